This design comes from an exercise in tuning for small area on the open sky130 flow, not from production work. In this exercise RTL edits were held to simulation tests only and were not proved equivalent to the original. Order is by start time. A run may have started before the one above it ended, and the first run may already hold edits. Some runs may be left out. An edit can pass the tests and still lose a function that they never use.

File: flow/run.sh
#!/bin/bash
# synth_recipe.tcl (not shown) runs the flow's synth.tcl, then flattens the netlist and writes it again
# the make line also repeats each setting of config.mk as NAME=value (left out here)
make -C /OpenROAD-flow-scripts/flow DESIGN_CONFIG=/design/flow/config.mk WORK_HOME=/design/flow/orfs CLKGATE_MAP_FILE= SYNTH_SCRIPT=/design/flow/synth_recipe.tcl finish
File: flow/config.mk
export PLATFORM = sky130hd
export DESIGN_NAME = VGA
export DESIGN_NICKNAME = VGA
export VERILOG_FILES = /design/flow/design.v
export SDC_FILE = /design/flow/constraint.sdc
export NUM_CORES = 4
export LEC_CHECK = 0
export CAP_MARGIN = 20
export CORE_MARGIN = 2
export CORE_UTILIZATION = 40
export PLACE_DENSITY = 0.6
export SLEW_MARGIN = 20
File: flow/constraint.sdc
create_clock -name core_clock -period 160.0 [get_ports {clk}]
set_input_delay 32.0000 -clock core_clock [delete_from_list [all_inputs] [get_ports {clk}]]
set_output_delay 32.0000 -clock core_clock [all_outputs]
set_load 0.01 [all_outputs]
File: flow/design.v
module hvsync_generator(
    input clk,
    input rst,
    output vga_h_sync,
    output vga_v_sync,
    output reg inDisplayArea,
    output reg [9:0] CounterX,
    output reg [9:0] CounterY
  );
    reg vga_HS, vga_VS;
    wire CounterXmaxed = (CounterX == 800);
    wire CounterYmaxed = (CounterY == 525);
    always @(posedge clk)
    if (rst)
      CounterX <= 0;
    else if (CounterXmaxed)
      CounterX <= 0;
    else
      CounterX <= CounterX + 1;
    always @(posedge clk)
    begin
      if (rst)
        CounterY <= 0;
      else if (CounterXmaxed)
      begin
        if(CounterYmaxed)
          CounterY <= 0;
        else
          CounterY <= CounterY + 1;
      end
    end
    always @(posedge clk)
    if (rst)
    begin
      vga_HS <= 0;
      vga_VS <= 0;
    end
    else
    begin
      vga_HS <= (CounterX > (640 + 16) && (CounterX < (640 + 16 + 96)));    
      vga_VS <= (CounterY > (480 + 10) && (CounterY < (480 + 10 + 2)));    
    end
    always @(posedge clk)
    if (rst)
        inDisplayArea <= 0;
    else
    begin
        inDisplayArea <= (CounterX < 640) && (CounterY < 480); 
    end
    assign vga_h_sync = ~vga_HS;
    assign vga_v_sync = ~vga_VS;
endmodule
module AccelText(
    input clk,
    input rst,
    input inDisplayArea,
    input [9:0] CounterX,
    input [9:0] CounterY,
    input [7:0] ax,
    input [7:0] ay,
    input [7:0] az,
    output reg [2:0] pixel 
);
    localparam START_X = 100;   
    localparam START_Y = 100;   
    localparam CHAR_WIDTH = 16;
    localparam CHAR_HEIGHT = 16;
    localparam CHAR_SPACE = 4;     
    localparam LINE_GAP = 4;     
    localparam LINE0_Y = START_Y;
    localparam LINE1_Y = START_Y + CHAR_HEIGHT + LINE_GAP;
    localparam LINE2_Y = START_Y + 2*(CHAR_HEIGHT + LINE_GAP);
    localparam TOTAL_CHARS = 6;
    localparam CHAR_AREA = CHAR_WIDTH + CHAR_SPACE;
    reg [3:0] xCen, xDec, xUni;
    reg [3:0] yCen, yDec, yUni;
    reg [3:0] zCen, zDec, zUni;
    reg [7:0] ax_abs, ay_abs, az_abs;
	 reg sign_x, sign_y, sign_z;
    always @(*) begin
		  if (ax[7]) begin
            sign_x = 1;
            ax_abs = (~ax) + 1;
        end else begin
            sign_x = 0;
            ax_abs = ax;
        end
        if (ay[7]) begin
            sign_y = 1;
            ay_abs = (~ay) + 1;
        end else begin
            sign_y = 0;
            ay_abs = ay;
        end
        if (az[7]) begin
            sign_z = 1;
            az_abs = (~az) + 1;
        end else begin
            sign_z = 0;
            az_abs = az;
        end
        xUni = ax_abs%10;
        xDec = (ax_abs%100)/10;
        xCen = (ax_abs%1_000)/100;
        yUni = ay_abs%10;
        yDec = (ay_abs%100)/10;
        yCen = (ay_abs%1_000)/100;
        zUni = az_abs%10;
        zDec = (az_abs%100)/10;
        zCen = (az_abs%1_000)/100;
    end
    function [15:0] pattern_x;
        input [3:0] row;
        begin
            case(row)
                0: pattern_x = 16'b0000000000000000;
                1: pattern_x = 16'b0000000000000000;
                2: pattern_x = 16'b1100000000000011;
                3: pattern_x = 16'b0110000000000110;
                4: pattern_x = 16'b0011000000001100;
                5: pattern_x = 16'b0001100000011000;
                6: pattern_x = 16'b0000110000110000;
                7: pattern_x = 16'b0000011001100000;
                8: pattern_x = 16'b0000001111000000;
                9: pattern_x = 16'b0000001111000000;
                10: pattern_x = 16'b0000011001100000;
                11: pattern_x = 16'b0000110000110000;
                12: pattern_x = 16'b0001100000011000;
                13: pattern_x = 16'b0011000000001100;
                14: pattern_x = 16'b0110000000000110;
                15: pattern_x = 16'b1100000000000011;
                default: pattern_x = 16'b0;
            endcase
        end
    endfunction
    function [15:0] pattern_y;
        input [3:0] row;
        begin
            case(row)
                0: pattern_y = 16'b0000000000000000;
                1: pattern_y = 16'b0000000000000000;
                2: pattern_y = 16'b1100000000000011;
                3: pattern_y = 16'b0110000000000110;
                4: pattern_y = 16'b0011000000001100;
                5: pattern_y = 16'b0001100000011000;
                6: pattern_y = 16'b0000110000110000;
                7: pattern_y = 16'b0000011001100000;
                8: pattern_y = 16'b0000001111000000;
                9: pattern_y = 16'b0000000110000000;
                10: pattern_y = 16'b0000000110000000;
                11: pattern_y = 16'b0000000110000000;
                12: pattern_y = 16'b0000000110000000;
                13: pattern_y = 16'b0000000110000000;
                14: pattern_y = 16'b0000000110000000;
                15: pattern_y = 16'b0000000110000000;
                default: pattern_y = 16'b0;
            endcase
        end
    endfunction
    function [15:0] pattern_z;
        input [3:0] row;
        begin
            case(row)
                0: pattern_z = 16'b0000000000000000;
                1: pattern_z = 16'b0000000000000000;
                2: pattern_z = 16'b1111111111111111;
                3: pattern_z = 16'b0000000000001111;
                4: pattern_z = 16'b0000000000011110;
                5: pattern_z = 16'b0000000000111000;
                6: pattern_z = 16'b0000000001110000;
                7: pattern_z = 16'b0000000011100000;
                8: pattern_z = 16'b0000000111000000;
                9: pattern_z = 16'b0000001110000000;
                10: pattern_z = 16'b0000011100000000;
                11: pattern_z = 16'b0000111000000000;
                12: pattern_z = 16'b0001110000000000;
                13: pattern_z = 16'b0011100000000000;
                14: pattern_z = 16'b0111000000000000;
                15: pattern_z = 16'b1111111111111111;
                default: pattern_z = 16'b0;
            endcase
        end
    endfunction
    function [15:0] pattern_equal;
        input [3:0] row;
        begin
            case(row)
                0: pattern_equal = 16'b0000000000000000;
                1: pattern_equal = 16'b0000000000000000;
                2: pattern_equal = 16'b0000000000000000;
                3: pattern_equal = 16'b0000000000000000;
                4: pattern_equal = 16'b1111111111111111;
                5: pattern_equal = 16'b1111111111111111;
                6: pattern_equal = 16'b0000000000000000;
                7: pattern_equal = 16'b0000000000000000;
                8: pattern_equal = 16'b1111111111111111;
                9: pattern_equal = 16'b1111111111111111;
                10: pattern_equal = 16'b0000000000000000;
                11: pattern_equal = 16'b0000000000000000;
                12: pattern_equal = 16'b0000000000000000;
                13: pattern_equal = 16'b0000000000000000;
                14: pattern_equal = 16'b0000000000000000;
                15: pattern_equal = 16'b0000000000000000;
                default: pattern_equal = 16'b0;
            endcase
        end
    endfunction
    function [15:0] pattern_digit;
        input [3:0] digit;
        input [3:0] row;
        begin
            case(digit)
                4'd0: case(row)
                      0:  pattern_digit = 16'b0000111111110000;
							 1:  pattern_digit = 16'b0011000000001100;
							 2:  pattern_digit = 16'b0100000000000010;
							 3:  pattern_digit = 16'b1000000000000001;
							 4:  pattern_digit = 16'b1000000000000001;
							 5:  pattern_digit = 16'b1000000000000001;
							 6:  pattern_digit = 16'b1000000000000001;
							 7:  pattern_digit = 16'b1000000000000001;
							 8:  pattern_digit = 16'b1000000000000001;
							 9:  pattern_digit = 16'b1000000000000001;
							 10: pattern_digit = 16'b1000000000000001;
							 11: pattern_digit = 16'b0100000000000010;
							 12: pattern_digit = 16'b0011000000001100;
							 13: pattern_digit = 16'b0000111111110000;
							 14: pattern_digit = 16'b0000000000000000;
							 15: pattern_digit = 16'b0000000000000000;
                      endcase
                4'd1: case(row)
                      0:  pattern_digit = 16'b0000000110000000;
							 1:  pattern_digit = 16'b0000011110000000;
							 2:  pattern_digit = 16'b0001110110000000;
							 3:  pattern_digit = 16'b0111000110000000;
							 4:  pattern_digit = 16'b0000000110000000;
							 5:  pattern_digit = 16'b0000000110000000;
							 6:  pattern_digit = 16'b0000000110000000;
							 7:  pattern_digit = 16'b0000000110000000;
							 8:  pattern_digit = 16'b0000000110000000;
							 9:  pattern_digit = 16'b0000000110000000;
							 10: pattern_digit = 16'b0000000110000000;
							 11: pattern_digit = 16'b0000000110000000;
							 12: pattern_digit = 16'b0111111111111110;
							 13: pattern_digit = 16'b0000000000000000;
							 14: pattern_digit = 16'b0000000000000000;
							 15: pattern_digit = 16'b0000000000000000;
                      endcase
                4'd2: case(row)
                      0:  pattern_digit = 16'b0000111111110000;
							 1:  pattern_digit = 16'b0011000000001100;
							 2:  pattern_digit = 16'b0100000000000010;
							 3:  pattern_digit = 16'b0000000000000010;
							 4:  pattern_digit = 16'b0000000000000100;
							 5:  pattern_digit = 16'b0000000000011000;
							 6:  pattern_digit = 16'b0000000001100000;
							 7:  pattern_digit = 16'b0000000110000000;
							 8:  pattern_digit = 16'b0000011000000000;
							 9:  pattern_digit = 16'b000011000000000;
							 10: pattern_digit = 16'b0001100000000000;
							 11: pattern_digit = 16'b0011100000000000;
							 12: pattern_digit = 16'b0011111111111110;
							 13: pattern_digit = 16'b0000000000000000;
							 14: pattern_digit = 16'b0000000000000000;
							 15: pattern_digit = 16'b0000000000000000;
                      endcase
                4'd3: case(row)
                      0:  pattern_digit = 16'b0000111111110000;
							 1:  pattern_digit = 16'b0011000000001100;
							 2:  pattern_digit = 16'b0100000000000010;
							 3:  pattern_digit = 16'b0000000000000010;
							 4:  pattern_digit = 16'b0000000000000100;
							 5:  pattern_digit = 16'b0000000111111000;
							 6:  pattern_digit = 16'b0000000000000100;
							 7:  pattern_digit = 16'b0000000000000010;
							 8:  pattern_digit = 16'b0000000000000010;
							 9:  pattern_digit = 16'b0100000000000010;
							 10: pattern_digit = 16'b0011000000000100;
							 11: pattern_digit = 16'b0001000000001000;
							 12: pattern_digit = 16'b0000111111110000;
							 13: pattern_digit = 16'b0000000000000000;
							 14: pattern_digit = 16'b0000000000000000;
							 15: pattern_digit = 16'b0000000000000000;
                      endcase
					  4'd4: case(row)
							 0:  pattern_digit = 16'b0000000001100000;
							 1:  pattern_digit = 16'b0000000011100000;
							 2:  pattern_digit = 16'b0000000111100000;
							 3:  pattern_digit = 16'b0000001101100000;
							 4:  pattern_digit = 16'b0000011001100000;
							 5:  pattern_digit = 16'b0000110001100000;
							 6:  pattern_digit = 16'b0001100001100000;
							 7:  pattern_digit = 16'b0011000001100000;
							 8:  pattern_digit = 16'b0111111111111110;
							 9:  pattern_digit = 16'b0000000001100000;
							 10: pattern_digit = 16'b0000000001100000;
							 11: pattern_digit = 16'b0000000001100000;
							 12: pattern_digit = 16'b0000000001100000;
							 13: pattern_digit = 16'b0000000000000000;
							 14: pattern_digit = 16'b0000000000000000;
							 15: pattern_digit = 16'b0000000000000000;
						    endcase
					  4'd5: case(row)
							 0:  pattern_digit = 16'b0111111111111100;
							 1:  pattern_digit = 16'b0110000000000000;
							 2:  pattern_digit = 16'b0110000000000000;
							 3:  pattern_digit = 16'b0110000000000000;
							 4:  pattern_digit = 16'b0110111111100000;
							 5:  pattern_digit = 16'b0111000000110000;
							 6:  pattern_digit = 16'b0000000000011000;
							 7:  pattern_digit = 16'b0000000000001100;
							 8:  pattern_digit = 16'b0000000000001100;
							 9:  pattern_digit = 16'b0110000000001100;
							 10: pattern_digit = 16'b0011000000011000;
							 11: pattern_digit = 16'b0001110001110000;
							 12: pattern_digit = 16'b0000011111000000;
							 13: pattern_digit = 16'b0000000000000000;
							 14: pattern_digit = 16'b0000000000000000;
							 15: pattern_digit = 16'b0000000000000000;
						    endcase
					  4'd6: case(row)
							 0:  pattern_digit = 16'b0000011111110000;
							 1:  pattern_digit = 16'b0001100000001100;
							 2:  pattern_digit = 16'b0011000000000000;
							 3:  pattern_digit = 16'b0110000000000000;
							 4:  pattern_digit = 16'b0110000000000000;
							 5:  pattern_digit = 16'b1100111111100000;
							 6:  pattern_digit = 16'b1101000000110000;
							 7:  pattern_digit = 16'b1100000000011000;
							 8:  pattern_digit = 16'b1100000000001100;
							 9:  pattern_digit = 16'b1100000000001100;
							 10: pattern_digit = 16'b0110000000001100;
							 11: pattern_digit = 16'b0011110001111000;
							 12: pattern_digit = 16'b0000011111000000;
							 13: pattern_digit = 16'b0000000000000000;
							 14: pattern_digit = 16'b0000000000000000;
							 15: pattern_digit = 16'b0000000000000000;
						    endcase
					  4'd7: case(row)
							 0:  pattern_digit = 16'b0111111111111110;
							 1:  pattern_digit = 16'b0000000000000110;
							 2:  pattern_digit = 16'b0000000000001100;
							 3:  pattern_digit = 16'b0000000000011000;
							 4:  pattern_digit = 16'b0000000000110000;
							 5:  pattern_digit = 16'b0000000001100000;
							 6:  pattern_digit = 16'b0000000011000000;
							 7:  pattern_digit = 16'b0000000110000000;
							 8:  pattern_digit = 16'b0000001100000000;
							 9:  pattern_digit = 16'b0000011000000000;
							 10: pattern_digit = 16'b0000110000000000;
							 11: pattern_digit = 16'b0001100000000000;
							 12: pattern_digit = 16'b0011000000000000;
							 13: pattern_digit = 16'b0000000000000000;
							 14: pattern_digit = 16'b0000000000000000;
							 15: pattern_digit = 16'b0000000000000000;
						    endcase
					  4'd8: case(row)
							 0:  pattern_digit = 16'b0000111111110000;
							 1:  pattern_digit = 16'b0011000000001100;
							 2:  pattern_digit = 16'b0100000000000010;
							 3:  pattern_digit = 16'b0100000000000010;
							 4:  pattern_digit = 16'b0100000000000010;
							 5:  pattern_digit = 16'b0011000000001100;
							 6:  pattern_digit = 16'b0000111111110000;
							 7:  pattern_digit = 16'b0011000000001100;
							 8:  pattern_digit = 16'b0100000000000010;
							 9:  pattern_digit = 16'b0100000000000010;
							 10: pattern_digit = 16'b0100000000000010;
							 11: pattern_digit = 16'b0011000000001100;
							 12: pattern_digit = 16'b0000111111110000;
							 13: pattern_digit = 16'b0000000000000000;
							 14: pattern_digit = 16'b0000000000000000;
							 15: pattern_digit = 16'b0000000000000000;
						    endcase
					  4'd9: case(row)
							 0:  pattern_digit = 16'b0000111111110000;
							 1:  pattern_digit = 16'b0011000000001100;
							 2:  pattern_digit = 16'b0100000000000010;
							 3:  pattern_digit = 16'b0100000000000010;
							 4:  pattern_digit = 16'b0100000000000010;
							 5:  pattern_digit = 16'b0011000000001110;
							 6:  pattern_digit = 16'b0000111111111110;
							 7:  pattern_digit = 16'b0000000000000010;
							 8:  pattern_digit = 16'b0000000000000010;
							 9:  pattern_digit = 16'b0000000000000010;
							 10: pattern_digit = 16'b0010000000000110;
							 11: pattern_digit = 16'b0001100000001100;
							 12: pattern_digit = 16'b0000011111110000;
							 13: pattern_digit = 16'b0000000000000000;
							 14: pattern_digit = 16'b0000000000000000;
							 15: pattern_digit = 16'b0000000000000000;
						    endcase
                default: pattern_digit = 8'b0;
            endcase
        end
    endfunction
    function [15:0] pattern_sign;
        input sign;  
        input [3:0] row;
        begin
            if (sign) begin
                if (row == 7)
                    pattern_sign = 16'b0000001111110000;
                else
                    pattern_sign = 16'b0000000000000000;
            end else begin
                pattern_sign = 16'b0000000000000000;
            end
        end
    endfunction
    always @(posedge clk) begin
        if (rst)
            pixel <= 3'b000;
        else if (inDisplayArea) begin
            pixel <= 3'b000;
            if (CounterY >= LINE0_Y && CounterY < LINE0_Y + CHAR_HEIGHT) begin
                if (CounterX >= START_X && CounterX < START_X + TOTAL_CHARS*CHAR_AREA - CHAR_SPACE) begin
                    integer char_index, col;
                    char_index = (CounterX - START_X) / CHAR_AREA;
                    col = (CounterX - START_X) % CHAR_AREA;
                    if (col < CHAR_WIDTH) begin
                        reg [15:0] pattern;
                        case(char_index)
                            0: pattern = pattern_x(CounterY - LINE0_Y);
                            1: pattern = pattern_equal(CounterY - LINE0_Y);
                            2: pattern = pattern_sign(sign_x, CounterY - LINE0_Y);
                            3: pattern = pattern_digit(xCen, CounterY - LINE0_Y);
                            4: pattern = pattern_digit(xDec, CounterY - LINE0_Y);
                            5: pattern = pattern_digit(xUni, CounterY - LINE0_Y);
                            default: pattern = 16'b0;
                        endcase
                        if (pattern[15 - col])
                            pixel <= 3'b101; 
                        else
                            pixel <= 3'b000;
                    end else
                        pixel <= 3'b000;
                end else
                    pixel <= 3'b000;
            end
            else if (CounterY >= LINE1_Y && CounterY < LINE1_Y + CHAR_HEIGHT) begin
                if (CounterX >= START_X && CounterX < START_X + TOTAL_CHARS*CHAR_AREA - CHAR_SPACE) begin
                    integer char_index, col;
                    char_index = (CounterX - START_X) / CHAR_AREA;
                    col = (CounterX - START_X) % CHAR_AREA;
                    if (col < CHAR_WIDTH) begin
                        reg [15:0] pattern;
                        case(char_index)
                            0: pattern = pattern_y(CounterY - LINE1_Y);
                            1: pattern = pattern_equal(CounterY - LINE1_Y);
                            2: pattern = pattern_sign(sign_y, CounterY - LINE1_Y);
                            3: pattern = pattern_digit(yCen, CounterY - LINE1_Y);
                            4: pattern = pattern_digit(yDec, CounterY - LINE1_Y);
                            5: pattern = pattern_digit(yUni, CounterY - LINE1_Y);
                            default: pattern = 16'b0;
                        endcase
                        if (pattern[15 - col])
                            pixel <= 3'b101;
                        else
                            pixel <= 3'b000;
                    end else
                        pixel <= 3'b000;
                end else
                    pixel <= 3'b000;
            end
            else if (CounterY >= LINE2_Y && CounterY < LINE2_Y + CHAR_HEIGHT) begin
                if (CounterX >= START_X && CounterX < START_X + TOTAL_CHARS*CHAR_AREA - CHAR_SPACE) begin
                    integer char_index, col;
                    char_index = (CounterX - START_X) / CHAR_AREA;
                    col = (CounterX - START_X) % CHAR_AREA;
                    if (col < CHAR_WIDTH) begin
                        reg [15:0] pattern;
                        case(char_index)
                            0: pattern = pattern_z(CounterY - LINE2_Y);
                            1: pattern = pattern_equal(CounterY - LINE2_Y);
                            2: pattern = pattern_sign(sign_z, CounterY - LINE2_Y);
                            3: pattern = pattern_digit(zCen, CounterY - LINE2_Y);
                            4: pattern = pattern_digit(zDec, CounterY - LINE2_Y);
                            5: pattern = pattern_digit(zUni, CounterY - LINE2_Y);
                            default: pattern = 16'b0;
                        endcase
                        if (pattern[15 - col])
                            pixel <= 3'b101;
                        else
                            pixel <= 3'b000;
                    end else
                        pixel <= 3'b000;
                end else
                    pixel <= 3'b000;
            end else
                pixel <= 3'b000;
        end else
            pixel <= 3'b000;
    end
endmodule
module VGA(
    input clk,
    input rst,
    input [7:0] ax, 
    input [7:0] ay, 
    input [7:0] az, 
    output [2:0] pixel,
    output hsync_out,
    output vsync_out
);
    wire inDisplayArea;
    wire [9:0] CounterX, CounterY;
    hvsync_generator hvsync (
        .clk(clk),
        .rst(rst),
        .vga_h_sync(hsync_out),
        .vga_v_sync(vsync_out),
        .CounterX(CounterX),
        .CounterY(CounterY),
        .inDisplayArea(inDisplayArea)
    );
	AccelText accel_text_inst (
		.clk(clk),
        .rst(rst),
		.inDisplayArea(inDisplayArea),
		.CounterX(CounterX),
		.CounterY(CounterY),
		.ax(ax),
		.ay(ay),
		.az(az),
		.pixel(pixel)
	);
endmodule
==> impl_metrics.ini, run 1 <==
[run_status]
status = complete, no violations

[floorplanning]
die_w_um = 217
dieArea_um2 = 47000
core.rowCount = 77
initial_core_util = 0.408
die_h_um = 217
core_um2 = 44400
top_level_ports = 31

[final_layout]
fin_util = 0.428
nets = 2944
fill_cells = 4771
final_common_cell = nand2_1
seqCellArea_um2 = 485
multiInputGateArea_um2 = 16500
n_antenna_cell = 0
most-common-layout-cells = nand2_1, nor2_1, a21oi_1
areaGrowthSynthToFinish_pct = 5.05
drive_gt1_frac = 0.0837

[cts]
cts_root_buffer = clkbuf_16
clock_latency_ps = 270
cts_buffers = 3
cts_buffer_depth = 2
cts_hold_buf = 0
h-tree-depth = 1
clock_sinks = 24
ctsResizeCount = 0
postCtsSetupBuffers = 0
cts_tree = yes
clkTransAtPathRegs_ps = 70

[synthesis]
netlist_area_um2 = 18100
synthArstFlopShare = 0
synth_warnings = 2
syn_area_per_cell_um2 = 6.12
synthCells = 2956
ys_ff_latch = 24
synth-seq-area-share = 0.0265
ys.flop_type = dfxtp_1
ys_types = 135
synth_edf_count = 0

[sta]
relSlewSlack = 0.183
tightest_slew_ps = 1230
max_freq_mhz = 24.0
rsz0062_at_grt = no
skew_ps = 5.26
tns_ps = 0
finalCriticalPeriod_ps = 41650
hold_violations = 0
drv_slew = 0
period_share = 0.260
setup_viol = 0

[worst_setup_path]
cp_common_cell = ha_1
crit_type = in2reg
startpoint = ay[0]
critPathCaptureType = flip-flop
slowest_delay_ps = 810
startpoint_type = input port
rr_startpoint = hvsync.CounterX[3]$_SDFF_PP0_
worstPathArrival_ps = 41790
cp.required_ps = 160150
crit_family = compound AO/OA/AOI/OAI gates
worst-path-max-fanout = 56
cp_slowest_cell = a2111oi_0
crit_buf_inv = 7

[routing]
wire_per_inst_um = 30.6
route.detailed.drc = 0
drt-vias-per-instance = 7.61
vias = 26200
first_pass_iters = 7
wirelength_mm = 105
drtIter0Drc = 5094
ant_nets = 0

[global_route]
grt_start_max_net_pins = 57
track_usage = 0.427
antenna_found_initial = 2
grt_remaining_overflow = 0
first_global_vias = 23800
grt_pass1_wl_mm = 155

[placed_design]
io_buffer_count = 29
place_congestion = 1.12
place_hpwl_mm = 78.2

[worst_hold_path]
hp-class = reg2reg
worstHoldStart = hvsync.CounterY[9]$_SDFFE_PP0P_

[job]
drv_cap = 0
cell type report:
| class | count | share of cell area |
|---|---|---|
| Inverter | 78 | 0.0155 |
| Sequential cell | 24 | 0.0255 |
| Clock buffer | 3 | 0.00395 |
| Clock inverter | 1 | 0.00158 |
| Multi-Input combinational cell | 2644 | 0.869 |
| Timing Repair Buffer | 107 | 0.0455 |
| Tap cell | 592 | 0.0389 |
metal layers:
metal | share of wire | vias up | track usage | wire length [um]
met4 | 0.074 | 2 | 0.251 | 7780
met2 | 0.41 | 2312 | 0.627 | 42800
li1 | - | 11200 | - | -
met3 | 0.13 | 541 | 0.0977 | 13900
met1 | 0.39 | 12200 | 0.570 | 40900
met5 | 0.00012 | - | 0 | 13
through the flow:
step / worst slack, ps / instance area, um^2 / hold slack [ps] / std cells
4_1_cts: 118640 / 19000 / 550 / 3449
5_1_grt: 117850 / 19000 / 625 / 3449
3_3_place_gp: 118470 / 18900 / 527 / 3445
2_1_floorplan: 119830 / 18100 / 488 / 2963
6_report: 118350 / 19000 / 560 / 3449
3_5_place_dp: 118380 / 18900 / 538 / 3445
Yosys cell counts (13+ instances only):
master | count | area, um^2
o21ai_0 | 220 | 1100
xor2_1 | 13 | 114
ha_1 | 60 | 751
nand2b_1 | 35 | 219
or3_1 | 28 | 175
nand3_1 | 113 | 566
o221ai_1 | 27 | 236
and3_1 | 20 | 125
o22ai_1 | 52 | 325
mux2_2 | 14 | 158
o21a_1 | 28 | 210
a22oi_1 | 30 | 225
xnor2_1 | 36 | 315
and2_1 | 29 | 181
buf_2 | 44 | 220
nand4_1 | 35 | 219
dfxtp_1 | 24 | 480
nor2_1 | 350 | 1310
a32oi_1 | 19 | 166
clkbuf_1 | 143 | 537
nor4_1 | 39 | 244
o21ai_1 | 19 | 95.1
o2111ai_1 | 17 | 149
mux2i_1 | 31 | 310
a211o_1 | 17 | 149
a211oi_1 | 50 | 375
a311oi_1 | 22 | 193
nand2_1 | 348 | 1310
or2_2 | 18 | 113
a221oi_1 | 20 | 175
o211ai_1 | 58 | 435
inv_1 | 67 | 251
a21boi_0 | 13 | 97.6
a21oi_1 | 286 | 1430
a31oi_1 | 57 | 357
nor2b_1 | 30 | 188
nor3_1 | 118 | 591
buf_1 | 23 | 86.3
a21o_1 | 31 | 233
o31ai_1 | 36 | 270
a2111oi_0 | 24 | 210
worst paths after layout:
kind	end	slack, ps	cells past startpoint
worst max-delay path	accel_text_inst.pixel[0]$_SDFF_PP0_	118350	36
worst min-delay path	hvsync.CounterY[9]$_SDFFE_PP0P_	560	2
worst max register to register	accel_text_inst.pixel[0]$_SDFF_PP0_	152100	23
worst min register to register	hvsync.CounterY[9]$_SDFFE_PP0P_	560	2
worst min-delay path, cell delays in order, from the launching register on:
cell	delay, ps
dfxtp_1	360
o21ai_0	90
a21oi_1	60
flip-flops by register name, indices dropped and copies added, names as in the netlist:
signal / cells
hvsync.inDisplayArea: 1
hvsync.vga_HS: 1
hvsync.vga_VS: 1
hvsync.CounterX: 10
hvsync.CounterY: 10
accel_text_inst.pixel: 1
cell families after synthesis:
logic type / share of synthesized area
xor gates and xnor gates: 0.0267
muxes: 0.0327
AOI/OAI and AO/OA: 0.470
other: 0.000415
buffers and inverters: 0.0658
DFF: 0.0265
and+or+nand+nor: 0.336
adders and majority gates: 0.0415
Power of run 1 is not shown: the default activity estimate is doubtful for this run.
==> run 2, diff against run 1 <==
==> flow/design.v (replaced) <==
module hvsync_generator(
    input clk,
    input rst,
    output vga_h_sync,
    output vga_v_sync,
    output reg [4:0] rx,
    output reg [5:0] qx,
    output reg [4:0] ry,
    output reg [4:0] qy
  );
    reg vga_HS, vga_VS;
    wire rxmax = rx[4] & rx[1] & rx[0];                       
    wire xmax  = qx[5] & qx[3];                               
    wire rymax = ry[4] & ry[1] & ry[0];                       
    wire ymax  = qy[4] & qy[3] & qy[1] & ry[2] & ry[0] & ~ry[1] & ~ry[3];  
    always @(posedge clk)
      if (rst | xmax) begin
        rx <= 0;
        qx <= 0;
      end else if (rxmax) begin
        rx <= 0;
        qx <= qx + 1;
      end else
        rx <= rx + 1;
    always @(posedge clk)
      if (rst | (xmax & ymax)) begin
        ry <= 0;
        qy <= 0;
      end else if (xmax) begin
        if (rymax) begin
          ry <= 0;
          qy <= qy + 1;
        end else
          ry <= ry + 1;
      end
    wire q32 = qx == 6'd32, q37 = qx == 6'd37;
    wire q33_36 = qx[5] & ~qx[3] & (qx[2] ? ~(qx[1] | qx[0]) : (qx[1] | qx[0]));
    wire hs_n = (q32 & rx[4] & (rx[1] | rx[0])) | q33_36 | (q37 & ~rx[4] & ~(rx[3] & rx[2]));
    wire vs_n = qy[4] & qy[3] & ~qy[1] & ~qy[0] & ry[3] & ~ry[2] & ry[1] & ry[0];
    always @(posedge clk)
    if (rst) begin
      vga_HS <= 0;
      vga_VS <= 0;
    end else begin
      vga_HS <= hs_n;
      vga_VS <= vs_n;
    end
    assign vga_h_sync = ~vga_HS;
    assign vga_v_sync = ~vga_VS;
endmodule
module AccelText(
    input clk,
    input rst,
    input [1:0] lsel,       
    input [2:0] cidx,       
    input [3:0] row,        
    input [3:0] col,        
    input inText,           
    input [7:0] ax,
    input [7:0] ay,
    input [7:0] az,
    output pix
);
    localparam [4095:0] ROM = 4096'hfc00000000000000000000000000000000000000000000000000000ffffffff00000000ffffffff0000000000000000ffff000e001c0038007000e001c0038007000e001c007800f000ffff00000000018001800180018001800180018003c006600c301818300c6006c00300000000c0036006300c18180c30066003c003c006600c301818300c6006c003000000000000000000000fe0301860044000400040007ff0700c400240024002300c0ff00000000000000ff0300c400240024002300c0ff0300c400240024002300c0ff0000000000000000c00180030006000c00180030006000c001800300060007ffe00000000000003e01e3c30063003300318030c0b07f300060006000c30180fe000000000000003e00e38180c30063000300018000c0e07f60006000600063ffe00000000000006000600060006007ffe060c06180630066006c00780070006000000000000000ff01008200c40024000400020001f80200040004002300c0ff00000000000007ffc001c001800600060018006001800200040004002300c0ff00000000000007ffe01800180018001800180018001800180018e01b801e00180000000000ff0300c4002800180018001800180018001800180014002300c0ff0;
    reg [7:0] a;
    always @(*)
        case (lsel)
            2'd1: a = ax;
            2'd2: a = ay;
            default: a = az;
        endcase
    wire [7:0] v = a[7] ? (~a) + 8'd1 : a;
    wire [6:0] w = v[7:1];
    wire [3:0] q = w / 7'd5;
    wire [2:0] r = w % 7'd5;
    wire h = q >= 4'd10;                       
    wire [3:0] t = h ? q - 4'd10 : q;          
    reg [3:0] code;
    always @(*)
        case (cidx)
            3'd0: code = 4'd9 + lsel;
            3'd1: code = 4'd13;
            3'd2: code = {3'b111, ~a[7]};
            3'd3: code = {3'b000, h};
            3'd4: code = t;
            default: code = {r, v[0]};
        endcase
    reg p;
    always @(posedge clk)
        if (rst)
            p <= 1'b0;
        else
            p <= inText & ROM[{code, row, col}];
    assign pix = p;
endmodule
module VGA(
    input clk,
    input rst,
    input [7:0] ax,
    input [7:0] ay,
    input [7:0] az,
    output [2:0] pixel,
    output hsync_out,
    output vsync_out
);
    wire [4:0] rx, ry, qy;
    wire [5:0] qx;
    wire pix;
    hvsync_generator hvsync (
        .clk(clk), .rst(rst),
        .vga_h_sync(hsync_out), .vga_v_sync(vsync_out),
        .rx(rx), .qx(qx), .ry(ry), .qy(qy)
    );
    wire [2:0] cidx = qx[2:0] + 3'd3;                  
    wire qx_in = (qx[5:3] == 3'd0 & qx[2] & (qx[1] | qx[0])) | (qx[5:3] == 3'd1 & ~qx[2] & ~(qx[1] & qx[0]));
    wire qy_in = qy[4:3] == 2'd0 & qy[2] & (qy[1] | qy[0]);
    wire inText = qx_in & qy_in & ~rx[4] & ~ry[4];
    AccelText accel_text_inst (
        .clk(clk), .rst(rst),
        .lsel(qy[1:0]), .cidx(cidx), .row(ry[3:0]), .col(rx[3:0]), .inText(inText),
        .ax(ax), .ay(ay), .az(az), .pix(pix)
    );
    assign pixel = {pix, 1'b0, pix};
endmodule
--- a/flow/config.mk
+++ b/flow/config.mk
@@ -7,6 +7,6 @@
 export LEC_CHECK = 0
 export CAP_MARGIN = 20
 export CORE_MARGIN = 2
-export CORE_UTILIZATION = 40
-export PLACE_DENSITY = 0.6
+export CORE_UTILIZATION = 70
+export PLACE_DENSITY = 0.85
 export SLEW_MARGIN = 20
==> impl_metrics.ini, run 2 <==
[run_status]
status = complete, no violations

[synthesis]
ys_ff_latch = 24
synth_edf_count = 0
synthCells = 656
ys_types = 85
synth.most_common_cell = nand2_1
synth_warnings = 2
synth_area_leader_cell = dfxtp_1
synth-seq-area-share = 0.105
ys.flop_type = dfxtp_1
netlist_area_um2 = 4560
syn_area_per_cell_um2 = 6.95
synth_top_area_frac = 0.105
ys_top_cells_by_count = nand2_1, nor2_1, o21ai_0, a21oi_1, clkbuf_1
synthArstFlopShare = 0
synth_area_leaders = dfxtp_1, ha_1, nand2_1

[cts]
h-tree-depth = 1
cts_tree = yes
postCtsSetupBuffers = 0
clock_sinks = 24
clock_latency_ps = 270
cts_hold_buf = 0
cts_buffer_depth = 2
cts_buffers = 3
cts_root_buffer = clkbuf_8
ctsResizeCount = 0
clkTransAtPathRegs_ps = 90

[final_layout]
fill_cells = 500
most-common-layout-cells = nand2_1, nor2_1, o21ai_0
seqCellArea_um2 = 483
n_antenna_cell = 0
stdcell_area_um2 = 4810
areaGrowthSynthToFinish_pct = 5.60
largest_register_ffs = 6
final_common_cell = nand2_1
drive_gt1_frac = 0.0701
largest-register = hvsync.qx
multiInputGateArea_um2 = 3750
nets = 700

[sta]
rsz0062_at_grt = no
period_share = 0.230
drv_slew = 0
hold_violations = 0
finalCriticalPeriod_ps = 36730
tightest_slew_ps = 1050
max_freq_mhz = 27.2
relSlewSlack = 0.296
skew_ps = 11.1
setup_viol = 0
tns_ps = 0

[floorplanning]
die_h_um = 84.7
dieArea_um2 = 7170
die_w_um = 84.7
core_um2 = 6310
initial_core_util = 0.722
top_level_ports = 31
core.rowCount = 29

[global_route]
antenna_found_initial = 0
grt_pass1_wl_mm = 22.6
grt_remaining_overflow = 0
grt_start_max_net_pins = 65
track_usage = 0.376
first_global_vias = 4683

[worst_setup_path]
startpoint_type = input port
critPathCaptureType = flip-flop
startpoint = ay[1]
cp.required_ps = 160150
worst-path-max-fanout = 8
reg2reg_slack_ps = 154040
cp_slowest_cell = or4_1
cp_cell_sequence = clkdlybuf4s50_1 -> a22o_1 -> mux2i_2 -> ha_1 -> nor3b_1 -> a31oi_1 -> or4_1 -> o311a_2 -> o21ai_1 -> o21ai_0 -> a222oi_1 -> o22ai_1 -> inv_1 -> ha_1 -> a31oi_1 -> o31ai_1 -> or3_1 -> nor3_1 -> nor4b_4
slowest_delay_ps = 630
crit_type = in2reg
crit_family = compound AO/OA/AOI/OAI gates
rr_startpoint = hvsync.qy[0]$_SDFFE_PP0P_
worstPathArrival_ps = 36880
crit_buf_inv = 2

[routing]
drt-vias-per-instance = 7.39
ant_nets = 0
drtIter0Drc = 859
route.detailed.drc = 0
vias = 5311
wire_per_inst_um = 19.5
first_pass_iters = 6
wirelength_mm = 14.0

[worst_hold_path]
hp-class = reg2reg
worstHoldStart = hvsync.ry[4]$_SDFFE_PP0P_

[placed_design]
place_congestion = 1.02
place_hpwl_mm = 10.1
place_area_um2 = 4740
io_buffer_count = 29

[job]
drv_cap = 0
run 2: area by class of cell:
type / instances / share of cell area
clock buffers: 3 / 0.00858
clock inverters: 1 / 0.00624
inverters: 19 / 0.0148
multi-input cells: 560 / 0.780
flip-flops and latches: 24 / 0.100
well taps: 77 / 0.0200
repair buffers: 35 / 0.0697
run 2: kinds of logic (layout without fill, tap and decap cells):
logic type / count (synthesis) / count (layout) / share of synthesized area
AO/OA/AOI/OAI: 241 / 241 / 0.375
XOR/XNOR: 21 / 21 / 0.0404
adder cells (fa/ha/maj): 32 / 32 / 0.0873
buffers and inverters: 72 / 58 / 0.0714
flip-flops: 24 / 24 / 0.105
multiplexers: 27 / 27 / 0.0648
other: 1 / 1 / 0.000823
AND/OR/NAND/NOR: 238 / 238 / 0.255
run 2: per-stage QoR:
| stage | hold slack (ps) | util | std cells | setup WS, ps |
|---|---|---|---|---|
| after floorplan | 468 | - | 656 | 124060 |
| after global placement | 513 | 0.750 | 715 | 123360 |
| after detailed placement | 525 | 0.750 | 715 | 123140 |
| after CTS | 537 | 0.762 | 719 | 123410 |
| after global routing | 575 | 0.762 | 719 | 122980 |
| final | 540 | 0.762 | 719 | 123270 |
run 2: routing by layer:
layer  part of all wire  up-vias  GRT usage
met5                  0        -          0
met2               0.45      433      0.618
met3               0.13       62     0.0570
li1                   -     2418          -
met4              0.030        0      0.104
met1               0.40     2398      0.511
run 2: path summary, 6_finish.rpt:
path | endpoint | cells after the start
worst max register to register | accel_text_inst.p$_SDFF_PP0_ | 19
worst min-delay path | hvsync.ry[4]$_SDFFE_PP0P_ | 1
worst max-delay path | accel_text_inst.p$_SDFF_PP0_ | 19
worst min register to register | hvsync.ry[4]$_SDFFE_PP0P_ | 1
Power of run 2 is not shown: the default activity estimate is doubtful for this run.
==> run 3, diff against run 2 <==
==> flow/flow/run.sh (new file) <==
#!/bin/bash
bash standard.sh > standard.log 2>&1
==> flow/standard.sh (new file) <==
#!/bin/bash
# synth_recipe.tcl (not shown) runs the flow's synth.tcl, then flattens the netlist and writes it again
# the make line also repeats each setting of config.mk as NAME=value (left out here)
make -C /OpenROAD-flow-scripts/flow DESIGN_CONFIG=/design/flow/config.mk WORK_HOME=/design/flow/orfs CLKGATE_MAP_FILE= SYNTH_SCRIPT=/design/flow/synth_recipe.tcl "${@:-finish}"
removed: flow/run.sh
==> impl_metrics.ini, run 3 <==
[worst_setup_path]
cp.required_ps = 160150
r2r_cells = 19
slowest_delay_ps = 630
crit_type = in2reg
worst-path-max-fanout = 8
cp_cell_sequence = clkdlybuf4s50_1 -> a22o_1 -> mux2i_2 -> ha_1 -> nor3b_1 -> a31oi_1 -> or4_1 -> o311a_2 -> o21ai_1 -> o21ai_0 -> a222oi_1 -> o22ai_1 -> inv_1 -> ha_1 -> a31oi_1 -> o31ai_1 -> or3_1 -> nor3_1 -> nor4b_4
cp_slowest_cell = or4_1
rr_endpoint = accel_text_inst.p$_SDFF_PP0_
critPathCaptureType = flip-flop
crit_family = compound AO/OA/AOI/OAI gates
worstPathArrival_ps = 36880
crit_buf_inv = 2
reg2reg_slack_ps = 154040
startpoint_type = input port
rr_startpoint = hvsync.qy[0]$_SDFFE_PP0P_

[routing]
wire_per_inst_um = 19.5
first_pass_iters = 6
wirelength_mm = 14.0
ant_nets = 0
met3_length_mm = 1.78
met2_length_mm = 6.26
wl_met1_mm = 5.54
route.detailed.drc = 0
drt-vias-per-instance = 7.39
routed.top_layer = met4
vias = 5311
drtIter0Drc = 859

[sta]
skew_ps = 11.1
relSlewSlack = 0.296
max_freq_mhz = 27.2
hold_violations = 0
rsz0062_at_grt = no
drv_slew = 0
finalCriticalPeriod_ps = 36730
tightest_slew_ps = 1050
tns_ps = 0
period_share = 0.230
setup_viol = 0

[floorplanning]
core_um2 = 6310
initial_core_util = 0.722
die_h_um = 84.7
top_level_ports = 31
dieArea_um2 = 7170
die_w_um = 84.7
core.rowCount = 29

[final_layout]
most-common-layout-cells = nand2_1, nor2_1, o21ai_0
n_antenna_cell = 0
multiInputGateArea_um2 = 3750
largest_register_ffs = 6
largest-register = hvsync.qx
fill_cells = 500
final_common_cell = nand2_1
nets = 700
drive_gt1_frac = 0.0701
areaGrowthSynthToFinish_pct = 5.60
seqCellArea_um2 = 483

[synthesis]
synth_area_leaders = dfxtp_1, ha_1, nand2_1
ys_ff_latch = 24
ys.flop_type = dfxtp_1
ys_top_cells_by_count = nand2_1, nor2_1, o21ai_0, a21oi_1, clkbuf_1
synth_area_leader_cell = dfxtp_1
synth.most_common_cell = nand2_1
synthCells = 656
synthArstFlopShare = 0
syn_area_per_cell_um2 = 6.95
ys_types = 85
synth_warnings = 2
synth_top_area_frac = 0.105
netlist_area_um2 = 4560
synth-seq-area-share = 0.105
synth_edf_count = 0

[cts]
h-tree-depth = 1
clock_sinks = 24
cts_root_buffer = clkbuf_8
clock_latency_ps = 270
cts_tree = yes
postCtsSetupBuffers = 0
clkTransAtPathRegs_ps = 90
cts_hold_buf = 0
cts_buffers = 3
ctsResizeCount = 0
cts_buffer_depth = 2

[run_status]
status = complete, no violations

[placed_design]
place_hpwl_mm = 10.1
io_buffer_count = 29
place_congestion = 1.02

[worst_hold_path]
worstHoldEndpoint = hvsync.ry[4]$_SDFFE_PP0P_
worstHoldStart = hvsync.ry[4]$_SDFFE_PP0P_
hp-class = reg2reg
min_path_cells = 1

[global_route]
first_global_vias = 4683
grt_start_max_net_pins = 65
grt_pass1_wl_mm = 22.6
track_usage = 0.376
grt_remaining_overflow = 0
antenna_found_initial = 0

[job]
drv_cap = 0
[run 3: cell counts after synthesis]
No cell type changed its count.
[run 3: worst max path at each step]
stage | from | to | slack, ps | cells after the start
after floorplan | ay[1] | accel_text_inst.p$_SDFF_PP0_ | 124060 | 19
after global placement | ay[1] | accel_text_inst.p$_SDFF_PP0_ | 123360 | 19
after detailed placement | ay[1] | accel_text_inst.p$_SDFF_PP0_ | 123140 | 19
after CTS | ay[1] | accel_text_inst.p$_SDFF_PP0_ | 123410 | 19
after global routing | ay[1] | accel_text_inst.p$_SDFF_PP0_ | 122980 | 19
final | ay[1] | accel_text_inst.p$_SDFF_PP0_ | 123270 | 19
[run 3: cell type report]
cell class,instances,share of cell area
clock buffer,3,0.00858
multi-input combinational,560,0.780
clock inverter,1,0.00624
tap,77,0.0200
sequential,24,0.100
inverter,19,0.0148
timing repair buffer,35,0.0697
[run 3: cells by family (layout without fill, tap and decap cells)]
| logic type | after synthesis | after routing | synth area share |
|---|---|---|---|
| XOR/XNOR | 21 | 21 | 0.0404 |
| flip-flops | 24 | 24 | 0.105 |
| multiplexers | 27 | 27 | 0.0648 |
| adder cells (fa/ha/maj) | 32 | 32 | 0.0873 |
| buffers and inverters | 72 | 58 | 0.0714 |
| other | 1 | 1 | 0.000823 |
| AO/OA/AOI/OAI | 241 | 241 | 0.375 |
| AND/OR/NAND/NOR | 238 | 238 | 0.255 |
[run 3: through the flow]
stage	setup slack, ps	instance area (um^2)	hold slack, ps	instances	utilization
2_1_floorplan	124060	4560	468	656	-
3_3_place_gp	123360	4740	513	715	0.750
3_5_place_dp	123140	4740	525	715	0.750
4_1_cts	123410	4810	537	719	0.762
5_1_grt	122980	4810	575	719	0.762
6_report	123270	4810	540	719	0.762
[run 3: routing by layer]
layer,up-vias,global-route usage
li1,2418,-
met1,2398,0.511
met2,433,0.618
met3,62,0.0570
met4,0,0.104
met5,-,0
Power of run 3 is not shown: the default activity estimate is doubtful for this run.
==> run 4, diff against run 3 <==
==> flow/flow/run.sh (replaced) <==
#!/bin/bash
# Standard synthesis, then an area-oriented re-mapping of the combinational logic
# (registers untouched), then the standard layout steps.
set -euo pipefail
W=$PWD
R=$W/orfs/results/$FLOW_PLATFORM/VGA/base
LIB=$FLOW_HOME/platforms/$FLOW_PLATFORM/lib/sky130_fd_sc_hd__tt_025C_1v80.lib
YOSYS=$FLOW_HOME/../tools/install/yosys/bin/yosys
[ -x "$YOSYS" ] || YOSYS=yosys

bash standard.sh synth > $W/1_standard_synth.log 2>&1
cp $R/1_2_yosys.v $W/1_2_yosys_standard.v

python3 $W/flow/libmodels.py $LIB $W/1_2_yosys_standard.v $W/cells.v > $W/1_libmodels.log 2>&1
grep -v blackbox $W/cells.v > $W/cells_map.v
DU="-dont_use *probe* -dont_use *lpflow* -dont_use *clkbuf* -dont_use *clkinv* -dont_use *dly* -dont_use *_bleeder*"
$YOSYS -p "read_liberty -lib $LIB; read_verilog $W/1_2_yosys_standard.v; hierarchy -top $FLOW_TOP; \
  techmap -map $W/cells_map.v; proc; opt_expr; techmap; opt -fast; opt_clean; \
  read_liberty -lib -ignore_redef $LIB; abc -liberty $LIB $DU -script $W/flow/abc_area.script; opt_clean -purge; \
  hilomap -singleton -hicell sky130_fd_sc_hd__conb_1 HI -locell sky130_fd_sc_hd__conb_1 LO; \
  insbuf -buf sky130_fd_sc_hd__buf_1 A X; splitnets; opt_clean -purge; \
  tee -o $W/remap_stat.txt stat -liberty $LIB; check -assert; \
  write_verilog -noattr -nohex -nodec $W/1_2_yosys_remapped.v" > $W/1_remap.log 2>&1
cp $W/1_2_yosys_remapped.v $R/1_2_yosys.v
rm -f $R/1_synth.odb $R/1_synth.sdc

bash standard.sh finish "BUFFER_PORTS_ARGS=-buffer_cell sky130_fd_sc_hd__buf_1" > $W/2_standard_layout.log 2>&1
==> flow/flow/abc_area.script (new file) <==
strash
&get -n
&deepsyn -T 60
&put
dch
map -a
topo
==> flow/flow/libmodels.py (new file) <==
#!/usr/bin/env python3
# Writes Verilog models of the library cells a netlist uses: combinational cells
# as logic (from their liberty functions), every other cell as a blackbox.
# usage: libmodels.py LIB NETLIST OUT
import re, sys
lib, netlist, out = sys.argv[1:4]
used = set(re.findall(r'^\s*(sky130_fd_sc_hd__\w+)\s', open(netlist).read(), re.M))
text = open(lib).read()
starts = [(m.start(), m.group(1)) for m in re.finditer(r'^\s*cell\s*\(\s*"?(\w+)"?\s*\)\s*\{', text, re.M)]
res = []
for i, (pos, name) in enumerate(starts):
    if name not in used:
        continue
    body = text[pos: starts[i + 1][0] if i + 1 < len(starts) else len(text)]
    seq = re.search(r'^\s*(ff|latch|statetable)\s*\(', body, re.M) is not None
    pins = []
    for pm in re.finditer(r'^\s*pin\s*\(\s*"?(\w+)"?\s*\)\s*\{', body, re.M):
        seg = body[pm.end(): pm.end() + 20000]
        nxt = re.search(r'^\s*pin\s*\(', seg, re.M)
        if nxt:
            seg = seg[:nxt.start()]
        d = re.search(r'direction\s*:\s*"?(\w+)"?', seg).group(1)
        f = re.search(r'^\s*function\s*:\s*"([^"]*)"', seg, re.M)
        pins.append((pm.group(1), d, f.group(1) if f else None))
    ports = ', '.join(('input ' if d == 'input' else 'output ') + p for p, d, f in pins)
    if seq or any(d == 'output' and f is None for p, d, f in pins):
        res.append('(* blackbox *) module %s(%s); endmodule' % (name, ports))
        continue
    lines = ['module %s(%s);' % (name, ports)]
    for p, d, f in pins:
        if d == 'output':
            e = f.replace('!', '~').replace('+', '|').replace('*', '&')
            lines.append('  assign %s = %s;' % (p, e))
    lines.append('endmodule')
    res.append('\n'.join(lines))
open(out, 'w').write('\n'.join(res) + '\n')
==> impl_metrics.ini, run 4 <==
[synthesis]
synth_warnings = 2
netlist_area_um2 = 2620
syn_area_per_cell_um2 = 5.49
synthCells = 477

[worst_hold_path]
worstHoldStart = hvsync.qy[4]$_SDFFE_PP0P_
min_path_cells = 1
hp-class = reg2reg
worstHoldEndpoint = hvsync.qy[4]$_SDFFE_PP0P_

[cts]
ctsResizeCount = 0
cts_buffer_depth = 2
cts_hold_buf = 0
h-tree-depth = 1
clock_sinks = 24
clock_latency_ps = 260
postCtsSetupBuffers = 0
cts_tree = yes
cts_root_buffer = clkbuf_8
cts_buffers = 3
clkTransAtPathRegs_ps = 80

[floorplanning]
initial_core_util = 0.721
core.rowCount = 22
die_w_um = 65.2
die_h_um = 65.2
dieArea_um2 = 4250
top_level_ports = 31
core_um2 = 3630

[sta]
setup_viol = 0
drv_slew = 0
rsz0062_at_grt = no
relSlewSlack = 0.320
finalCriticalPeriod_ps = 36040
skew_ps = 5.34
tns_ps = 0
max_freq_mhz = 27.7
layout_setup_ws_ps = 123960
tightest_slew_ps = 1010
period_share = 0.225
hold_violations = 0

[final_layout]
fin_cells = 554
stdcell_area_um2 = 2820
largest_register_ffs = 6
areaGrowthSynthToFinish_pct = 7.59
largest-register = hvsync.qx
nets = 534
n_antenna_cell = 0
most-common-layout-cells = nor2_1, inv_1, nand2_1
drive_gt1_frac = 0.0198
final_common_cell = nor2_1

[routing]
drt-vias-per-instance = 6.50
drtIter0Drc = 909
route.detailed.drc = 0
routed.top_layer = met4
wirelength_mm = 8.44
first_pass_iters = 9
wire_per_inst_um = 15.2
met3_length_mm = 1.22
met2_length_mm = 3.36
wl_met1_mm = 3.53
vias = 3602
ant_nets = 0

[global_route]
grt_remaining_overflow = 0
first_global_vias = 2970
track_usage = 0.402
grt_start_max_net_pins = 17
antenna_found_initial = 0
grt_pass1_wl_mm = 13.8

[placed_design]
place_hpwl_mm = 6.54
place_congestion = 1.12
place_area_um2 = 2780
pre_cts_slack_ps = 123830
placedCellCount = 551
io_buffer_count = 29

[job]
drv_cap = 0

[worst_setup_path]
startpoint = ax[1]
cp.required_ps = 160140
worst-path-max-fanout = 10
r2r_cells = 26
critPathCaptureType = flip-flop
worstPathArrival_ps = 36180
crit_type = in2reg
reg2reg_slack_ps = 154690
startpoint_type = input port
rr_endpoint = accel_text_inst.p$_SDFF_PP0_
rr_startpoint = hvsync.qy[0]$_SDFFE_PP0P_

[run_status]
status = complete, no violations
## run 4: final cells by class
cell class                      count  area (um^2)
Clock buffer                        3         41.3
Fill cell                         307          815
Inverter                           81          304
Multi-Input combinational cell    369         1820
Sequential cell                    24          480
Tap cell                           48         60.1
Timing Repair Buffer               29          109
## run 4: worst max-delay path by stage
stage	endpoint	slack, ps	cells past startpoint
after floorplan	accel_text_inst.p$_SDFF_PP0_	124430	23
after global placement	accel_text_inst.p$_SDFF_PP0_	124060	24
after detailed placement	accel_text_inst.p$_SDFF_PP0_	123830	24
after CTS	accel_text_inst.p$_SDFF_PP0_	124080	24
after global routing	accel_text_inst.p$_SDFF_PP0_	123480	28
final	accel_text_inst.p$_SDFF_PP0_	123960	24
## run 4: metal layers
layer | track usage | vias to the layer above
li1 | - | 1674
met3 | 0.0959 | 68
met2 | 0.577 | 292
met4 | 0.115 | 0
met5 | 0 | -
met1 | 0.594 | 1568
## run 4: through the flow
step                       util  hold slack [ps]
after floorplan               -              443
after detailed placement  0.764              486
after CTS                 0.776              502
after global placement    0.764              480
final                     0.776              504
after global routing      0.776              526
## run 4: worst max-delay path, stage by stage
cell,delay (ps)
buf_1,70
o22ai_1,140
o21bai_1,180
nand3_1,140
or2_2,310
nand3_1,90
o21ai_0,210
nor2_1,150
inv_1,80
or2_2,270
nand2_1,130
nor2_1,90
o311ai_0,400
a22oi_1,180
xor2_1,190
nor2_1,150
nor3_1,80
nor2_1,440
inv_1,200
a21oi_1,180
nor4_1,60
o21ai_0,150
nor3b_1,220
a311oi_1,70
Power of run 4 is not shown: the default activity estimate is doubtful for this run.
==> run 5, diff against run 4 <==
==> flow/design.v (replaced) <==
module hvsync_generator(
    input clk,
    input rst,
    output vga_h_sync,
    output vga_v_sync,
    output reg [4:0] rx,
    output reg [5:0] qx,
    output reg [4:0] ry,
    output reg [4:0] qy
  );
    reg vga_VS;
    reg [4:0] rx_next, ry_next;
    always @(*) begin
        case (rx)
          5'd0: rx_next = 5'd1;
          5'd1: rx_next = 5'd2;
          5'd2: rx_next = 5'd3;
          5'd3: rx_next = 5'd4;
          5'd4: rx_next = 5'd5;
          5'd5: rx_next = 5'd6;
          5'd6: rx_next = 5'd7;
          5'd7: rx_next = 5'd15;
          5'd15: rx_next = 5'd14;
          5'd14: rx_next = 5'd13;
          5'd13: rx_next = 5'd12;
          5'd12: rx_next = 5'd11;
          5'd11: rx_next = 5'd10;
          5'd10: rx_next = 5'd9;
          5'd9: rx_next = 5'd8;
          5'd8: rx_next = 5'd16;
          5'd16: rx_next = 5'd17;
          5'd17: rx_next = 5'd18;
          5'd18: rx_next = 5'd19;
          5'd19: rx_next = 5'd0;
          default: rx_next = 5'd0;
        endcase
        case (ry)
          5'd0: ry_next = 5'd1;
          5'd1: ry_next = 5'd2;
          5'd2: ry_next = 5'd3;
          5'd3: ry_next = 5'd4;
          5'd4: ry_next = 5'd5;
          5'd5: ry_next = 5'd6;
          5'd6: ry_next = 5'd7;
          5'd7: ry_next = 5'd15;
          5'd15: ry_next = 5'd14;
          5'd14: ry_next = 5'd13;
          5'd13: ry_next = 5'd12;
          5'd12: ry_next = 5'd11;
          5'd11: ry_next = 5'd10;
          5'd10: ry_next = 5'd9;
          5'd9: ry_next = 5'd8;
          5'd8: ry_next = 5'd16;
          5'd16: ry_next = 5'd17;
          5'd17: ry_next = 5'd18;
          5'd18: ry_next = 5'd19;
          5'd19: ry_next = 5'd0;
          default: ry_next = 5'd0;
        endcase
    end
    wire rxmax = rx[4] & rx[1] & rx[0];                       
    wire xmax  = qx[5] & qx[3];                               
    wire rymax = ry[4] & ry[1] & ry[0];                       
    wire ymax  = qy[4] & qy[3] & qy[1] & (ry == 5'd5);             
    always @(posedge clk)
      if (rst | xmax) begin
        rx <= 0;
        qx <= 0;
      end else begin
        rx <= rx_next;
        if (rxmax)
          qx <= qx + 1;
      end
    always @(posedge clk)
      if (rst | (xmax & ymax)) begin
        ry <= 0;
        qy <= 0;
      end else if (xmax) begin
        ry <= ry_next;
        if (rymax)
          qy <= qy + 1;
      end
    wire q32 = qx == 6'd32, q37 = qx == 6'd37;
    wire q33_36 = qx[5] & ~qx[3] & (qx[2] ? ~(qx[1] | qx[0]) : (qx[1] | qx[0]));
    wire hs_on = (q32 & rx[4] & rx[1]) | q33_36 | (q37 & ~rx[4] & ~((rx == 5'd10) | (rx == 5'd9) | (rx == 5'd8)));
    assign vga_h_sync = ~hs_on;
    wire vs_n = qy[4] & qy[3] & ~qy[1] & ~qy[0] & (ry == 5'd12);
    always @(posedge clk)
    if (rst)
      vga_VS <= 0;
    else
      vga_VS <= vs_n;
    assign vga_v_sync = ~vga_VS;
endmodule
module AccelText(
    input clk,
    input rst,
    input [1:0] lsel,       
    input [2:0] cq,         
    input [3:0] row,        
    input [3:0] col,        
    input inText,           
    input [7:0] ax,
    input [7:0] ay,
    input [7:0] az,
    output pix
);
    wire [3:0] code;
    wire bit_on;
    glyph_code gc (.cq(cq), .lsel(lsel), .ax(ax), .ay(ay), .az(az), .code(code));
    glyph_rom gr (.code(code), .row(row), .col(col), .y(bit_on));
    reg p;
    always @(posedge clk)
        if (rst)
            p <= 1'b0;
        else
            p <= inText & bit_on;
    assign pix = p;
endmodule
module glyph_code(input [2:0] cq, input [1:0] lsel, input [7:0] ax, input [7:0] ay, input [7:0] az, output [3:0] code);
  wire n34, n35, n36, n37, n38, n39, n40,
    n41, n42, n43, n44, n45, n46, n47, n48,
    n49, n50, n51, n52, n53, n54, n55, n56,
    n57, n58, n59, n60, n61, n62, n63, n64,
    n65, n66, n67, n68, n69, n70, n71, n72,
    n73, n74, n75, n76, n77, n78, n79, n80,
    n81, n82, n83, n84, n85, n86, n87, n88,
    n89, n90, n91, n92, n93, n94, n95, n96,
    n97, n98, n99, n100, n101, n102, n103,
    n104, n105, n106, n107, n108, n109, n110,
    n111, n112, n113, n114, n115, n116, n117,
    n118, n119, n120, n121, n122, n123, n124,
    n125, n126, n127, n128, n129, n130, n131,
    n132, n133, n134, n135, n136, n137, n138,
    n139, n140, n142, n143, n144, n145, n146,
    n147, n148, n149, n150, n151, n152, n153,
    n154, n155, n156, n157, n158, n159, n160,
    n161, n163, n164, n165, n166, n167, n168,
    n169, n170, n171, n172, n173, n174, n176,
    n177, n178, n179, n180, n181;
  assign n34 = ~lsel[0] & lsel[1];
  assign n35 = lsel[0] & ~lsel[1];
  assign n36 = ~n34 & ~n35;
  assign n37 = ~az[3] & n36;
  assign n38 = ~ay[3] & n34;
  assign n39 = ~ax[3] & n35;
  assign n40 = ~n38 & ~n39;
  assign n41 = ~n37 & n40;
  assign n42 = ~az[5] & n36;
  assign n43 = ~ay[5] & n34;
  assign n44 = ~ax[5] & n35;
  assign n45 = ~n43 & ~n44;
  assign n46 = ~n42 & n45;
  assign n47 = ~n41 & ~n46;
  assign n48 = n41 & n46;
  assign n49 = ~n47 & ~n48;
  assign n50 = az[6] & n36;
  assign n51 = ay[6] & n34;
  assign n52 = ax[6] & n35;
  assign n53 = ~n51 & ~n52;
  assign n54 = ~n50 & n53;
  assign n55 = ~az[4] & n36;
  assign n56 = ~ay[4] & n34;
  assign n57 = ~ax[4] & n35;
  assign n58 = ~n56 & ~n57;
  assign n59 = ~n55 & n58;
  assign n60 = n54 & n59;
  assign n61 = az[7] & n36;
  assign n62 = ay[7] & n34;
  assign n63 = ax[7] & n35;
  assign n64 = ~n62 & ~n63;
  assign n65 = ~n61 & n64;
  assign n66 = ~az[0] & n36;
  assign n67 = ~ay[0] & n34;
  assign n68 = ~ax[0] & n35;
  assign n69 = ~n67 & ~n68;
  assign n70 = ~n66 & n69;
  assign n71 = ~n65 & n70;
  assign n72 = az[1] & n36;
  assign n73 = ay[1] & n34;
  assign n74 = ax[1] & n35;
  assign n75 = ~n73 & ~n74;
  assign n76 = ~n72 & n75;
  assign n77 = ~n71 & n76;
  assign n78 = ~n65 & ~n77;
  assign n79 = az[2] & n36;
  assign n80 = ay[2] & n34;
  assign n81 = ax[2] & n35;
  assign n82 = ~n80 & ~n81;
  assign n83 = ~n79 & n82;
  assign n84 = n78 & ~n83;
  assign n85 = ~n60 & ~n84;
  assign n86 = ~n54 & ~n59;
  assign n87 = ~n78 & n83;
  assign n88 = ~n86 & ~n87;
  assign n89 = ~n85 & ~n88;
  assign n90 = ~n60 & ~n83;
  assign n91 = ~n86 & ~n90;
  assign n92 = n41 & ~n91;
  assign n93 = ~n41 & n91;
  assign n94 = ~n92 & ~n93;
  assign n95 = ~n60 & ~n86;
  assign n96 = ~n84 & ~n87;
  assign n97 = n95 & n96;
  assign n98 = n89 & ~n94;
  assign n99 = ~n95 & ~n98;
  assign n100 = ~n96 & n99;
  assign n101 = ~n97 & ~n100;
  assign n102 = n94 & n101;
  assign n103 = ~n89 & ~n102;
  assign n104 = n49 & ~n103;
  assign n105 = ~n49 & ~n89;
  assign n106 = ~n104 & ~n105;
  assign n107 = n71 & ~n76;
  assign n108 = ~n77 & ~n107;
  assign n109 = ~n46 & ~n65;
  assign n110 = n46 & n65;
  assign n111 = ~n109 & ~n110;
  assign n112 = n94 & n111;
  assign n113 = ~n94 & ~n111;
  assign n114 = ~n112 & ~n113;
  assign n115 = n108 & ~n114;
  assign n116 = n101 & n115;
  assign n117 = ~n106 & ~n116;
  assign n118 = cq[0] & ~n117;
  assign n119 = ~cq[1] & ~cq[2];
  assign n120 = ~n46 & ~n54;
  assign n121 = n46 & n54;
  assign n122 = ~n120 & ~n121;
  assign n123 = ~n111 & n122;
  assign n124 = n99 & n123;
  assign n125 = n106 & n124;
  assign n126 = ~cq[0] & n123;
  assign n127 = ~n125 & n126;
  assign n128 = n119 & ~n127;
  assign n129 = ~n118 & n128;
  assign n130 = cq[0] & ~cq[1];
  assign n131 = cq[1] & cq[2];
  assign n132 = ~n130 & ~n131;
  assign n133 = ~n119 & n132;
  assign n134 = ~n70 & n133;
  assign n135 = cq[1] & n65;
  assign n136 = cq[0] & cq[2];
  assign n137 = ~cq[1] & n34;
  assign n138 = n136 & ~n137;
  assign n139 = ~n135 & n138;
  assign n140 = ~n134 & ~n139;
  assign code[0] = ~n129 & n140;
  assign n142 = ~cq[1] & n36;
  assign n143 = n136 & ~n142;
  assign n144 = ~n108 & n133;
  assign n145 = ~n99 & ~n122;
  assign n146 = n111 & n145;
  assign n147 = ~cq[2] & ~n146;
  assign n148 = ~n125 & n147;
  assign n149 = n130 & n148;
  assign n150 = n145 & n149;
  assign n151 = ~n144 & ~n150;
  assign n152 = n106 & ~n151;
  assign n153 = ~n143 & ~n152;
  assign n154 = n108 & n133;
  assign n155 = n117 & n154;
  assign n156 = n106 & ~n111;
  assign n157 = ~n99 & ~n123;
  assign n158 = ~n124 & ~n157;
  assign n159 = ~n156 & n158;
  assign n160 = n149 & n159;
  assign n161 = ~n155 & ~n160;
  assign code[1] = ~n153 | ~n161;
  assign n163 = ~n122 & n149;
  assign n164 = ~n136 & ~n163;
  assign n165 = n153 & ~n164;
  assign n166 = n108 & ~n111;
  assign n167 = ~n108 & n111;
  assign n168 = ~n166 & ~n167;
  assign n169 = n106 & ~n168;
  assign n170 = n101 & ~n169;
  assign n171 = ~n101 & n169;
  assign n172 = n133 & ~n171;
  assign n173 = ~n170 & n172;
  assign n174 = ~n131 & ~n173;
  assign code[2] = n165 | ~n174;
  assign n176 = ~n132 & ~n148;
  assign n177 = ~n108 & ~n114;
  assign n178 = ~n106 & ~n177;
  assign n179 = ~n119 & ~n178;
  assign n180 = n153 & n179;
  assign n181 = ~code[2] & n180;
  assign code[3] = n176 | n181;
endmodule
module glyph_rom(input [3:0] code, input [3:0] row, input [3:0] col, output y);
  wire n14, n15, n16, n17, n18, n19, n20,
    n21, n22, n23, n24, n25, n26, n27, n28,
    n29, n30, n31, n32, n33, n34, n35, n36,
    n37, n38, n39, n40, n41, n42, n43, n44,
    n45, n46, n47, n48, n49, n50, n51, n52,
    n53, n54, n55, n56, n57, n58, n59, n60,
    n61, n62, n63, n64, n65, n66, n67, n68,
    n69, n70, n71, n72, n73, n74, n75, n76,
    n77, n78, n79, n80, n81, n82, n83, n84,
    n85, n86, n87, n88, n89, n90, n91, n92,
    n93, n94, n95, n96, n97, n98, n99,
    n100, n101, n102, n103, n104, n105, n106,
    n107, n108, n109, n110, n111, n112, n113,
    n114, n115, n116, n117, n118, n119, n120,
    n121, n122, n123, n124, n125, n126, n127,
    n128, n129, n130, n131, n132, n133, n134,
    n135, n136, n137, n138, n139, n140, n141,
    n142, n143, n144, n145, n146, n147, n148,
    n149, n150, n151, n152, n153, n154, n155,
    n156, n157, n158, n159, n160, n161, n162,
    n163, n164, n165, n166, n167, n168, n169,
    n170, n171, n172, n173, n174, n175, n176,
    n177, n178, n179, n180, n181, n182, n183,
    n184, n185, n186, n187, n188, n189, n190,
    n191, n192, n193, n194, n195, n196, n197,
    n198, n199, n200, n201, n202, n203, n204,
    n205, n206, n207, n208, n209, n210, n211,
    n212, n213, n214, n215, n216, n217, n218,
    n219, n220, n221, n222, n223, n224, n225,
    n226, n227, n228, n229, n230, n231, n232,
    n233, n234, n235, n236, n237, n238, n239,
    n240, n241, n242, n243, n244, n245, n246,
    n247, n248, n249, n250, n251, n252, n253,
    n254, n255, n256, n257, n258, n259, n260,
    n261, n262, n263, n264, n265, n266, n267,
    n268, n269, n270, n271, n272, n273, n274,
    n275, n276, n277, n278, n279, n280, n281,
    n282, n283, n284, n285, n286, n287, n288,
    n289, n290, n291, n292, n293, n294, n295,
    n296, n297, n298, n299, n300, n301, n302,
    n303, n304;
  assign n14 = ~row[0] & col[0];
  assign n15 = col[1] & ~col[2];
  assign n16 = row[1] & row[2];
  assign n17 = ~row[0] & ~col[0];
  assign n18 = n16 & ~n17;
  assign n19 = n15 & n18;
  assign n20 = row[1] & ~col[1];
  assign n21 = ~row[1] & col[1];
  assign n22 = ~n20 & ~n21;
  assign n23 = ~n14 & ~n22;
  assign n24 = ~row[0] & row[2];
  assign n25 = n23 & n24;
  assign n26 = row[2] & ~col[1];
  assign n27 = row[1] & col[1];
  assign n28 = ~n26 & ~n27;
  assign n29 = ~n16 & ~n17;
  assign n30 = ~n28 & n29;
  assign n31 = ~n25 & ~n30;
  assign n32 = col[2] & ~n31;
  assign n33 = ~n19 & ~n32;
  assign n34 = col[3] & ~n33;
  assign n35 = col[1] & col[2];
  assign n36 = n34 & ~n35;
  assign n37 = col[3] & n26;
  assign n38 = ~row[0] & col[2];
  assign n39 = ~row[1] & n38;
  assign n40 = ~n37 & n39;
  assign n41 = row[0] & n15;
  assign n42 = ~n38 & ~n41;
  assign n43 = ~row[1] & row[2];
  assign n44 = ~n42 & ~n43;
  assign n45 = col[3] & ~n18;
  assign n46 = row[0] & ~col[0];
  assign n47 = ~col[1] & ~n14;
  assign n48 = ~n46 & ~n47;
  assign n49 = ~n45 & ~n48;
  assign n50 = n44 & ~n49;
  assign n51 = ~col[0] & ~col[1];
  assign n52 = ~row[2] & ~n51;
  assign n53 = row[0] & col[2];
  assign n54 = ~n52 & n53;
  assign n55 = ~n45 & n54;
  assign n56 = ~n50 & ~n55;
  assign n57 = ~row[1] & ~row[2];
  assign n58 = ~row[0] & n57;
  assign n59 = col[1] & n58;
  assign n60 = n14 & n15;
  assign n61 = ~col[2] & ~col[3];
  assign n62 = ~n16 & n61;
  assign n63 = ~n60 & n62;
  assign n64 = ~n59 & ~n63;
  assign n65 = ~n51 & ~n64;
  assign n66 = n56 & n65;
  assign n67 = ~n40 & ~n66;
  assign n68 = ~n36 & n67;
  assign n69 = ~n14 & ~n68;
  assign n70 = row[0] & col[0];
  assign n71 = n37 & ~n70;
  assign n72 = row[2] & ~col[2];
  assign n73 = ~col[1] & ~col[3];
  assign n74 = n72 & n73;
  assign n75 = row[1] & ~n60;
  assign n76 = ~n74 & n75;
  assign n77 = ~n71 & n76;
  assign n78 = ~n69 & n77;
  assign n79 = ~col[1] & ~col[2];
  assign n80 = col[0] & n79;
  assign n81 = ~row[2] & row[3];
  assign n82 = n80 & ~n81;
  assign n83 = n78 & n82;
  assign n84 = ~row[1] & row[3];
  assign n85 = row[1] & ~row[3];
  assign n86 = ~n84 & ~n85;
  assign n87 = ~row[2] & n86;
  assign n88 = ~n42 & n87;
  assign n89 = row[2] & ~n84;
  assign n90 = ~col[2] & n51;
  assign n91 = n89 & n90;
  assign n92 = n79 & ~n89;
  assign n93 = ~row[2] & ~n85;
  assign n94 = ~n14 & ~n46;
  assign n95 = ~n93 & ~n94;
  assign n96 = n92 & n95;
  assign n97 = ~n91 & ~n96;
  assign n98 = ~n88 & n97;
  assign n99 = col[0] & n35;
  assign n100 = row[1] & col[0];
  assign n101 = ~n14 & ~n100;
  assign n102 = ~n79 & ~n101;
  assign n103 = ~n46 & ~n51;
  assign n104 = ~n102 & n103;
  assign n105 = row[0] & row[1];
  assign n106 = col[2] & ~n17;
  assign n107 = ~n105 & n106;
  assign n108 = ~n104 & ~n107;
  assign n109 = col[3] & ~n108;
  assign n110 = ~n99 & ~n109;
  assign n111 = row[2] & ~n38;
  assign n112 = ~n100 & n111;
  assign n113 = ~n110 & n112;
  assign n114 = n98 & ~n113;
  assign n115 = ~row[3] & ~n79;
  assign n116 = ~n114 & n115;
  assign n117 = n24 & n80;
  assign n118 = n15 & n43;
  assign n119 = ~row[2] & col[2];
  assign n120 = row[1] & n119;
  assign n121 = ~n118 & ~n120;
  assign n122 = ~n25 & ~n121;
  assign n123 = ~n117 & ~n122;
  assign n124 = row[3] & ~n123;
  assign n125 = n114 & n124;
  assign n126 = code[1] & ~n125;
  assign n127 = ~n116 & n126;
  assign n128 = ~n83 & n127;
  assign n129 = col[0] & col[1];
  assign n130 = ~n51 & ~n129;
  assign n131 = row[1] & ~n130;
  assign n132 = ~n35 & ~n131;
  assign n133 = ~n35 & ~n53;
  assign n134 = ~n27 & ~n133;
  assign n135 = ~n132 & n134;
  assign n136 = ~n57 & ~n135;
  assign n137 = n20 & n119;
  assign n138 = ~n72 & ~n119;
  assign n139 = ~n20 & n138;
  assign n140 = ~n137 & ~n139;
  assign n141 = n14 & ~n140;
  assign n142 = ~n48 & n72;
  assign n143 = row[1] & ~n138;
  assign n144 = ~n142 & ~n143;
  assign n145 = ~n141 & n144;
  assign n146 = n136 & n145;
  assign n147 = ~col[3] & ~n131;
  assign n148 = row[3] & ~n147;
  assign n149 = n146 & ~n148;
  assign n150 = ~n81 & ~n149;
  assign n151 = ~n90 & n105;
  assign n152 = row[2] & n151;
  assign n153 = ~code[0] & ~code[1];
  assign n154 = ~row[0] & ~row[1];
  assign n155 = ~n105 & ~n154;
  assign n156 = n52 & n155;
  assign n157 = ~n130 & ~n156;
  assign n158 = col[2] & col[3];
  assign n159 = ~n157 & n158;
  assign n160 = n153 & ~n159;
  assign n161 = ~row[2] & ~n151;
  assign n162 = ~n160 & ~n161;
  assign n163 = ~n152 & ~n162;
  assign n164 = ~n150 & n163;
  assign n165 = ~n51 & n53;
  assign n166 = n57 & n165;
  assign n167 = row[1] & ~row[2];
  assign n168 = n133 & n167;
  assign n169 = ~n166 & ~n168;
  assign n170 = ~col[3] & ~n169;
  assign n171 = ~n81 & ~n99;
  assign n172 = ~n170 & n171;
  assign n173 = ~n164 & ~n172;
  assign n174 = code[0] & ~code[1];
  assign n175 = ~n173 & n174;
  assign n176 = ~code[0] & n98;
  assign n177 = ~n175 & ~n176;
  assign n178 = ~n128 & n177;
  assign n179 = row[3] & ~n79;
  assign n180 = n110 & ~n179;
  assign n181 = ~code[0] & code[1];
  assign n182 = ~row[1] & ~col[1];
  assign n183 = col[0] & n182;
  assign n184 = n181 & ~n183;
  assign n185 = ~n163 & n184;
  assign n186 = ~n180 & n185;
  assign n187 = ~n150 & n186;
  assign n188 = ~code[3] & ~n187;
  assign n189 = ~n178 & n188;
  assign n190 = ~row[1] & n31;
  assign n191 = n61 & ~n190;
  assign n192 = row[2] & n165;
  assign n193 = n56 & ~n192;
  assign n194 = ~n191 & n193;
  assign n195 = ~n78 & ~n194;
  assign n196 = ~col[3] & ~n79;
  assign n197 = ~n23 & n196;
  assign n198 = n146 & n197;
  assign n199 = ~row[1] & ~col[0];
  assign n200 = n155 & ~n199;
  assign n201 = ~n121 & ~n200;
  assign n202 = n80 & ~n144;
  assign n203 = ~n201 & ~n202;
  assign n204 = ~n198 & n203;
  assign n205 = ~n115 & n174;
  assign n206 = n56 & n205;
  assign n207 = ~n204 & n206;
  assign n208 = ~n195 & n207;
  assign n209 = n22 & n46;
  assign n210 = ~n22 & ~n46;
  assign n211 = code[1] & ~n210;
  assign n212 = ~n209 & n211;
  assign n213 = n14 & ~n22;
  assign n214 = ~n140 & ~n213;
  assign n215 = n212 & n214;
  assign n216 = ~code[1] & n42;
  assign n217 = ~n203 & n216;
  assign n218 = ~n215 & ~n217;
  assign n219 = ~code[0] & ~n218;
  assign n220 = code[0] & code[1];
  assign n221 = n99 & n220;
  assign n222 = ~n219 & ~n221;
  assign n223 = row[3] & ~n222;
  assign n224 = ~code[1] & ~n80;
  assign n225 = row[3] & ~n35;
  assign n226 = ~n224 & ~n225;
  assign n227 = ~n212 & n226;
  assign n228 = n146 & n227;
  assign n229 = code[0] & col[3];
  assign n230 = n27 & n229;
  assign n231 = ~n41 & ~n230;
  assign n232 = ~n44 & n231;
  assign n233 = code[0] & n105;
  assign n234 = ~code[1] & ~row[3];
  assign n235 = ~n167 & n234;
  assign n236 = ~n233 & n235;
  assign n237 = ~n232 & n236;
  assign n238 = code[3] & ~n237;
  assign n239 = ~n228 & n238;
  assign n240 = ~n223 & n239;
  assign n241 = ~n208 & n240;
  assign n242 = ~code[2] & ~n241;
  assign n243 = ~n189 & n242;
  assign n244 = code[1] & ~n58;
  assign n245 = ~n68 & ~n244;
  assign n246 = n53 & n129;
  assign n247 = ~col[3] & ~n246;
  assign n248 = ~n90 & ~n247;
  assign n249 = n215 & n248;
  assign n250 = code[0] & ~n249;
  assign n251 = ~n245 & n250;
  assign n252 = ~col[3] & ~n33;
  assign n253 = n160 & ~n252;
  assign n254 = code[1] & ~col[3];
  assign n255 = n199 & n254;
  assign n256 = ~code[1] & ~n94;
  assign n257 = ~n14 & ~n155;
  assign n258 = ~n256 & ~n257;
  assign n259 = ~n254 & n258;
  assign n260 = ~n255 & ~n259;
  assign n261 = n142 & n260;
  assign n262 = row[3] & ~n261;
  assign n263 = ~n253 & ~n262;
  assign n264 = ~n251 & n263;
  assign n265 = n34 & ~n258;
  assign n266 = ~n14 & ~n52;
  assign n267 = ~col[3] & ~n266;
  assign n268 = ~n203 & n267;
  assign n269 = n15 & ~n260;
  assign n270 = n38 & n182;
  assign n271 = ~n153 & ~n220;
  assign n272 = ~n270 & n271;
  assign n273 = ~n269 & n272;
  assign n274 = ~n268 & n273;
  assign n275 = ~n265 & n274;
  assign n276 = row[3] & ~n163;
  assign n277 = ~n275 & n276;
  assign n278 = ~n198 & n220;
  assign n279 = n277 & ~n278;
  assign n280 = ~n264 & ~n279;
  assign n281 = n181 & ~n277;
  assign n282 = ~n195 & n281;
  assign n283 = ~n280 & ~n282;
  assign n284 = ~code[3] & ~n283;
  assign n285 = ~row[0] & n167;
  assign n286 = ~row[3] & ~n285;
  assign n287 = ~n209 & ~n286;
  assign n288 = col[3] & n146;
  assign n289 = ~n287 & ~n288;
  assign n290 = ~n45 & n214;
  assign n291 = row[3] & ~n58;
  assign n292 = ~n290 & n291;
  assign n293 = n153 & ~n292;
  assign n294 = ~n289 & n293;
  assign n295 = n86 & n174;
  assign n296 = n53 & ~n73;
  assign n297 = n85 & n181;
  assign n298 = n296 & n297;
  assign n299 = ~n295 & ~n298;
  assign n300 = row[2] & ~n299;
  assign n301 = code[3] & ~n300;
  assign n302 = ~n294 & n301;
  assign n303 = code[2] & ~n302;
  assign n304 = ~n284 & n303;
  assign y = n243 | n304;
endmodule
module VGA(
    input clk,
    input rst,
    input [7:0] ax,
    input [7:0] ay,
    input [7:0] az,
    output [2:0] pixel,
    output hsync_out,
    output vsync_out
);
    wire [4:0] rx, ry, qy;
    wire [5:0] qx;
    wire pix;
    hvsync_generator hvsync (
        .clk(clk), .rst(rst),
        .vga_h_sync(hsync_out), .vga_v_sync(vsync_out),
        .rx(rx), .qx(qx), .ry(ry), .qy(qy)
    );
    wire qx_in = (qx[5:3] == 3'd0 & qx[2] & (qx[1] | qx[0])) | (qx[5:3] == 3'd1 & ~qx[2] & ~(qx[1] & qx[0]));
    wire qy_in = qy[4:3] == 2'd0 & qy[2] & (qy[1] | qy[0]);
    wire inText = qx_in & qy_in & ~rx[4] & ~ry[4];
    AccelText accel_text_inst (
        .clk(clk), .rst(rst),
        .lsel(qy[1:0]), .cq(qx[2:0]), .row(ry[3:0]), .col(rx[3:0]), .inText(inText),
        .ax(ax), .ay(ay), .az(az), .pix(pix)
    );
    assign pixel = {pix, 1'b0, pix};
endmodule
==> flow/flow/run.sh (replaced) <==
#!/bin/bash
# Standard synthesis, then an area-oriented re-mapping of the combinational logic
# (registers untouched; best of several seeds), then the standard layout steps.
set -euo pipefail
W=$PWD
R=$W/orfs/results/$FLOW_PLATFORM/VGA/base
LIB=$FLOW_HOME/platforms/$FLOW_PLATFORM/lib/sky130_fd_sc_hd__tt_025C_1v80.lib
YOSYS=$FLOW_HOME/../tools/install/yosys/bin/yosys
[ -x "$YOSYS" ] || YOSYS=yosys
T=${REMAP_SECONDS:-400}

bash standard.sh synth > $W/1_standard_synth.log 2>&1
cp $R/1_2_yosys.v $W/1_2_yosys_standard.v

python3 $W/flow/libmodels.py $LIB $W/1_2_yosys_standard.v $W/cells.v > $W/1_libmodels.log 2>&1
grep -v blackbox $W/cells.v > $W/cells_map.v
DU="-dont_use *probe* -dont_use *lpflow* -dont_use *clkbuf* -dont_use *clkinv* -dont_use *dly* -dont_use *_bleeder*"
remap() {
  local s=$1
  sed -e "s/{T}/$T/" -e "s/{S}/$s/" $W/flow/abc_area.script > $W/abc_$s.script
  $YOSYS -p "read_liberty -lib $LIB; read_verilog $W/1_2_yosys_standard.v; hierarchy -top $FLOW_TOP; \
    techmap -map $W/cells_map.v; proc; opt_expr; techmap; opt -fast; opt_clean; \
    read_liberty -lib -ignore_redef $LIB; abc -liberty $LIB $DU -script $W/abc_$s.script; opt_clean -purge; \
    hilomap -singleton -hicell sky130_fd_sc_hd__conb_1 HI -locell sky130_fd_sc_hd__conb_1 LO; \
    insbuf -buf sky130_fd_sc_hd__buf_1 A X; splitnets; opt_clean -purge; \
    tee -o $W/remap_stat_$s.txt stat -liberty $LIB; check -assert; \
    write_verilog -noattr -nohex -nodec $W/1_2_yosys_remapped_$s.v" > $W/1_remap_$s.log 2>&1
}
SEEDS="1 2 3 4"
for s in $SEEDS; do remap $s & done
wait
best=""; bestA=""
for s in $SEEDS; do
  [ -f $W/1_2_yosys_remapped_$s.v ] || continue
  A=$(awk '/Chip area/ {print $NF}' $W/remap_stat_$s.txt)
  echo "seed $s area $A" >> $W/1_remap_summary.log
  if [ -z "$bestA" ] || awk "BEGIN{exit !($A < $bestA)}"; then best=$s; bestA=$A; fi
done
echo "best seed $best area $bestA" >> $W/1_remap_summary.log
cp $W/1_2_yosys_remapped_$best.v $R/1_2_yosys.v
rm -f $R/1_synth.odb $R/1_synth.sdc

bash standard.sh finish "BUFFER_PORTS_ARGS=-buffer_cell sky130_fd_sc_hd__buf_1" > $W/2_standard_layout.log 2>&1
==> flow/flow/abc_area.script (replaced) <==
strash
&get -n
&deepsyn -T {T} -S {S}
&put
dch
amap -F 4 -A 6
topo
==> impl_metrics.ini, run 5 <==
[run_status]
status = complete, no violations

[sta]
tns_ps = 0
setup_viol = 0
relSlewSlack = 0.486
drv_slew = 0
holdWs_ps = 498
rsz0062_at_grt = no
layout_setup_ws_ps = 123550
finalCriticalPeriod_ps = 36460
max_freq_mhz = 27.4
skew_ps = 8.61
period_share = 0.228
tightest_slew_ps = 763
hold_violations = 0

[final_layout]
largest_register_ffs = 6
nets = 470
areaGrowthSynthToFinish_pct = 7.51
n_antenna_cell = 0
final_common_cell = nor2_1
largest-register = hvsync.qx
most-common-layout-cells = nor2_1, inv_1, o21ai_0
seqCellArea_um2 = 460
fill_cells = 281
multiInputGateArea_um2 = 1690
drive_gt1_frac = 0.00677

[floorplanning]
initial_core_util = 0.724
die_h_um = 62.8
dieArea_um2 = 3940
die_w_um = 62.8
top_level_ports = 31
core.rowCount = 21
core_um2 = 3340

[routing]
wire_per_inst_um = 16.8
drtIter0Drc = 468
wirelength_mm = 8.23
vias = 3354
ant_nets = 0
drt-vias-per-instance = 6.86
route.detailed.drc = 0
first_pass_iters = 7

[cts]
postCtsSetupBuffers = 0
cts_buffers = 3
cts_buffer_depth = 2
clock_latency_ps = 310
clkTransAtPathRegs_ps = 120
cts_tree = yes
ctsResizeCount = 0
clock_sinks = 23
cts_hold_buf = 0
h-tree-depth = 1
cts_root_buffer = clkbuf_4

[placed_design]
place_congestion = 1.09
place_hpwl_mm = 6.27
pre_cts_slack_ps = 123440
io_buffer_count = 29

[global_route]
track_usage = 0.409
grt_start_max_net_pins = 17
grt_pass1_wl_mm = 13.2
grt_remaining_overflow = 0
antenna_found_initial = 0
first_global_vias = 2992

[worst_setup_path]
crit_buf_inv = 4
slowest_delay_ps = 520
cp.depth = 26
crit_family = compound AO/OA/AOI/OAI gates
startpoint_type = input port
cp_slowest_cell = a222oi_1
worstPathArrival_ps = 36710
cp.required_ps = 160250
r2r_cells = 27
critPathCaptureType = flip-flop
crit_type = in2reg
worst-path-max-fanout = 5

[synthesis]
netlist_area_um2 = 2420
syn_area_per_cell_um2 = 5.85
synthCells = 413
synth_warnings = 2

[worst_hold_path]
min_path_cells = 2
hp-class = reg2reg

[job]
drv_cap = 0
[run 5: stage by stage]
stage | std cells | instance area [um^2] | utilization
finish | 489 | 2600 | 0.779
global route | 489 | 2600 | 0.779
CTS | 489 | 2600 | 0.779
detailed placement | 485 | 2570 | 0.771
global placement | 485 | 2570 | 0.771
floorplan | 413 | 2420 | -
[run 5: worst min-delay path: cells and delay by family (launching register included)]
family	cells	cell delay [ps]
buffers and inverters	1	70
AO/OA/AOI/OAI	1	70
flip-flops	1	310
[run 5: path summary, 6_finish.rpt]
| kind | startpoint | end | slack, ps |
|---|---|---|---|
| max | ax[7] | accel_text_inst.p$_SDFF_PP0_ | 123550 |
| min | hvsync.qy[2]$_SDFFE_PP0P_ | hvsync.qy[2]$_SDFFE_PP0P_ | 500 |
| max reg2reg | hvsync.qy[1]$_SDFFE_PP0P_ | accel_text_inst.p$_SDFF_PP0_ | 154320 |
| min reg2reg | hvsync.qy[2]$_SDFFE_PP0P_ | hvsync.qy[2]$_SDFFE_PP0P_ | 500 |
[run 5: metal layers]
layer  track usage  up-vias  routed length (um)
met1         0.511     1479                3140
met2         0.699      276                3720
met5             0        -                   0
met4         0.150        0                 345
li1              -     1546                   -
met3        0.0775       53                1020
[run 5: cell type report]
cell class,instances,area share
Multi-Input combinational cell,320,0.652
Sequential cell,23,0.177
Inverter,67,0.0968
Timing Repair Buffer,29,0.0419
Tap cell,46,0.0221
Clock buffer,4,0.0101
Power of run 5 is not shown: the default activity estimate is doubtful for this run.
==> run 6, diff against run 5 <==
==> flow/flow/run.sh (replaced) <==
#!/bin/bash
# Standard synthesis, then an area-oriented re-mapping of the combinational logic
# (registers untouched): two rounds of ABC &deepsyn + amap, best of four seeds each,
# the second round starting from the first round's best; then the standard layout steps.
set -euo pipefail
W=$PWD
R=$W/orfs/results/$FLOW_PLATFORM/VGA/base
LIB=$FLOW_HOME/platforms/$FLOW_PLATFORM/lib/sky130_fd_sc_hd__tt_025C_1v80.lib
YOSYS=$FLOW_HOME/../tools/install/yosys/bin/yosys
[ -x "$YOSYS" ] || YOSYS=yosys
T=${REMAP_SECONDS:-300}

bash standard.sh synth > $W/1_standard_synth.log 2>&1
cp $R/1_2_yosys.v $W/1_2_yosys_standard.v

DU="-dont_use *probe* -dont_use *lpflow* -dont_use *clkbuf* -dont_use *clkinv* -dont_use *dly* -dont_use *_bleeder*"
round() {
  local in=$1 r=$2
  python3 $W/flow/libmodels.py $LIB $in $W/cells_$r.v > $W/1_libmodels_$r.log 2>&1
  grep -v blackbox $W/cells_$r.v > $W/cells_map_$r.v
  for s in 1 2 3 4; do remap $in $r $s & done
  wait
}
# remap uses cells_map_<round>.v through its second argument's round prefix
remap() {
  local in=$1 r=$2 s=$3 tag=$2_$3
  sed -e "s/{T}/$T/" -e "s/{S}/$s/" $W/flow/abc_area.script > $W/abc_$tag.script
  $YOSYS -p "read_liberty -lib $LIB; read_verilog $in; hierarchy -top $FLOW_TOP; \
    techmap -map $W/cells_map_$r.v; proc; opt_expr; techmap; opt -fast; opt_clean; \
    read_liberty -lib -ignore_redef $LIB; abc -liberty $LIB $DU -script $W/abc_$tag.script; opt_clean -purge; \
    hilomap -singleton -hicell sky130_fd_sc_hd__conb_1 HI -locell sky130_fd_sc_hd__conb_1 LO; \
    insbuf -buf sky130_fd_sc_hd__buf_1 A X; splitnets; opt_clean -purge; \
    tee -o $W/remap_stat_$tag.txt stat -liberty $LIB; check -assert; \
    write_verilog -noattr -nohex -nodec $W/1_2_yosys_remapped_$tag.v" > $W/1_remap_$tag.log 2>&1
}
best=""; bestA=""
pick() {
  for f in $W/remap_stat_$1_*.txt; do
    local tag=${f#$W/remap_stat_}; tag=${tag%.txt}
    [ -f $W/1_2_yosys_remapped_$tag.v ] || continue
    local A=$(awk '/Chip area/ {print $NF}' $f)
    echo "$tag area $A" >> $W/1_remap_summary.log
    if [ -z "$bestA" ] || awk "BEGIN{exit !($A < $bestA)}"; then best=$tag; bestA=$A; fi
  done
}
round $W/1_2_yosys_standard.v r1
pick r1
cp $W/1_2_yosys_remapped_$best.v $W/1_2_yosys_round1.v
round $W/1_2_yosys_round1.v r2
pick r2
echo "best $best area $bestA" >> $W/1_remap_summary.log
cp $W/1_2_yosys_remapped_$best.v $R/1_2_yosys.v
rm -f $R/1_synth.odb $R/1_synth.sdc

bash standard.sh finish "BUFFER_PORTS_ARGS=-buffer_cell sky130_fd_sc_hd__buf_1" > $W/2_standard_layout.log 2>&1
==> impl_metrics.ini, run 6 <==
[routing]
drtIter0Drc = 727
ant_nets = 0
wirelength_mm = 7.58
route.detailed.drc = 0
first_pass_iters = 10
vias = 3195
drt-vias-per-instance = 6.86
wire_per_inst_um = 16.3

[global_route]
grt_remaining_overflow = 0
antenna_found_initial = 0
grt_start_max_net_pins = 16
grt_pass1_wl_mm = 11.4
track_usage = 0.393
first_global_vias = 2597

[worst_setup_path]
critPathCaptureType = flip-flop
slowest_delay_ps = 630
cp.required_ps = 160200
startpoint = az[7]
cp_slowest_cell = a211oi_1
crit_type = in2reg
startpoint_type = input port
worst-path-max-fanout = 7
rr_startpoint = hvsync.qy[0]$_SDFFE_PP0P_
cp_common_cell = nor2_1
cp_cell_sequence = buf_1 -> a222oi_1 -> nor2_1 -> nand2_1 -> nor2_1 -> o21ai_0 -> nand2_1 -> o21ai_0 -> nor2_1 -> nor2_1 -> inv_1 -> o221ai_1 -> o41ai_1 -> a211oi_1 -> o211ai_1 -> a21oi_1 -> nor3_1 -> o22a_1 -> o21a_1 -> nor3b_1 -> nor2_1 -> a21oi_1 -> nor4b_1
r2r_cells = 24
reg2reg_slack_ps = 154530
worstPathArrival_ps = 36570

[cts]
cts_buffers = 3
cts_buffer_depth = 2
postCtsSetupBuffers = 0
cts_root_buffer = clkbuf_4
ctsResizeCount = 0
clock_latency_ps = 310
clock_sinks = 23
clkTransAtPathRegs_ps = 120
cts_hold_buf = 0
cts_tree = yes
h-tree-depth = 1

[run_status]
status = complete, no violations

[final_layout]
largest-register = hvsync.qx
areaGrowthSynthToFinish_pct = 7.73
largest_register_ffs = 6
drive_gt1_frac = 0.00714
final_common_cell = nor2_1
most-common-layout-cells = nor2_1, inv_1, nand2_1
nets = 447
fin_util = 0.770
n_antenna_cell = 0

[sta]
period_share = 0.227
tns_ps = 0
tightest_slew_ps = 700
rsz0062_at_grt = no
hold_violations = 0
setup_viol = 0
skew_ps = 2.26
finalCriticalPeriod_ps = 36370
drv_slew = 0
relSlewSlack = 0.532
max_freq_mhz = 27.5

[floorplanning]
die_w_um = 61.9
die_h_um = 61.9
top_level_ports = 31
dieArea_um2 = 3830
core.rowCount = 21
initial_core_util = 0.714
core_um2 = 3280

[synthesis]
synthCells = 390
netlist_area_um2 = 2350
syn_area_per_cell_um2 = 6.02
synth_warnings = 2

[job]
drv_cap = 0

[placed_design]
io_buffer_count = 29
place_congestion = 1.15
place_hpwl_mm = 5.75

[worst_hold_path]
hp-class = reg2reg
worstHoldStart = hvsync.qy[2]$_SDFFE_PP0P_
min_path_cells = 2
-- run 6: path summary, 6_finish.rpt --
| kind | endpoint |
|---|---|
| worst min-delay path | hvsync.qy[2]$_SDFFE_PP0P_ |
| worst min register to register | hvsync.qy[2]$_SDFFE_PP0P_ |
| worst max register to register | accel_text_inst.p$_SDFF_PP0_ |
| worst max-delay path | accel_text_inst.p$_SDFF_PP0_ |
-- run 6: cell type report --
class,count,area (um^2)
multi-input cells,297,1620
fillers,271,757
flip-flops and latches,23,460
inverters,67,251
repair buffers,29,109
well taps,46,57.6
clock buffers,4,26.3
-- run 6: stage by stage --
stage                     instances  hold slack, ps  setup slack [ps]  instance area (um^2)
after floorplan                 390             446            124080                  2350
after global placement          462             475            123700                  2500
after detailed placement        462             486            123390                  2500
after CTS                       466             503            123720                  2530
after global routing            466             526            123170                  2530
final                           466             505            123630                  2530
-- run 6: worst max-delay path: cells and delay by family --
kind,cells,cell delay [ps]
compound gates,11,3310
buf+inv,2,120
simple gates,10,1130
-- run 6: layer usage --
metal | GRT usage | vias up | share of wire
met1 | 0.521 | 1362 | 0.39
met3 | 0.0766 | 72 | 0.13
met5 | 0 | - | 0
met4 | 0.155 | 0 | 0.049
li1 | - | 1477 | -
met2 | 0.629 | 284 | 0.42
Power of run 6 is not shown: the default activity estimate is doubtful for this run.
==> run 7, diff against run 6 <==
--- a/flow/flow/run.sh
+++ b/flow/flow/run.sh
@@ -1,14 +1,15 @@
 #!/bin/bash
 # Standard synthesis, then an area-oriented re-mapping of the combinational logic
-# (registers untouched): two rounds of ABC &deepsyn + amap, best of four seeds each,
-# the second round starting from the first round's best; then the standard layout steps.
+# (registers untouched): rounds of ABC &deepsyn + amap with four seeds each, each round
+# starting from the best netlist so far; then the standard layout steps.
 set -euo pipefail
 W=$PWD
 R=$W/orfs/results/$FLOW_PLATFORM/VGA/base
 LIB=$FLOW_HOME/platforms/$FLOW_PLATFORM/lib/sky130_fd_sc_hd__tt_025C_1v80.lib
 YOSYS=$FLOW_HOME/../tools/install/yosys/bin/yosys
 [ -x "$YOSYS" ] || YOSYS=yosys
-T=${REMAP_SECONDS:-300}
+T=${REMAP_SECONDS:-200}
+ROUNDS=${REMAP_ROUNDS:-4}
 
 bash standard.sh synth > $W/1_standard_synth.log 2>&1
 cp $R/1_2_yosys.v $W/1_2_yosys_standard.v
@@ -18,7 +19,8 @@
   local in=$1 r=$2
   python3 $W/flow/libmodels.py $LIB $in $W/cells_$r.v > $W/1_libmodels_$r.log 2>&1
   grep -v blackbox $W/cells_$r.v > $W/cells_map_$r.v
-  for s in 1 2 3 4; do remap $in $r $s & done
+  local n=${r#r}; [ $n -le 2 ] && n=0 || n=$((n - 2))
+  for s in 1 2 3 4; do remap $in $r $(( (n * 4 + s) % 100 )) & done
   wait
 }
 # remap uses cells_map_<round>.v through its second argument's round prefix
@@ -43,13 +45,15 @@
     if [ -z "$bestA" ] || awk "BEGIN{exit !($A < $bestA)}"; then best=$tag; bestA=$A; fi
   done
 }
-round $W/1_2_yosys_standard.v r1
-pick r1
-cp $W/1_2_yosys_remapped_$best.v $W/1_2_yosys_round1.v
-round $W/1_2_yosys_round1.v r2
-pick r2
+# round N: four seeds from the best netlist so far; keep the best overall
+cur=$W/1_2_yosys_standard.v
+for n in $(seq 1 $ROUNDS); do
+  round $cur r$n
+  pick r$n
+  cur=$W/1_2_yosys_remapped_$best.v
+done
 echo "best $best area $bestA" >> $W/1_remap_summary.log
-cp $W/1_2_yosys_remapped_$best.v $R/1_2_yosys.v
+cp $cur $R/1_2_yosys.v
 rm -f $R/1_synth.odb $R/1_synth.sdc
 
 bash standard.sh finish "BUFFER_PORTS_ARGS=-buffer_cell sky130_fd_sc_hd__buf_1" > $W/2_standard_layout.log 2>&1
--- a/flow/config.mk
+++ b/flow/config.mk
@@ -8,5 +8,6 @@
 export CAP_MARGIN = 20
 export CORE_MARGIN = 2
 export CORE_UTILIZATION = 70
+export CTS_BUF_LIST = sky130_fd_sc_hd__clkbuf_8
 export PLACE_DENSITY = 0.85
 export SLEW_MARGIN = 20
==> impl_metrics.ini, run 7 <==
[run_status]
status = complete, no violations

[cts]
cts_buffers = 3
ctsResizeCount = 0
cts_buffer_depth = 2
clock_latency_ps = 270
clock_sinks = 23
postCtsSetupBuffers = 0
cts_tree = yes
clkTransAtPathRegs_ps = 80
cts_hold_buf = 0
h-tree-depth = 1
cts_root_buffer = clkbuf_8

[sta]
finalCriticalPeriod_ps = 36440
drv_slew = 0
max_freq_mhz = 27.4
holdWs_ps = 513
skew_ps = 3.57
period_share = 0.228
tightest_slew_ps = 655
hold_violations = 0
relSlewSlack = 0.552
setup_viol = 0
rsz0062_at_grt = no
tns_ps = 0

[final_layout]
largest_register_ffs = 6
largest-register = hvsync.qx
areaGrowthSynthToFinish_pct = 8.53
n_antenna_cell = 0
fill_cells = 237
drive_gt1_frac = 0.00723
nets = 442
final_common_cell = nor2_1
fin_util = 0.811
most-common-layout-cells = nor2_1, inv_1, o21ai_0
fin_cells = 459

[global_route]
grt_use_met1 = 0.585
use_met3 = 0.103
first_global_vias = 2740
antenna_found_initial = 0
gr-max-usage-layer = met2
grt_pass1_wl_mm = 12.3
grt_start_max_net_pins = 18
grt_remaining_overflow = 0
track_usage = 0.429
use_met2 = 0.642

[routing]
route.detailed.drc = 0
vias = 3189
drt-vias-per-instance = 6.95
wirelength_mm = 7.74
first_pass_iters = 9
drtIter0Drc = 662
wire_per_inst_um = 16.9
ant_nets = 0

[worst_hold_path]
hp-class = reg2reg

[worst_setup_path]
cp_slowest_cell = o311ai_0
slowest_delay_ps = 530
cp_common_cell = o21ai_0
worst-path-max-fanout = 8
cp.required_ps = 160170
startpoint_type = input port
worstPathArrival_ps = 36610
crit_family = compound AO/OA/AOI/OAI gates
crit_buf_inv = 4
critPathCaptureType = flip-flop
crit_type = in2reg

[floorplanning]
die_w_um = 61.6
top_level_ports = 31
core_um2 = 3100
initial_core_util = 0.747
dieArea_um2 = 3790
die_h_um = 61.6
core.rowCount = 20

[placed_design]
place_congestion = 1.14
place_hpwl_mm = 5.76
io_buffer_count = 29
placedCellCount = 455

[synthesis]
synthCells = 385
synth_warnings = 2
netlist_area_um2 = 2320
syn_area_per_cell_um2 = 6.02

[job]
drv_cap = 0
[run 7: worst register-to-register path, delay by kind of cell (launching register included)]
family	cells	cell delay (ps)
compound gates	14	3490
simple gates	8	820
buf+inv	4	690
flops	1	370
[run 7: worst paths after layout]
check,start,endpoint,slack [ps],cells after the start
max reg2reg,hvsync.qy[1]$_SDFFE_PP0P_,accel_text_inst.p$_SDFF_PP0_,154530,26
min,hvsync.qy[3]$_SDFFE_PP0P_,hvsync.vga_VS$_SDFF_PP0_,510,2
min reg2reg,hvsync.qy[3]$_SDFFE_PP0P_,hvsync.vga_VS$_SDFF_PP0_,510,2
max,az[7],accel_text_inst.p$_SDFF_PP0_,123560,25
[run 7: routing by layer]
metal / up-vias / part of all wire
li1: 1471 / -
met1: 1372 / 0.40
met2: 284 / 0.42
met3: 62 / 0.14
met4: 0 / 0.041
met5: - / 0
[run 7: through the flow]
stage | worst slack, ps | instance area (um^2)
finish | 123560 | 2520
global route | 122810 | 2520
CTS | 123680 | 2520
floorplan | 124070 | 2320
global placement | 123640 | 2470
detailed placement | 123410 | 2470
[run 7: final cells by class]
| type | instances | area, um^2 | area share |
|---|---|---|---|
| clock buffer | 3 | 41.3 | 0.0164 |
| clock inverter | 1 | 3.75 | 0.00149 |
| inverter | 61 | 229 | 0.0910 |
| multi-input combinational | 298 | 1620 | 0.643 |
| sequential | 23 | 460 | 0.183 |
| tap | 44 | 55.1 | 0.0219 |
| timing repair buffer | 29 | 109 | 0.0433 |
Power of run 7 is not shown: the default activity estimate is doubtful for this run.
==> run 8, diff against run 7 <==
==> flow/design.v (replaced) <==
module hvsync_generator(
    input clk,
    input rst,
    output vga_h_sync,
    output vga_v_sync,
    output reg [4:0] rx,
    output reg [5:0] qx,
    output reg [4:0] ry,
    output reg [4:0] qy
  );
    reg vga_VS;
    reg [4:0] rx_next, ry_next;
    always @(*) begin
        case (rx)
          5'd0: rx_next = 5'd1;
          5'd1: rx_next = 5'd2;
          5'd2: rx_next = 5'd3;
          5'd3: rx_next = 5'd4;
          5'd4: rx_next = 5'd5;
          5'd5: rx_next = 5'd6;
          5'd6: rx_next = 5'd7;
          5'd7: rx_next = 5'd15;
          5'd15: rx_next = 5'd14;
          5'd14: rx_next = 5'd13;
          5'd13: rx_next = 5'd12;
          5'd12: rx_next = 5'd11;
          5'd11: rx_next = 5'd10;
          5'd10: rx_next = 5'd9;
          5'd9: rx_next = 5'd8;
          5'd8: rx_next = 5'd16;
          5'd16: rx_next = 5'd17;
          5'd17: rx_next = 5'd18;
          5'd18: rx_next = 5'd19;
          5'd19: rx_next = 5'd0;
          default: rx_next = 5'd0;
        endcase
        case (ry)
          5'd0: ry_next = 5'd1;
          5'd1: ry_next = 5'd2;
          5'd2: ry_next = 5'd3;
          5'd3: ry_next = 5'd4;
          5'd4: ry_next = 5'd5;
          5'd5: ry_next = 5'd6;
          5'd6: ry_next = 5'd7;
          5'd7: ry_next = 5'd15;
          5'd15: ry_next = 5'd14;
          5'd14: ry_next = 5'd13;
          5'd13: ry_next = 5'd12;
          5'd12: ry_next = 5'd11;
          5'd11: ry_next = 5'd10;
          5'd10: ry_next = 5'd9;
          5'd9: ry_next = 5'd8;
          5'd8: ry_next = 5'd16;
          5'd16: ry_next = 5'd17;
          5'd17: ry_next = 5'd18;
          5'd18: ry_next = 5'd19;
          5'd19: ry_next = 5'd0;
          default: ry_next = 5'd0;
        endcase
    end
    wire rxmax = rx[4] & rx[1] & rx[0];                       
    wire xmax  = qx[5] & qx[3];                               
    wire rymax = ry[4] & ry[1] & ry[0];                       
    wire ymax  = qy[4] & qy[3] & qy[1] & (ry == 5'd5);             
    always @(posedge clk)
      if (rst | xmax) begin
        rx <= 0;
        qx <= 0;
      end else begin
        rx <= rx_next;
        if (rxmax)
          qx <= qx + 1;
      end
    always @(posedge clk)
      if (rst | (xmax & ymax)) begin
        ry <= 0;
        qy <= 0;
      end else if (xmax) begin
        ry <= ry_next;
        if (rymax)
          qy <= qy + 1;
      end
    wire q32 = qx == 6'd32, q37 = qx == 6'd37;
    wire q33_36 = qx[5] & ~qx[3] & (qx[2] ? ~(qx[1] | qx[0]) : (qx[1] | qx[0]));
    wire hs_on = (q32 & rx[4] & rx[1]) | q33_36 | (q37 & ~rx[4] & ~((rx == 5'd10) | (rx == 5'd9) | (rx == 5'd8)));
    assign vga_h_sync = ~hs_on;
    wire vs_n = qy[4] & qy[3] & ~qy[1] & ~qy[0] & (ry == 5'd12);
    always @(posedge clk)
    if (rst)
      vga_VS <= 0;
    else
      vga_VS <= vs_n;
    assign vga_v_sync = ~vga_VS;
endmodule
module AccelText(
    input clk,
    input rst,
    input [1:0] lsel,       
    input [2:0] cidx,       
    input [3:0] row,        
    input [3:0] col,        
    input inText,           
    input [7:0] ax,
    input [7:0] ay,
    input [7:0] az,
    output pix
);
    localparam [4095:0] ROM = 4096'hf0c00000000000000000000000000000ffffffff00000000000000000000000000000000ffffffff0000000000000000c08080c000e000700038001c000effffe000700038001e000f00ffff00000000c0c080808080808080808080808080806060303018180c0c0606030300000000c0c0c0c06060303018180c0c060603036060303018180c0c06060303000000000200020006040c18f0e00000000000000200fef00e0c0202020202020c0cf0f00202020202020c0cf0f00000000000000c0cf0f00c0c0202020202020c0cf0f000c0006000300018000c0000000000008080c0006000300018000c000600fefe0c030c030c06783cc0e00000000000001803300be0f300060006000c0c18f0e00c000c06180c7038c0e00000000000000c001800300ee0f6000600060006fcfefefe6000600060006000000000000000600c60186030606060c0e080e000600002000202040c0808f0f000000000000002000400f8800400020002020c0cf0f0006000600018001cfefc0000000000008080600018000400020002020c0cf0f08080808080808080fefe0000000000008080808080808080808e80b880e0808001010101010102020c0cf0f0000000000101010101010101010102020c0cf0f0;
    reg [7:0] a;
    always @(*)
        case (lsel)
            2'd1: a = ax;
            2'd2: a = ay;
            default: a = az;
        endcase
    wire [7:0] v = a[7] ? (~a) + 8'd1 : a;
    wire [3:0] q = v / 8'd10;
    wire [3:0] u = v % 8'd10;                  
    wire h = q >= 4'd10;                       
    wire [3:0] t = h ? q - 4'd10 : q;          
    reg [3:0] digit, dcode, code;
    always @(*) begin
        case (cidx)
            3'd3: digit = {3'b000, h};
            3'd4: digit = t;
            default: digit = u;
        endcase
        dcode = digit;
        case (cidx)
            3'd0: code = lsel == 2'd1 ? 4'd10 : lsel == 2'd2 ? 4'd11 : 4'd12;
            3'd1: code = 4'd13;
            3'd2: code = a[7] ? 4'd14 : 4'd15;
            default: code = dcode;
        endcase
    end
    wire [3:0] rowa = row;
    wire [3:0] cola = col;
    reg p;
    always @(posedge clk)
        if (rst)
            p <= 1'b0;
        else
            p <= inText & ROM[{code, rowa, cola}];
    assign pix = p;
endmodule
module VGA(
    input clk,
    input rst,
    input [7:0] ax,
    input [7:0] ay,
    input [7:0] az,
    output [2:0] pixel,
    output hsync_out,
    output vsync_out
);
    wire [4:0] rx, ry, qy;
    wire [5:0] qx;
    wire pix;
    hvsync_generator hvsync (
        .clk(clk), .rst(rst),
        .vga_h_sync(hsync_out), .vga_v_sync(vsync_out),
        .rx(rx), .qx(qx), .ry(ry), .qy(qy)
    );
    wire [2:0] cidx = qx[2:0] + 3'd3;                  
    wire qx_in = (qx[5:3] == 3'd0 & qx[2] & (qx[1] | qx[0])) | (qx[5:3] == 3'd1 & ~qx[2] & ~(qx[1] & qx[0]));
    wire qy_in = qy[4:3] == 2'd0 & qy[2] & (qy[1] | qy[0]);
    wire inText = qx_in & qy_in & ~rx[4] & ~ry[4];
    AccelText accel_text_inst (
        .clk(clk), .rst(rst),
        .lsel(qy[1:0]), .cidx(cidx), .row(ry[3:0]), .col(rx[3:0]), .inText(inText),
        .ax(ax), .ay(ay), .az(az), .pix(pix)
    );
    assign pixel = {pix, 1'b0, pix};
endmodule
==> impl_metrics.ini, run 8 <==
[run_status]
status = complete, no violations

[final_layout]
largest-register = hvsync.qx
seqCellArea_um2 = 460
drive_gt1_frac = 0.00976
most-common-layout-cells = nor2_1, inv_1, o21ai_0
largest_register_ffs = 6
fill_cells = 247
multiInputGateArea_um2 = 1580
final_common_cell = nor2_1
nets = 437
n_antenna_cell = 0
areaGrowthSynthToFinish_pct = 8.85

[sta]
tns_ps = 0
period_share = 0.226
setup_viol = 0
drv_slew = 0
tightest_slew_ps = 917
relSlewSlack = 0.389
finalCriticalPeriod_ps = 36160
max_freq_mhz = 27.7
rsz0062_at_grt = no
hold_violations = 0
skew_ps = 4.16
layout_setup_ws_ps = 123840

[cts]
h-tree-depth = 1
cts_tree = yes
clkTransAtPathRegs_ps = 80
cts_buffer_depth = 2
clock_sinks = 23
clock_latency_ps = 270
ctsResizeCount = 0
cts_hold_buf = 0
cts_buffers = 3
postCtsSetupBuffers = 0
cts_root_buffer = clkbuf_8

[synthesis]
syn_area_per_cell_um2 = 5.91
synth_warnings = 2
synthCells = 380
netlist_area_um2 = 2250

[global_route]
track_usage = 0.414
grt_remaining_overflow = 0
antenna_found_initial = 0
first_global_vias = 2625
grt_pass1_wl_mm = 11.6
grt_start_max_net_pins = 18

[placed_design]
place_hpwl_mm = 5.63
place_congestion = 1.15
io_buffer_count = 29
pre_cts_slack_ps = 123660

[routing]
wire_per_inst_um = 16.4
drt-vias-per-instance = 6.98
vias = 3171
ant_nets = 0
first_pass_iters = 10
wirelength_mm = 7.45
drtIter0Drc = 575
route.detailed.drc = 0

[floorplanning]
core.rowCount = 20
top_level_ports = 31
die_w_um = 60.7
core_um2 = 3050
dieArea_um2 = 3680
die_h_um = 60.7
initial_core_util = 0.736

[worst_hold_path]
hp-class = reg2reg

[worst_setup_path]
worst-path-max-fanout = 7
startpoint_type = input port
critPathCaptureType = flip-flop
cp.required_ps = 160200
worstPathArrival_ps = 36360
crit_type = in2reg

[job]
drv_cap = 0
[run 8: worst paths after layout]
path | start | end | slack, ps | cells past startpoint
setup / recovery | ax[6] | accel_text_inst.p$_SDFF_PP0_ | 123840 | 27
hold / removal | hvsync.qy[4]$_SDFFE_PP0P_ | hvsync.qy[4]$_SDFFE_PP0P_ | 480 | 1
setup reg to reg | hvsync.ry[2]$_SDFFE_PP0P_ | accel_text_inst.p$_SDFF_PP0_ | 154220 | 28
hold reg to reg | hvsync.qy[4]$_SDFFE_PP0P_ | hvsync.qy[4]$_SDFFE_PP0P_ | 480 | 1
[run 8: layer usage]
| metal | part of all wire | vias to the layer above | track usage |
|---|---|---|---|
| met2 | 0.44 | 255 | 0.641 |
| li1 | - | 1453 | - |
| met1 | 0.38 | 1399 | 0.551 |
| met4 | 0.052 | 0 | 0.189 |
| met5 | 0 | - | 0 |
| met3 | 0.13 | 64 | 0.0917 |
[run 8: area by class of cell]
class | count | area share
inverter | 51 | 0.0783
clock buffer | 3 | 0.0169
tap | 44 | 0.0225
clock inverter | 1 | 0.00205
multi-input combinational | 303 | 0.648
timing repair buffer | 29 | 0.0445
sequential | 23 | 0.188
[run 8: per-stage QoR]
stage / utilization / cell area (um^2) / hold WS (ps) / cells
after floorplan: - / 2250 / 437 / 380
after global routing: 0.801 / 2450 / 510 / 454
final: 0.801 / 2450 / 477 / 454
after detailed placement: 0.786 / 2400 / 460 / 450
after global placement: 0.786 / 2400 / 453 / 450
after CTS: 0.801 / 2450 / 474 / 454
[run 8: critical path, stage by stage]
cell	delay, ps
buf_1	70
a222oi_1	720
nor2_1	100
a21oi_1	200
nand2_1	100
o22ai_1	170
nor3_1	90
o21ai_0	220
nand2_1	70
o21ai_0	140
inv_1	100
nor2_1	220
a2111oi_0	120
nor2_1	120
nor2_1	50
o21a_1	210
o221ai_1	410
inv_1	190
a22oi_1	220
nor2_1	60
a211oi_1	180
a31oi_1	60
nor2_1	100
a21o_1	100
o2111a_1	160
nor2_1	40
nor3_1	120
Power of run 8 is not shown: the default activity estimate is doubtful for this run.
==> run 9, diff against run 8 <==
--- a/flow/flow/run.sh
+++ b/flow/flow/run.sh
@@ -9,7 +9,7 @@
 YOSYS=$FLOW_HOME/../tools/install/yosys/bin/yosys
 [ -x "$YOSYS" ] || YOSYS=yosys
 T=${REMAP_SECONDS:-200}
-ROUNDS=${REMAP_ROUNDS:-4}
+ROUNDS=${REMAP_ROUNDS:-6}
 
 bash standard.sh synth > $W/1_standard_synth.log 2>&1
 cp $R/1_2_yosys.v $W/1_2_yosys_standard.v
==> impl_metrics.ini, run 9 <==
[run_status]
status = complete, no violations

[routing]
first_pass_iters = 7
wirelength_mm = 7.49
route.detailed.drc = 0
drtIter0Drc = 758
ant_nets = 0
drt-vias-per-instance = 6.91
wire_per_inst_um = 16.9
vias = 3067

[placed_design]
place_hpwl_mm = 5.58
pre_cts_slack_ps = 123350
io_buffer_count = 29
place_congestion = 1.13

[floorplanning]
initial_core_util = 0.737
core_um2 = 3050
core.rowCount = 20
dieArea_um2 = 3690
die_h_um = 60.7
top_level_ports = 31
die_w_um = 60.7

[global_route]
grt_pass1_wl_mm = 11.5
track_usage = 0.412
antenna_found_initial = 0
use_met2 = 0.602
grt_remaining_overflow = 0
grt_use_met1 = 0.570
grt_start_max_net_pins = 18
use_met3 = 0.128
first_global_vias = 2507
gr-max-usage-layer = met2

[sta]
hold_violations = 0
skew_ps = 3.01
max_freq_mhz = 27.3
tightest_slew_ps = 905
layout_setup_ws_ps = 123380
tns_ps = 0
finalCriticalPeriod_ps = 36620
relSlewSlack = 0.397
drv_slew = 0
period_share = 0.229
setup_viol = 0
rsz0062_at_grt = no

[cts]
clock_sinks = 23
cts_tree = yes
clock_latency_ps = 260
ctsResizeCount = 0
cts_hold_buf = 0
postCtsSetupBuffers = 0
h-tree-depth = 1
clkTransAtPathRegs_ps = 70
cts_buffers = 3
cts_buffer_depth = 2
cts_root_buffer = clkbuf_8

[final_layout]
largest-register = hvsync.qx
n_antenna_cell = 0
nets = 427
largest_register_ffs = 6
final_common_cell = nor2_1
most-common-layout-cells = nor2_1, inv_1, o21ai_0
areaGrowthSynthToFinish_pct = 8.78
drive_gt1_frac = 0.00750
fill_cells = 244

[worst_setup_path]
cp.required_ps = 160190
startpoint_type = input port
worst-path-max-fanout = 7
crit_type = in2reg
worstPathArrival_ps = 36800
critPathCaptureType = flip-flop

[synthesis]
synthCells = 370
syn_area_per_cell_um2 = 6.08
synth_warnings = 2
netlist_area_um2 = 2250

[job]
drv_cap = 0

[worst_hold_path]
hp-class = reg2reg
run 9: critical path, stage by stage:
cell      delay (ps)
buf_1             70
a222oi_1         800
nor2_1           180
nor3_1           470
nor2_1           130
nand2_1           90
nand2_1           60
nor2_1           130
o21ai_0          160
inv_1            130
o22ai_1          120
a21oi_1          240
o21a_1           190
a31oi_1          110
a21oi_1          140
a31oi_1           90
a31oi_1          430
inv_1            160
nor2_1           130
a21oi_1           60
nor3_1           160
nor2_1            70
nor2_1            80
o32a_1           140
nor2_1            40
nand4b_1         170
nand2_1           80
nor3b_1          170
run 9: final timing paths:
kind / startpoint / end / slack, ps / depth (start not counted)
worst max register to register: hvsync.qy[1]$_SDFFE_PP0P_ / accel_text_inst.p$_SDFF_PP0_ / 154260 / 29
worst max-delay path: ax[7] / accel_text_inst.p$_SDFF_PP0_ / 123380 / 28
worst min-delay path: hvsync.qy[2]$_SDFFE_PP0P_ / hvsync.qy[2]$_SDFFE_PP0P_ / 500 / 2
worst min register to register: hvsync.qy[2]$_SDFFE_PP0P_ / hvsync.qy[2]$_SDFFE_PP0P_ / 500 / 2
run 9: cell type report:
cell class / instances / area [um^2] / share of cell area
inverters: 52 / 195 / 0.0797
clock inverters: 1 / 3.75 / 0.00153
flip-flops and latches: 23 / 460 / 0.188
well taps: 44 / 55.1 / 0.0225
repair buffers: 29 / 109 / 0.0445
clock buffers: 3 / 41.3 / 0.0169
multi-input cells: 292 / 1580 / 0.647
run 9: per-layer routing:
layer  vias up  wire length (um)
li1       1432                 -
met1      1307              2900
met2       255              3120
met3        73              1090
met4         0               385
met5         -                 0
run 9: per-stage QoR:
step | hold slack, ps | cell area, um^2 | util | std cells
after global routing | 520 | 2450 | 0.802 | 444
final | 500 | 2450 | 0.802 | 444
after detailed placement | 487 | 2400 | 0.787 | 440
after floorplan | 451 | 2250 | - | 370
after CTS | 502 | 2450 | 0.802 | 444
after global placement | 474 | 2400 | 0.787 | 440
Power of run 9 is not shown: the default activity estimate is doubtful for this run.

-- what the ideal ports hide --
No port has a modelled driver above. Below, the same layouts with a new extraction and two added sets of constraints. Step 1, drivers: a clkbuf_16 drives clk and a buf_2 each remaining input, both assumed. Step 2, shift: input delay + t, output delay - t, t = (earliest + latest rising clock arrival at the registers) / 2. This alone moves slack from input paths to output paths. a / b / c = no drivers / after step 1 / after step 2; a / b = the first two.
run	t, ns	setup WS [ns]	worst slew at a driven data input, ns
run 1	0.306	118.353 / 118.369 / 118.063	0.05
run 2	0.294	123.270 / 123.267 / 122.972	0.04
run 3	0.294	123.270 / 123.267 / 122.972	0.04
run 4	0.283	123.963 / 123.968 / 123.685	0.03
run 5	0.336	123.545 / 123.548 / 123.212	0.04
run 6	0.327	123.627 / 123.627 / 123.300	0.04
run 7	0.290	123.558 / 123.562 / 123.271	0.04
run 8	0.290	123.839 / 123.841 / 123.551	0.04
run 9	0.284	123.384 / 123.388 / 123.103	0.04
After both steps setup and hold are still met in every run listed. For run 5, which loses most, drivers alone change the setup slack by +0.003 ns; drivers and shift together by -0.333 ns.
